What follows belongs to an exercise in optimizing a design on an open flow for small area, a short achievable clock period and few clock cycles; a production flow would make more cautious choices. The RTL was checked by simulation tests, not by an equivalence proof against the original design. Runs are listed by start time; runs that overlapped did not see each other's results, and the first one shown may already differ from the original design. The series may have gaps, and a smaller design here may also do less where the tests do not look.

File: design/flow/config.mk
export PLATFORM = sky130hd
export DESIGN_NAME = md5
export DESIGN_NICKNAME = md5
export VERILOG_FILES = /design/flow/design.v
export SDC_FILE = /design/flow/constraint.sdc
export NUM_CORES = 4
export LEC_CHECK = 0
export CAP_MARGIN = 20
export CORE_MARGIN = 2
export CORE_UTILIZATION = 30
export SLEW_MARGIN = 20
File: design/flow/constraint.sdc
create_clock -name core_clock -period 11.0 [get_ports {PCLK_IN}]
set_input_delay 2.2000 -clock core_clock [delete_from_list [all_inputs] [get_ports {PCLK_IN}]]
set_output_delay 2.2000 -clock core_clock [all_outputs]
set_load 0.01 [all_outputs]
File: design/flow/design.v
module rodadas(
	input logic [31:0] a, b, c, d, x, s, t,
	input logic [1:0] e,
	output logic [31:0] output_A
  );
	logic [31:0] aa;
	always_comb
		case(e)
			2'b00: begin
				aa = ((a + (((b) & (c)) | ((~b) & (d))) + x + t) << s) | ((a + (((b) & (c)) | ((~b) & (d))) + x + t) >> (6'd32 - s));
			end
			2'b01: begin
				aa = ((a + (((b) & (d)) | ((c) & (~d))) + x + t) << s) | ((a + (((b) & (d)) | ((c) & (~d))) + x + t) >> (6'd32 - s));
			end
			2'b10: begin
				aa = ((a + ((b) ^ (c) ^ (d)) + x + t) << s) | ((a + ((b) ^ (c) ^ (d)) + x + t) >> (6'd32 - s));
			end
			default: begin
				aa = ((a + ((c) ^ ((b) | (~d))) + x + t) << s) | ((a + ((c) ^ ((b) | (~d))) + x + t) >> (6'd32 - s));
			end
		endcase
	assign output_A = aa + b;
endmodule
module md5(
	input  logic  PCLK_IN,            
	input  logic  PRESETn_IN,         
	input  logic  PSEL_IN,            
	input  logic  PENABLE_IN,         
	input  logic  PWRITE_IN,          
	input  logic  [04:0] PADDR_IN,    
	input  logic  [31:0] PWDATA_IN,   
	output logic  [31:0] PRDATA_OUT,  
	output logic  PREADY_OUT
);
	logic [2:0] APB;
	localparam logic [2:0] IDLE = 3'd0;
	localparam logic [2:0] SETUP = 3'd1;
	localparam logic [2:0] ACCESS = 3'd2;
	logic [31:0]PRDATA[19:0];   
	logic [31:0]S[15:0];		    
	logic [31:0]T[63:0];		    
	logic [31:0] XX, SS, TT, RR,
		     MA, MB, MC, MD;
	logic [01:0] EE;
	logic [0:03]j;      
	logic [0:03]k;      
	logic [0:01]c;      
	logic [0:31]CONS;   
	rodadas rod(
		 .a(MA), .b(MB), .c(MC), .d(MD),
		 .x(XX), .s(SS), .t(TT), .e(EE),
		 .output_A(RR)
	);
	function automatic [31:0] changeEndian;
		input [31:0] value;
		changeEndian = {value[7:0], value[15:8], value[23:16], value[31:24]};
	endfunction
	always @(negedge PRESETn_IN or posedge PCLK_IN) begin
		if (!PRESETn_IN) begin
	S[4'd00] <= 32'd07;
	S[4'd01] <= 32'd12;
	S[4'd02] <= 32'd17;
	S[4'd03] <= 32'd22;
	S[4'd04] <= 32'd05;
	S[4'd05] <= 32'd09;
	S[4'd06] <= 32'd14;
	S[4'd07] <= 32'd20;
	S[4'd08] <= 32'd04;
	S[4'd09] <= 32'd11;
	S[4'd10] <= 32'd16;
	S[4'd11] <= 32'd23;
	S[4'd12] <= 32'd06;
	S[4'd13] <= 32'd10;
	S[4'd14] <= 32'd15;
	S[4'd15] <= 32'd21;
	T[6'd00] <= 32'hd76aa478;
	T[6'd01] <= 32'he8c7b756;
	T[6'd02] <= 32'h242070db;
	T[6'd03] <= 32'hc1bdceee;
	T[6'd04] <= 32'hf57c0faf;
	T[6'd05] <= 32'h4787c62a;
	T[6'd06] <= 32'ha8304613;
	T[6'd07] <= 32'hfd469501;
	T[6'd08] <= 32'h698098d8;
	T[6'd09] <= 32'h8b44f7af;
	T[6'd10] <= 32'hffff5bb1;
	T[6'd11] <= 32'h895cd7be;
	T[6'd12] <= 32'h6b901122;
	T[6'd13] <= 32'hfd987193;
	T[6'd14] <= 32'ha679438e;
	T[6'd15] <= 32'h49b40821;
	T[6'd16] <= 32'hf61e2562;
	T[6'd17] <= 32'hc040b340;
	T[6'd18] <= 32'h265e5a51;
	T[6'd19] <= 32'he9b6c7aa;
	T[6'd20] <= 32'hd62f105d;
	T[6'd21] <= 32'h02441453;
	T[6'd22] <= 32'hd8a1e681;
	T[6'd23] <= 32'he7d3fbc8;
	T[6'd24] <= 32'h21e1cde6;
	T[6'd25] <= 32'hc33707d6;
	T[6'd26] <= 32'hf4d50d87;
	T[6'd27] <= 32'h455a14ed;
	T[6'd28] <= 32'ha9e3e905;
	T[6'd29] <= 32'hfcefa3f8;
	T[6'd30] <= 32'h676f02d9;
	T[6'd31] <= 32'h8d2a4c8a;
	T[6'd32] <= 32'hfffa3942;
	T[6'd33] <= 32'h8771f681;
	T[6'd34] <= 32'h6d9d6122;
	T[6'd35] <= 32'hfde5380c;
	T[6'd36] <= 32'ha4beea44;
	T[6'd37] <= 32'h4bdecfa9;
	T[6'd38] <= 32'hf6bb4b60;
	T[6'd39] <= 32'hbebfbc70;
	T[6'd40] <= 32'h289b7ec6;
	T[6'd41] <= 32'heaa127fa;
	T[6'd42] <= 32'hd4ef3085;
	T[6'd43] <= 32'h04881d05;
	T[6'd44] <= 32'hd9d4d039;
	T[6'd45] <= 32'he6db99e5;
	T[6'd46] <= 32'h1fa27cf8;
	T[6'd47] <= 32'hc4ac5665;
	T[6'd48] <= 32'hf4292244;
	T[6'd49] <= 32'h432aff97;
	T[6'd50] <= 32'hab9423a7;
	T[6'd51] <= 32'hfc93a039;
	T[6'd52] <= 32'h655b59c3;
	T[6'd53] <= 32'h8f0ccc92;
	T[6'd54] <= 32'hffeff47d;
	T[6'd55] <= 32'h85845dd1;
	T[6'd56] <= 32'h6fa87e4f;
	T[6'd57] <= 32'hfe2ce6e0;
	T[6'd58] <= 32'ha3014314;
	T[6'd59] <= 32'h4e0811a1;
	T[6'd60] <= 32'hf7537e82;
	T[6'd61] <= 32'hbd3af235;
	T[6'd62] <= 32'h2ad7d2bb;
	T[6'd63] <= 32'heb86d391;
			for(int i = 0; i <= 15; i++) PRDATA[i] <= 32'h0;
			PRDATA[5'h10] <= 32'h67452301;
			PRDATA[5'h11] <= 32'hefcdab89;
			PRDATA[5'h12] <= 32'h98badcfe;
			PRDATA[5'h13] <= 32'h10325476;
			j <= 4'b0;
			k <= 4'b0;
			c <= 2'b0;
			CONS <= 32'b0;
			PREADY_OUT <= 1'd0;
			APB <= IDLE;
		end
		else begin
			case (APB)
				IDLE : begin
					if (PSEL_IN && !PENABLE_IN)
						APB <= SETUP;
				end
				SETUP : begin
					if (PSEL_IN) begin
						if(PENABLE_IN) begin
							APB <= ACCESS;
							j <= 4'b0;
							k <= 4'b0;
							c <= 2'b0;
							CONS <= 32'b0;
							PREADY_OUT <= 1'd0;
						end
						else
							if (PWRITE_IN) begin
								if(PADDR_IN <= 5'h0f)
									PRDATA[PADDR_IN] <= PWDATA_IN;
							end
							else
								if(PADDR_IN <= 5'h0f)
									PRDATA_OUT <= PRDATA[PADDR_IN];
								else if(PADDR_IN <= 5'h13)
									PRDATA_OUT <= changeEndian(PRDATA[PADDR_IN]);
								else
									PRDATA_OUT <= 32'h0;
					end
				end
				ACCESS : begin
					if(CONS <= 64) begin
						if(CONS == 0) begin
							MA <= PRDATA[5'h10];
							MB <= PRDATA[5'h11];
							MC <= PRDATA[5'h12];
							MD <= PRDATA[5'h13];
						end
						else begin
							MA <= MD;
							MD <= MC;
							MC <= MB;
							MB <= RR;
						end
						XX <= changeEndian(PRDATA[k]);
						SS <= S[j];
						TT <= T[CONS[26:31]];
						EE <= c;
						if((CONS <= 11) && (j == 4'd3 )) j <= 4'd0;
						else if((CONS <= 27) && (j == 4'd07 )) j <= 4'd04;
						else if((CONS <= 43) && (j == 4'd11 )) j <= 4'd08;
						else if((CONS <= 59) && (j == 4'd15 )) j <= 4'd12;
						else j <= j + 1'b1;
						if(CONS < 15) k <= k + 1'b1;
						else if(CONS == 15) begin
							k <= 4'd1;
							c <= c + 1'b1;
						end
						else if(CONS <= 30) k <= k + 4'b0101;
						else if(CONS == 31) begin
							k <= 4'd5;
							c <= c + 1'b1;
						end
						else if(CONS <= 46) k <= k + 4'b0011;
						else if(CONS == 47) begin
							k <= 4'd0;
							c <= c + 1'b1;
						end
						else if(CONS <= 63) k <= k + 4'b0111;
						else k <= 0;
						CONS <= CONS + 32'b1;
						PRDATA_OUT <= 32'b1;
					end
					else begin
						PRDATA[5'h10] <= PRDATA[5'h10] + MA;
						PRDATA[5'h11] <= PRDATA[5'h11] + MB;
						PRDATA[5'h12] <= PRDATA[5'h12] + MC;
						PRDATA[5'h13] <= PRDATA[5'h13] + MD;
						CONS <= CONS + 32'b1;
						PREADY_OUT <= 1'd1;
						APB <= SETUP;
					end
				end
				default : APB <= IDLE;
			endcase
		end
	end
endmodule
File: design/flow/run.sh
#!/bin/bash
# synth_recipe.tcl (not shown) runs the flow's synth.tcl, then flattens the netlist and writes it again
# the make line also repeats each setting of config.mk as NAME=value (left out here)
make -C /OpenROAD-flow-scripts/flow DESIGN_CONFIG=/design/flow/config.mk WORK_HOME=/design/flow/orfs CLKGATE_MAP_FILE= SYNTH_SCRIPT=/design/flow/synth_recipe.tcl finish
==> metrics.yaml, run 1 <==
required_ns: 11.43
drc: 0
layout_setup_ws_ns: 0.349
tightest_slew_ns: 1.35
cp-start-kind: "register"
die_w_um: 514
yosysTopAreaCellShare_pct: 19.9
routed-via-count: 76142
cp_max_fo: 7
path_delay_family: "compound AO/OA/AOI/OAI gates"
slew_viol_final: 0
clkLatencyLatePin_ns: 0.75
portBuffers: 74
cts_num_sinks: 916
endpoint_kind: "register"
globalRouteOverflowTotal: 0
root_buffer: "clkbuf_16"
synth_enable_flop_cells: 231
avgSynthCellArea_um2: 9.00
yosysTopAreaCell: "dfrtp_1"
synth.area.top_cells: "dfrtp_1 (20%), mux2_2 (9.8%), edfxtp_1 (8.9%)"
drt_iter0_markers: 10461
routedWlPerCell_um: 32.8
cts_buffer_depth: 3
rsz0062_at_grt: "no"
fin_crit_sh_pct: 96.8
drt_pass1_iterations: 9
synth_seq_cells: 916
met1_length_um: 156000
holdCritPathClass: "reg2reg"
setup_violations: 0
relSlewSlack_pct: 9.26
first_global_vias: 73316
path_clk_slew_ns: 0.06
fmax_mhz: 93.9
gp_congestion: 1.03
clock_skew_ns: 0.0777
maxCapViolCount: 0
crit_top_cell: "a21oi_1"
worstSetupPathType: "reg2reg"
via_per_inst: 6.29
grtUsageTotal_pct: 28.9
fill_cells: 26518
cts-buffers-inserted: 90
wirelength_um: 397000
yosys.cell_count.top_type: "nand2_1"
place_ws_ns: 0.476
pin_count: 75
die_h_um: 514
seq_area_um2: 24200
start_util_pct: 30.1
nets: 9092
wl_met2_um: 172000
worst-path-buf-inv: 5
synthCells: 8666
core-area_um2: 259000
drive_gt1_share_pct: 16.7
hold_violations: 0
antenna_found_initial: 37
row_count: 187
synth_common_cells: "nand2_1 (730), mux2_2 (677), nor2_1 (663), a21oi_1 (648), dfrtp_1 (621)"
synth-async-reset-ratio_pct: 74.8
dpl.hpwl_um: 294000
crit_path_max_incr_delay_ns: 0.60
status: "complete, no violations"
period_needed_ns: 10.65
hold_buffers: 0
tritoncts: "yes"
grt_pass1_wl_um: 556000
ant_nets: 0
critPathArrivalTime_ns: 11.08
cts_max_level: 3
dr_wl_met3_um: 38400
ys_types: 87
finalSetupTns_ns: 0
grt_max_degree: 191
yosysSeqAreaShare_pct: 31.0
syn_nets: 9161
ys_warn_count: 5
area_growth_pct: 11.9
dieArea_um2: 264000
routed.top_layer: "met5"
cpMaxStageDelayCell: "xnor2_1"
multi_input_area_um2: 50600
syn_area_um2: 78000
synth_ff_type: "dfrtp_1"
[per-layer routing]
layer / up-vias / track usage (%)
li1: 32110 / -
met1: 37745 / 36.9
met2: 4908 / 44.4
met3: 1345 / 5.86
met4: 34 / 18.4
met5: - / 0
[worst paths after layout]
| kind | depth (start not counted) | slack [ns] | start | to |
|---|---|---|---|---|
| max in group asynchronous | 4 | 6.61 | PRESETn_IN | PRDATA[18][29] |
| hold reg to reg | 2 | 0.48 | PRDATA[19][20] | PRDATA[19][20] |
| setup / recovery | 35 | 0.35 | XX[12] | MB[31] |
| hold / removal | 2 | 0.48 | PRDATA[19][20] | PRDATA[19][20] |
| setup reg to reg | 35 | 0.35 | XX[12] | MB[31] |
| min in group asynchronous | 1 | 1.40 | PRESETn_IN | PRDATA[3][7] |
[per-stage QoR]
stage | hold slack [ns] | utilization [%] | std cells | cell area [um^2]
2_1_floorplan | 0.435 | - | 8666 | 78000
3_3_place_gp | 0.455 | 32.4 | 11903 | 84000
3_5_place_dp | 0.469 | 32.5 | 11907 | 84100
4_1_cts | 0.478 | 33.6 | 12074 | 87100
5_1_grt | 0.504 | 33.6 | 12077 | 87100
6_report | 0.479 | 33.7 | 12105 | 87200
[cell type report]
class | instances | area share, %
repair buffers | 449 | 4.19
diodes | 31 | 0.0890
well taps | 3402 | 4.88
multi-input cells | 6758 | 58.0
inverters | 382 | 1.66
clock inverters | 39 | 0.588
flip-flops and latches | 916 | 27.7
clock buffers | 128 | 2.91
[worst min-delay path, stage by stage (launching register included)]
cell	delay, ns
dfstp_2	0.39
nand2_1	0.05
nand2_1	0.04
[state kept, by name (all words and copies together) (netlist names)]
register / cells
PRDATA_OUT: 32
c: 2
CONS: 32
MA: 32
EE: 2
MC: 32
MD: 32
SS: 5
k: 4
PREADY_OUT: 1
XX: 32
TT: 32
APB: 2
j: 4
PRDATA: 640
MB: 32
[layout by cell type (no fill, tap or decap), types with 50 or more instances in the layout]
cell / n
a22oi_1: 266
mux2i_1: 259
nand4_1: 113
a221oi_1: 122
dfstp_2: 64
nand3_1: 148
and2_1: 56
o211ai_1: 71
xnor2_1: 229
a211oi_1: 134
inv_1: 375
o21a_1: 63
nand2_1: 717
and3_1: 72
o21ai_0: 544
a21oi_1: 645
nor2b_1: 50
buf_4: 365
nor2_1: 643
nand2b_1: 84
o22ai_1: 63
a21o_1: 139
xor2_1: 166
clkdlybuf4s50_1: 72
ha_1: 291
edfxtp_1: 231
a22o_1: 114
a31oi_1: 87
fa_1: 160
clkbuf_16: 91
dfrtp_1: 619
mux2_2: 677
nor3_1: 111
mux4_2: 61
[timing repair]
| action | CTS | global route |
|---|---|---|
| setup endpoints to repair | 0 | 5 |
| endpoints found under the hold margin | 0 | 0 |
| resized for setup | 0 | 1 |
| setup buffers | 0 | 0 |
[kinds of logic after synthesis]
kind of cell	after synthesis	synth area share, %
compound gates	2704	23.1
xor+xnor	405	4.55
fa+ha+maj	453	8.81
buf+inv	992	4.78
flops	916	31.0
mux	997	14.9
simple gates	2199	12.9
Testbench counts, summed over its fixed seeds: cycles 8,352.
Power of run 1 is not shown: default switching activity piles up to over one toggle a cycle in this logic, so the estimate is an artifact.
==> run 2: changes to the inputs <==
==> design/flow/design.v (replaced) <==
module rodadas(
	input  logic [31:0] b, c, d, p, addend,
	input  logic [1:0]  grp,
	input  logic [3:0]  sidx,
	input  logic        en,
	output logic [31:0] output_A
);
	logic [31:0] f, t, r;
	always_comb
		case (grp)
			2'd0: f = (b & c) | (~b & d);
			2'd1: f = (b & d) | (c & ~d);
			2'd2: f = b ^ c ^ d;
			default: f = c ^ (b | ~d);
		endcase
	assign t = f + p;
	always_comb begin
		case (sidx)
			4'd0:  r = {t[24:0], t[31:25]};   
			4'd1:  r = {t[19:0], t[31:20]};   
			4'd2:  r = {t[14:0], t[31:15]};   
			4'd3:  r = {t[9:0],  t[31:10]};   
			4'd4:  r = {t[26:0], t[31:27]};   
			4'd5:  r = {t[22:0], t[31:23]};   
			4'd6:  r = {t[17:0], t[31:18]};   
			4'd7:  r = {t[11:0], t[31:12]};   
			4'd8:  r = {t[27:0], t[31:28]};   
			4'd9:  r = {t[20:0], t[31:21]};   
			4'd10: r = {t[15:0], t[31:16]};   
			4'd11: r = {t[8:0],  t[31:9]};    
			4'd12: r = {t[25:0], t[31:26]};   
			4'd13: r = {t[21:0], t[31:22]};   
			4'd14: r = {t[16:0], t[31:17]};   
			default: r = {t[10:0], t[31:11]};  
		endcase
		if (!en) r = 32'd0;
	end
	assign output_A = addend + r;
endmodule
module md5(
	input  logic  PCLK_IN,
	input  logic  PRESETn_IN,
	input  logic  PSEL_IN,
	input  logic  PENABLE_IN,
	input  logic  PWRITE_IN,
	input  logic  [04:0] PADDR_IN,
	input  logic  [31:0] PWDATA_IN,
	output logic  [31:0] PRDATA_OUT,
	output logic  PREADY_OUT
);
	logic [31:0] M [15:0];
	logic [31:0] R0, R1, R2, R3;
	logic [31:0] A, B, C, D, P;
	logic [1:0]  ph;
	logic [5:0]  rnd;      
	logic        run;      
	logic        pend;     
	logic        fin;      
	logic        w0;       
	wire wr    = PSEL_IN & ~PENABLE_IN & PWRITE_IN;
	wire start = PSEL_IN & PENABLE_IN & ~run & ~fin;
	wire go0   = ~run & (ph == 2'd0) & (start | pend) & ~w0;    
	wire spec  = run | (ph == 2'd0);    
	wire load3 = ~run & (ph == 2'd3);   
	wire addf  = fin | (run & (rnd >= 6'd61));
	logic [5:0] kidx;
	assign kidx = load3 ? 6'd0 : rnd + 6'd1;
	logic [31:0] K;
	always_comb
		case (kidx)
			6'd00: K = 32'hd76aa478; 6'd01: K = 32'he8c7b756; 6'd02: K = 32'h242070db; 6'd03: K = 32'hc1bdceee;
			6'd04: K = 32'hf57c0faf; 6'd05: K = 32'h4787c62a; 6'd06: K = 32'ha8304613; 6'd07: K = 32'hfd469501;
			6'd08: K = 32'h698098d8; 6'd09: K = 32'h8b44f7af; 6'd10: K = 32'hffff5bb1; 6'd11: K = 32'h895cd7be;
			6'd12: K = 32'h6b901122; 6'd13: K = 32'hfd987193; 6'd14: K = 32'ha679438e; 6'd15: K = 32'h49b40821;
			6'd16: K = 32'hf61e2562; 6'd17: K = 32'hc040b340; 6'd18: K = 32'h265e5a51; 6'd19: K = 32'he9b6c7aa;
			6'd20: K = 32'hd62f105d; 6'd21: K = 32'h02441453; 6'd22: K = 32'hd8a1e681; 6'd23: K = 32'he7d3fbc8;
			6'd24: K = 32'h21e1cde6; 6'd25: K = 32'hc33707d6; 6'd26: K = 32'hf4d50d87; 6'd27: K = 32'h455a14ed;
			6'd28: K = 32'ha9e3e905; 6'd29: K = 32'hfcefa3f8; 6'd30: K = 32'h676f02d9; 6'd31: K = 32'h8d2a4c8a;
			6'd32: K = 32'hfffa3942; 6'd33: K = 32'h8771f681; 6'd34: K = 32'h6d9d6122; 6'd35: K = 32'hfde5380c;
			6'd36: K = 32'ha4beea44; 6'd37: K = 32'h4bdecfa9; 6'd38: K = 32'hf6bb4b60; 6'd39: K = 32'hbebfbc70;
			6'd40: K = 32'h289b7ec6; 6'd41: K = 32'heaa127fa; 6'd42: K = 32'hd4ef3085; 6'd43: K = 32'h04881d05;
			6'd44: K = 32'hd9d4d039; 6'd45: K = 32'he6db99e5; 6'd46: K = 32'h1fa27cf8; 6'd47: K = 32'hc4ac5665;
			6'd48: K = 32'hf4292244; 6'd49: K = 32'h432aff97; 6'd50: K = 32'hab9423a7; 6'd51: K = 32'hfc93a039;
			6'd52: K = 32'h655b59c3; 6'd53: K = 32'h8f0ccc92; 6'd54: K = 32'hffeff47d; 6'd55: K = 32'h85845dd1;
			6'd56: K = 32'h6fa87e4f; 6'd57: K = 32'hfe2ce6e0; 6'd58: K = 32'ha3014314; 6'd59: K = 32'h4e0811a1;
			6'd60: K = 32'hf7537e82; 6'd61: K = 32'hbd3af235; 6'd62: K = 32'h2ad7d2bb; default: K = 32'heb86d391;
		endcase
	logic [3:0] g;
	always_comb
		case (kidx[5:4])
			2'd0: g = kidx[3:0];
			2'd1: g = {kidx[1:0], 2'b0} + kidx[3:0] + 4'd1;           
			2'd2: g = {kidx[2:0], 1'b0} + kidx[3:0] + 4'd5;           
			default: g = {kidx[0], 3'b0} - kidx[3:0];                 
		endcase
	wire [31:0] X = {M[g][7:0], M[g][15:8], M[g][23:16], M[g][31:24]};
	wire [31:0] Ain = load3 ? R1 : D;
	wire [31:0] Bnext;
	rodadas rod(
		.b(B), .c(C), .d(D), .p(P),
		.addend(spec ? B : R2),
		.grp(rnd[5:4]), .sidx({rnd[5:4], rnd[1:0]}), .en(spec),
		.output_A(Bnext)
	);
	wire [31:0] Hsum = R3 + (B & {32{addf}});
	always @(posedge PCLK_IN) begin
		if (wr) M[PADDR_IN[3:0]] <= PWDATA_IN;
		A <= Ain;
		B <= Bnext;
		C <= B;
		D <= C;
		P <= Ain + K + X;
	end
	always @(posedge PCLK_IN or negedge PRESETn_IN) begin
		if (!PRESETn_IN) begin
			R3 <= 32'hefcdab89;
			R2 <= 32'h67452301;
			R1 <= 32'h10325476;
			R0 <= 32'h98badcfe;
			ph <= 2'd0;
			rnd <= 6'd0;
			run <= 1'b0;
			pend <= 1'b0;
			fin <= 1'b0;
			w0 <= 1'b0;
			PREADY_OUT <= 1'b0;
		end else begin
			R0 <= Hsum;
			R1 <= R0;
			R2 <= R1;
			R3 <= R2;
			ph <= ph + 2'd1;
			w0 <= wr & (PADDR_IN[3:0] == 4'd0);
			fin <= run & (rnd == 6'd63);
			if (go0) begin
				run <= 1'b1;
				pend <= 1'b0;
				rnd <= 6'd1;
			end else if (run) begin
				rnd <= rnd + 6'd1;
				if (rnd == 6'd63) run <= 1'b0;
			end else if (start)
				pend <= 1'b1;
			if (start)
				PREADY_OUT <= 1'b0;
			else if (run & (rnd == 6'd63))
				PREADY_OUT <= 1'b1;
		end
	end
	wire [1:0] j = (PADDR_IN[1:0] ^ 2'd1) - ph;
	logic [31:0] rsel;
	always_comb
		case (j)
			2'd0: rsel = Hsum;
			2'd1: rsel = R2;
			2'd2: rsel = R1;
			default: rsel = R0;
		endcase
	always @(posedge PCLK_IN)
		PRDATA_OUT <= {rsel[7:0], rsel[15:8], rsel[23:16], rsel[31:24]};
endmodule
==> metrics.yaml, run 2 <==
worstSetupPathType: "reg2reg"
ys_warn_count: 2  # -3
core-area_um2: 148000  # -43%
routed-via-count: 35872  # -53%
finalSetupTns_ns: 0  # unchanged
first_global_vias: 34045  # -54%
required_ns: 11.59  # +0.16 ns
die_w_um: 390  # -24%
drt_pass1_iterations: 8  # -1
syn_nets: 4594  # -50%
maxCapViolCount: 0  # unchanged
area_growth_pct: 14.5
cts-buffers-inserted: 89  # -1.1%
cpMaxStageDelayCell: "dfrtp_1"
routedWlPerCell_um: 25.1  # -24%
reg2reg_from: "rnd[0]"
drive_gt1_share_pct: 10.6  # -6.1 points
slew_viol_final: 0  # unchanged
cp-start-kind: "register"
crit_path_max_incr_delay_ns: 0.85  # +0.25 ns
critPathArrivalTime_ns: 9.65  # -1.43 ns
pin_count: 75  # unchanged
synth_enable_flop_cells: 512  # +120%
antenna_found_initial: 9  # -76%
grtUsageTotal_pct: 20.4  # -8.5 points
cp_max_fo: 34  # +27
hold_violations: 0  # unchanged
nets: 4590  # -50%
min_from: "R0[28]"
final_cell_mix: "nand2_1 (652), edfxtp_1 (512), a21oi_1 (331)"
path_clk_slew_ns: 0.07  # about the same
gp_congestion: 1.01  # -1.2%
avgSynthCellArea_um2: 10.3  # +14%
yosysTopAreaCellShare_pct: 34.4  # +14 points
clock_skew_ns: 0.0658  # -0.0119 ns
status: "complete, no violations"
r2r_slack_ns: 1.94  # +1.59 ns
synth-adder-area-share_pct: 6.43  # -2.4 points
synth_compound_area_share_pct: 21.2  # -1.9 points
synth_seq_cells: 813  # -11%
ys_types: 104  # +20%
syn_area_um2: 44700  # -43%
hold_buffers: 0  # unchanged
period_needed_ns: 9.06  # -1.59 ns
ant_nets: 0  # unchanged
setup_violations: 0  # unchanged
tightest_slew_ns: 1.20  # -0.157 ns
synthCells: 4346  # -50%
postCtsSetupBuffers: 0  # unchanged
relSlewSlack_pct: 19.7  # +10 points
root_buffer: "clkbuf_16"
synth.area.top_cells: "edfxtp_1 (34%), dfxtp_1 (7.2%), nand2_1 (5.5%)"
synth_top_family_by_area: "compound AO/OA/AOI/OAI gates"
dieArea_um2: 152000  # -42%
fin_crit_sh_pct: 82.4  # -14 points
grt_max_degree: 110  # -42%
endpoint_kind: "register"
synth_common_cells: "nand2_1 (653), edfxtp_1 (512), a21oi_1 (331), clkbuf_1 (227), o21ai_0 (220)"
yosys.cell_count.top_type: "nand2_1"
rsz0062_at_grt: "no"
rr_endpoint: "P[31]"
portBuffers: 73  # -1.4%
wirelength_um: 159000  # -60%
dpl.hpwl_um: 107000  # -64%
yosys.area_share.simple_pct: 13.3  # +0.38 points
worstRegToRegCells: 28  # -20%
ctsResizeCount: 0  # unchanged
synth-async-reset-ratio_pct: 17.3  # -57 points
cts_buffer_depth: 3  # unchanged
cts_num_sinks: 813  # -11%
row_count: 141  # -25%
cts_max_level: 3  # unchanged
via_per_inst: 5.65  # -10%
start_util_pct: 30.3  # +0.16 points
grt_pass1_wl_um: 233000  # -58%
holdCritPathClass: "reg2reg"
holdPathStages: 0  # -2
drt_iter0_markers: 4039  # -61%
die_h_um: 390  # -24%
drc: 0  # unchanged
synth_ff_type: "edfxtp_1"
yosysSeqAreaShare_pct: 49.6  # +19 points
synth_mux_area_share_pct: 2.03  # -13 points
largest_reg_flops: 512  # -20%
globalRouteOverflowTotal: 0  # unchanged
final_common_cell: "nand2_1"
fmax_mhz: 110  # +18%
synth_xor_area_share_pct: 4.27  # -0.28 points
clkLatencyLatePin_ns: 0.73  # -0.02 ns
yosysTopAreaCell: "edfxtp_1"
tritoncts: "yes"
holdPathEnd: "R1[28]"
run 2: routing by layer:
layer	up-vias	global-route usage [%]	routed length, um
met5	-	0	85
met4	14	7.44	6070
met3	340	4.75	13100
met2	1462	31.8	71200
met1	17750	27.7	68800
li1	16306	-	-
run 2: cell type report:
class / count / area, um^2
fillers: 14720 / 96600
flip-flops and latches: 813 / 22200
multi-input cells: 3174 / 21400
clock buffers: 119 / 2420
well taps: 1930 / 2410
repair buffers: 206 / 1820
clock inverters: 48 / 711
inverters: 58 / 218
diodes: 3 / 7.51
run 2: how the worst max path moves through the flow:
| stage | start | endpoint | slack, ns | cells past startpoint |
|---|---|---|---|---|
| finish | rnd[0] | P[31] | 1.94 | 28 |
| detailed placement | rnd[0] | P[31] | 2.14 | 28 |
| CTS | rnd[0] | P[31] | 2.09 | 28 |
| global placement | rnd[0] | P[31] | 2.11 | 28 |
| floorplan | rnd[5] | B[30] | 3.71 | 34 |
| global route | rnd[0] | P[31] | 1.46 | 30 |
run 2: kinds of logic (layout without fill, tap and decap cells):
kind of cell | Yosys count | in the layout
and+or+nand+nor | 1301 | 1301
adders and majority gates | 206 | 206
other | 0 | 3
buffers and inverters | 359 | 431
xor gates and xnor gates | 211 | 211
DFF | 813 | 813
AOI/OAI and AO/OA | 1409 | 1409
muxes | 47 | 47
run 2: critical path: cells and delay by family (launching register included):
kind,cells,cell delay (ns)
xor+xnor,3,0.55
fa+ha+maj,5,2.12
buf+inv,5,1.63
compound gates,10,2.24
flops,1,0.85
simple gates,5,1.54
run 2: per-stage QoR:
step / setup WS (ns) / hold WS, ns / instance area [um^2] / std cells / util (%)
after floorplan: 3.71 / 0.349 / 44700 / 4346 / -
after global placement: 2.11 / 0.352 / 48100 / 6181 / 32.5
after detailed placement: 2.14 / 0.356 / 48100 / 6181 / 32.5
after CTS: 2.09 / 0.350 / 51200 / 6348 / 34.6
after global routing: 1.46 / 0.356 / 51200 / 6348 / 34.6
final: 1.94 / 0.353 / 51200 / 6351 / 34.6
Testbench counts for the RTL of run 2, summed over its fixed seeds: cycles 8,116.
Power of run 2 is left out for the same reason.
==> run 3: changes to the inputs <==
==> design/flow/design.v (replaced) <==
module rodadas(
	input  logic [31:0] b, c, d, p, addend,
	input  logic [3:0]  fsel,
	input  logic [1:0]  ysel,
	input  logic [3:0]  xsel,
	output logic [31:0] output_A
);
	logic [31:0] f, t, y, r;
	assign f = ({32{fsel[0]}} & ((b & c) | (~b & d)))
	         | ({32{fsel[1]}} & ((b & d) | (c & ~d)))
	         | ({32{fsel[2]}} & (b ^ c ^ d))
	         | ({32{fsel[3]}} & (c ^ (b | ~d)));
	assign t = f + p;
	always_comb
		case (ysel)
			2'd0: y = {t[27:0], t[31:28]};   
			2'd1: y = {t[22:0], t[31:23]};   
			2'd2: y = {t[17:0], t[31:18]};   
			default: y = {t[11:0], t[31:12]};  
		endcase
	assign r = ({32{xsel[0]}} & y)
	         | ({32{xsel[1]}} & {y[30:0], y[31]})
	         | ({32{xsel[2]}} & {y[29:0], y[31:30]})
	         | ({32{xsel[3]}} & {y[28:0], y[31:29]});
	assign output_A = addend + r;
endmodule
module md5(
	input  logic  PCLK_IN,
	input  logic  PRESETn_IN,
	input  logic  PSEL_IN,
	input  logic  PENABLE_IN,
	input  logic  PWRITE_IN,
	input  logic  [04:0] PADDR_IN,
	input  logic  [31:0] PWDATA_IN,
	output logic  [31:0] PRDATA_OUT,
	output logic  PREADY_OUT
);
	logic [31:0] M [15:0];
	logic [31:0] R0, R1, R2, R3;
	logic [31:0] A, B, C, D, P, AK, XR;
	logic [1:0]  ph;
	logic [5:0]  rnd;      
	logic        run;      
	logic        pend;     
	logic        fin;      
	logic        w0;       
	logic        spec;     
	logic [3:0]  fsel;     
	logic [1:0]  ysel;     
	logic [3:0]  xsel;     
	wire wr    = PSEL_IN & ~PENABLE_IN & PWRITE_IN;
	wire start = PSEL_IN & PENABLE_IN & ~run & ~fin;
	wire go0   = ~run & (ph == 2'd0) & (start | pend) & ~w0;    
	wire idle2 = ~run & (ph == 2'd2);   
	wire idle3 = ~run & (ph == 2'd3);   
	wire idle0 = ~run & (ph == 2'd0);   
	wire addf  = fin | (run & (rnd >= 6'd61));
	logic [5:0] n2;
	always_comb
		if (run) n2 = rnd + 6'd2;
		else case (ph)
			2'd2: n2 = 6'd0;
			2'd3: n2 = 6'd1;
			default: n2 = 6'd2;
		endcase
	logic [31:0] K;
	always_comb
		case (n2)
			6'd00: K = 32'hd76aa478; 6'd01: K = 32'he8c7b756; 6'd02: K = 32'h242070db; 6'd03: K = 32'hc1bdceee;
			6'd04: K = 32'hf57c0faf; 6'd05: K = 32'h4787c62a; 6'd06: K = 32'ha8304613; 6'd07: K = 32'hfd469501;
			6'd08: K = 32'h698098d8; 6'd09: K = 32'h8b44f7af; 6'd10: K = 32'hffff5bb1; 6'd11: K = 32'h895cd7be;
			6'd12: K = 32'h6b901122; 6'd13: K = 32'hfd987193; 6'd14: K = 32'ha679438e; 6'd15: K = 32'h49b40821;
			6'd16: K = 32'hf61e2562; 6'd17: K = 32'hc040b340; 6'd18: K = 32'h265e5a51; 6'd19: K = 32'he9b6c7aa;
			6'd20: K = 32'hd62f105d; 6'd21: K = 32'h02441453; 6'd22: K = 32'hd8a1e681; 6'd23: K = 32'he7d3fbc8;
			6'd24: K = 32'h21e1cde6; 6'd25: K = 32'hc33707d6; 6'd26: K = 32'hf4d50d87; 6'd27: K = 32'h455a14ed;
			6'd28: K = 32'ha9e3e905; 6'd29: K = 32'hfcefa3f8; 6'd30: K = 32'h676f02d9; 6'd31: K = 32'h8d2a4c8a;
			6'd32: K = 32'hfffa3942; 6'd33: K = 32'h8771f681; 6'd34: K = 32'h6d9d6122; 6'd35: K = 32'hfde5380c;
			6'd36: K = 32'ha4beea44; 6'd37: K = 32'h4bdecfa9; 6'd38: K = 32'hf6bb4b60; 6'd39: K = 32'hbebfbc70;
			6'd40: K = 32'h289b7ec6; 6'd41: K = 32'heaa127fa; 6'd42: K = 32'hd4ef3085; 6'd43: K = 32'h04881d05;
			6'd44: K = 32'hd9d4d039; 6'd45: K = 32'he6db99e5; 6'd46: K = 32'h1fa27cf8; 6'd47: K = 32'hc4ac5665;
			6'd48: K = 32'hf4292244; 6'd49: K = 32'h432aff97; 6'd50: K = 32'hab9423a7; 6'd51: K = 32'hfc93a039;
			6'd52: K = 32'h655b59c3; 6'd53: K = 32'h8f0ccc92; 6'd54: K = 32'hffeff47d; 6'd55: K = 32'h85845dd1;
			6'd56: K = 32'h6fa87e4f; 6'd57: K = 32'hfe2ce6e0; 6'd58: K = 32'ha3014314; 6'd59: K = 32'h4e0811a1;
			6'd60: K = 32'hf7537e82; 6'd61: K = 32'hbd3af235; 6'd62: K = 32'h2ad7d2bb; default: K = 32'heb86d391;
		endcase
	logic [3:0] g;
	always_comb
		case (n2[5:4])
			2'd0: g = n2[3:0];
			2'd1: g = {n2[1:0], 2'b0} + n2[3:0] + 4'd1;           
			2'd2: g = {n2[2:0], 1'b0} + n2[3:0] + 4'd5;           
			default: g = {n2[0], 3'b0} - n2[3:0];                 
		endcase
	function automatic [31:0] bswap(input [31:0] v);
		bswap = {v[7:0], v[15:8], v[23:16], v[31:24]};
	endfunction
	wire [31:0] Xin = idle3 ? bswap(M[0]) : idle0 ? bswap(M[1]) : XR;
	wire [31:0] Bnext;
	logic [5:0] rnd_n;
	logic       run_n;
	always_comb begin
		rnd_n = rnd;
		run_n = run;
		if (go0) begin
			run_n = 1'b1;
			rnd_n = 6'd1;
		end else if (run) begin
			rnd_n = rnd + 6'd1;
			if (rnd == 6'd63) run_n = 1'b0;
		end
	end
	wire spec_n = run_n | (ph == 2'd3);
	logic [1:0] xs;
	always_comb
		case ({rnd_n[5:4], rnd_n[1:0]})
			4'd0, 4'd1, 4'd2: xs = 2'd3;
			4'd3: xs = 2'd2;
			4'd4: xs = 2'd1;
			4'd5, 4'd6, 4'd7: xs = 2'd0;
			4'd8: xs = 2'd0;
			4'd9, 4'd10: xs = 2'd2;
			4'd11: xs = 2'd3;
			4'd12: xs = 2'd2;
			default: xs = 2'd1;
		endcase
	always @(posedge PCLK_IN) begin
		spec <= spec_n;
		fsel <= 4'b0001 << rnd_n[5:4];
		ysel <= rnd_n[1:0];
		xsel <= {4{spec_n}} & (4'b0001 << xs);
	end
	rodadas rod(
		.b(B), .c(C), .d(D), .p(P),
		.addend(spec ? B : R2),
		.fsel(fsel), .ysel(ysel), .xsel(xsel),
		.output_A(Bnext)
	);
	wire [31:0] Hsum = R3 + (B & {32{addf}});
	always @(posedge PCLK_IN) begin
		if (wr) M[PADDR_IN[3:0]] <= PWDATA_IN;
		A <= idle3 ? R1 : D;
		B <= Bnext;
		C <= B;
		D <= C;
		AK <= (idle2 ? R0 : C) + K;
		XR <= bswap(M[g]);
		P <= AK + Xin;
	end
	always @(posedge PCLK_IN or negedge PRESETn_IN) begin
		if (!PRESETn_IN) begin
			R3 <= 32'hefcdab89;
			R2 <= 32'h67452301;
			R1 <= 32'h10325476;
			R0 <= 32'h98badcfe;
			ph <= 2'd0;
			rnd <= 6'd0;
			run <= 1'b0;
			pend <= 1'b0;
			fin <= 1'b0;
			w0 <= 1'b0;
			PREADY_OUT <= 1'b0;
		end else begin
			R0 <= Hsum;
			R1 <= R0;
			R2 <= R1;
			R3 <= R2;
			ph <= ph + 2'd1;
			w0 <= wr & (PADDR_IN[3:0] == 4'd0);
			fin <= run & (rnd == 6'd63);
			run <= run_n;
			rnd <= rnd_n;
			if (go0)
				pend <= 1'b0;
			else if (start)
				pend <= 1'b1;
			if (start)
				PREADY_OUT <= 1'b0;
			else if (run & (rnd == 6'd63))
				PREADY_OUT <= 1'b1;
		end
	end
	wire [1:0] j = (PADDR_IN[1:0] ^ 2'd1) - ph;
	logic [31:0] rsel;
	always_comb
		case (j)
			2'd0: rsel = Hsum;
			2'd1: rsel = R2;
			2'd2: rsel = R1;
			default: rsel = R0;
		endcase
	always @(posedge PCLK_IN)
		PRDATA_OUT <= bswap(rsel);
endmodule
--- a/design/flow/config.mk
+++ b/design/flow/config.mk
@@ -8,4 +8,5 @@
 export CAP_MARGIN = 20
 export CORE_MARGIN = 2
 export CORE_UTILIZATION = 30
+export SETUP_SLACK_MARGIN = 5
 export SLEW_MARGIN = 20
==> metrics.yaml, run 3 <==
cp-start-kind: "register"
yosys.area_share.simple_pct: 10.2  # -3.1 points
finalSetupTns_ns: 0  # unchanged
die_w_um: 393  # +0.64%
fmax_mhz: 157  # +42%
grt_pass1_wl_um: 195000  # -17%
yosysSeqAreaShare_pct: 52.3  # +2.7 points
drt_iter0_markers: 2573  # -36%
synth_xor_area_share_pct: 4.19  # -0.088 points
worstSetupPathType: "reg2reg"
crit_path_max_incr_delay_ns: 0.53  # -0.32 ns
cts_buffer_depth: 3  # unchanged
clock_skew_ns: 0.0600  # -0.00577 ns
clkLatencyLatePin_ns: 0.73  # about the same
die_h_um: 393  # +0.64%
nets: 4142  # -9.8%
synth-async-reset-ratio_pct: 15.9  # -1.5 points
final_cell_mix: "edfxtp_1 (512), nand2_1 (337), dfxtp_1 (229)"
crit_top_cell: "nand2_2"
setup_violations: 0  # unchanged
synth_ff_type: "edfxtp_1"
relSlewSlack_pct: 23.6  # +3.9 points
period_needed_ns: 6.38  # -2.68 ns
synth_enable_flop_cells: 512  # unchanged
synth_common_cells: "edfxtp_1 (512), nand2_1 (350), a21oi_1 (238), dfxtp_1 (235), ha_1 (197)"
cp_max_fo: 14  # -59%
rsz0062_at_grt: "yes"
syn_area_um2: 45300  # +1.3%
synthCells: 3756  # -14%
use_met3_pct: 2.78  # -2.0 points
cpMaxStageDelayCell: "mux4_2"
maxCapViolCount: 0  # unchanged
portBuffers: 73  # unchanged
largest_reg_flops: 512  # unchanged
grt_use_met2_pct: 26.8  # -5.0 points
tritoncts: "yes"
grt_max_degree: 129  # +17%
gp_congestion: 0.933  # -8.0%
pin_count: 75  # unchanged
cts-buffers-inserted: 90  # +1.1%
routedWlPerCell_um: 21.8  # -13%
root_buffer: "clkbuf_16"
syn_nets: 4006  # -13%
grt_util_met1_pct: 22.7  # -5.0 points
final_common_cell: "edfxtp_1"
dpl.hpwl_um: 82200  # -23%
drive_gt1_share_pct: 21.9  # +11 points
ys_types: 90  # -13%
synth-adder-area-share_pct: 5.93  # -0.51 points
endpoint_kind: "register"
yosysTopAreaCellShare_pct: 33.9  # -0.44 points
synth_top_family_by_area: "compound AO/OA/AOI/OAI gates"
antenna_found_initial: 9  # unchanged
synth_seq_cells: 888  # +9.2%
drc: 0  # unchanged
synth_mux_area_share_pct: 11.0  # +9.0 points
core-area_um2: 150000  # +1.4%
slew_viol_final: 0  # unchanged
yosys.cell_count.top_type: "edfxtp_1"
cts_max_level: 3  # unchanged
area_growth_pct: 19.4
wirelength_um: 131000  # -18%
dieArea_um2: 154000  # +1.3%
tightest_slew_ns: 1.14  # -0.0516 ns
grtUsageTotal_pct: 16.5  # -3.9 points
ys_warn_count: 2  # unchanged
holdCritPathClass: "reg2reg"
drt_pass1_iterations: 6  # -2
critPathArrivalTime_ns: 6.96  # -2.69 ns
grt.busiest_layer: "met2"
synth.area.top_cells: "edfxtp_1 (34%), dfxtp_1 (10%), mux4_2 (8.3%)"
hold_violations: 0  # unchanged
routed-via-count: 31771  # -11%
globalRouteOverflowTotal: 0  # unchanged
status: "complete, no violations"
path_clk_slew_ns: 0.06  # about the same
start_util_pct: 30.2  # -0.038 points
cts_num_sinks: 888  # +9.2%
avgSynthCellArea_um2: 12.1  # +17%
via_per_inst: 5.31  # -6.0%
synth_compound_area_share_pct: 13.9  # -7.3 points
fin_crit_sh_pct: 58.0  # -24 points
first_global_vias: 30983  # -9.0%
row_count: 142  # +0.71%
ant_nets: 0  # unchanged
required_ns: 11.58  # about the same
yosysTopAreaCell: "edfxtp_1"
## run 3: per-layer routing
layer	up-vias	wire length, um	share of wire [%]
met5	-	37	0.028
met4	6	3550	2.7
met3	209	7530	5.8
met2	955	61600	47
met1	16033	57900	44
li1	14568	-	-
## run 3: final cells by class
cell class                 instances  area (um^2)
antenna                            1         2.50
clock buffer                     118         2490
clock inverter                    52          599
fill                           14595        95800
inverter                          68          268
multi-input combinational       2603        22100
sequential                       888        23700
tap                             2016         2520
timing repair buffer             241         2390
## run 3: timing repair
item,4_1_cts,5_1_grt
hold buffers,0,0
resized for setup,182,148
gates cloned,2,4
buffers inserted,58,44
setup endpoints to repair,47,35
pin swaps,60,86
hold endpoints to repair,0,0
## run 3: cells by family (layout without fill, tap and decap cells)
group                      after synthesis  count (layout)
DFF                                    888             888
other                                    0               1
muxes                                  282             282
AOI/OAI and AO/OA                      959             959
xor gates and xnor gates               215             215
and+or+nand+nor                        939             939
buffers and inverters                  265             479
adders and majority gates              208             208
## run 3: critical path, delay by kind of cell, from the launching register on
family | cells | cell delay (ns)
compound gates | 11 | 2.59
simple gates | 8 | 0.92
fa+ha+maj | 2 | 0.70
buf+inv | 4 | 0.60
mux | 1 | 0.53
flops | 1 | 0.42
xor+xnor | 2 | 0.46
## run 3: worst paths after layout
path                       startpoint  cells after the start  slack (ns)  endpoint
setup / recovery              fsel[1]                     28        4.62     B[31]
hold / removal                 R1[28]                      0        0.37    R2[28]
setup reg to reg              fsel[1]                     28        4.62     B[31]
hold reg to reg                R1[28]                      0        0.37    R2[28]
max in group asynchronous  PRESETn_IN                      2        8.20    R1[29]
min in group asynchronous  PRESETn_IN                      1        1.49     R0[9]
## run 3: through the flow
stage | hold WS [ns] | cells | util (%) | worst slack [ns] | area, um^2
2_1_floorplan | 0.347 | 3756 | - | 5.04 | 45300
4_1_cts | 0.356 | 5937 | 35.3 | 4.73 | 52900
3_5_place_dp | 0.357 | 5707 | 32.2 | 2.86 | 48300
3_3_place_gp | 0.350 | 5707 | 32.2 | 2.85 | 48300
5_1_grt | 0.363 | 5986 | 36.1 | 4.33 | 54100
6_report | 0.368 | 5987 | 36.1 | 4.62 | 54100
Testbench counts for the RTL of run 3, summed over its fixed seeds: cycles 8,116.
Power of run 3 is left out for the same reason.
==> run 4: changes to the inputs <==
==> design/flow/design.v (replaced) <==
module rodadas(
	input  logic [31:0] b, fu, fv, p, addend,
	input  logic [15:0] ssel,
	output logic [31:0] output_A
);
	logic [31:0] f, t, r;
	assign f = (b & fu) | (~b & fv);
	assign t = f + p;
	function automatic [31:0] rotl(input [31:0] v, input integer s);
		rotl = (v << s) | (v >> (32 - s));
	endfunction
	assign r = ({32{ssel[0]}}  & rotl(t, 7))  | ({32{ssel[1]}}  & rotl(t, 12))
	         | ({32{ssel[2]}}  & rotl(t, 17)) | ({32{ssel[3]}}  & rotl(t, 22))
	         | ({32{ssel[4]}}  & rotl(t, 5))  | ({32{ssel[5]}}  & rotl(t, 9))
	         | ({32{ssel[6]}}  & rotl(t, 14)) | ({32{ssel[7]}}  & rotl(t, 20))
	         | ({32{ssel[8]}}  & rotl(t, 4))  | ({32{ssel[9]}}  & rotl(t, 11))
	         | ({32{ssel[10]}} & rotl(t, 16)) | ({32{ssel[11]}} & rotl(t, 23))
	         | ({32{ssel[12]}} & rotl(t, 6))  | ({32{ssel[13]}} & rotl(t, 10))
	         | ({32{ssel[14]}} & rotl(t, 15)) | ({32{ssel[15]}} & rotl(t, 21));
	assign output_A = addend + r;
endmodule
module md5(
	input  logic  PCLK_IN,
	input  logic  PRESETn_IN,
	input  logic  PSEL_IN,
	input  logic  PENABLE_IN,
	input  logic  PWRITE_IN,
	input  logic  [04:0] PADDR_IN,
	input  logic  [31:0] PWDATA_IN,
	output logic  [31:0] PRDATA_OUT,
	output logic  PREADY_OUT
);
	logic [31:0] M [15:0];
	logic [31:0] R0, R1, R2, R3;
	logic [31:0] A, B, C, D, P;
	logic [1:0]  ph;
	logic [5:0]  rnd;      
	logic        run;      
	logic        pend;     
	logic        fin;      
	logic        w0;       
	logic        spec;     
	logic [31:0] FU, FV;   
	logic [15:0] ssel;     
	logic [5:0]  ki;       
	logic [3:0]  gi;       
	wire wr    = PSEL_IN & ~PENABLE_IN & PWRITE_IN;
	wire start = PSEL_IN & PENABLE_IN & ~run & ~fin;
	wire go0   = ~run & (ph == 2'd0) & (start | pend) & ~w0;    
	wire idle3 = ~run & (ph == 2'd3);   
	wire addf  = fin | (run & (rnd >= 6'd61));
	logic [31:0] K;
	always_comb
		case (ki)
			6'd00: K = 32'hd76aa478; 6'd01: K = 32'he8c7b756; 6'd02: K = 32'h242070db; 6'd03: K = 32'hc1bdceee;
			6'd04: K = 32'hf57c0faf; 6'd05: K = 32'h4787c62a; 6'd06: K = 32'ha8304613; 6'd07: K = 32'hfd469501;
			6'd08: K = 32'h698098d8; 6'd09: K = 32'h8b44f7af; 6'd10: K = 32'hffff5bb1; 6'd11: K = 32'h895cd7be;
			6'd12: K = 32'h6b901122; 6'd13: K = 32'hfd987193; 6'd14: K = 32'ha679438e; 6'd15: K = 32'h49b40821;
			6'd16: K = 32'hf61e2562; 6'd17: K = 32'hc040b340; 6'd18: K = 32'h265e5a51; 6'd19: K = 32'he9b6c7aa;
			6'd20: K = 32'hd62f105d; 6'd21: K = 32'h02441453; 6'd22: K = 32'hd8a1e681; 6'd23: K = 32'he7d3fbc8;
			6'd24: K = 32'h21e1cde6; 6'd25: K = 32'hc33707d6; 6'd26: K = 32'hf4d50d87; 6'd27: K = 32'h455a14ed;
			6'd28: K = 32'ha9e3e905; 6'd29: K = 32'hfcefa3f8; 6'd30: K = 32'h676f02d9; 6'd31: K = 32'h8d2a4c8a;
			6'd32: K = 32'hfffa3942; 6'd33: K = 32'h8771f681; 6'd34: K = 32'h6d9d6122; 6'd35: K = 32'hfde5380c;
			6'd36: K = 32'ha4beea44; 6'd37: K = 32'h4bdecfa9; 6'd38: K = 32'hf6bb4b60; 6'd39: K = 32'hbebfbc70;
			6'd40: K = 32'h289b7ec6; 6'd41: K = 32'heaa127fa; 6'd42: K = 32'hd4ef3085; 6'd43: K = 32'h04881d05;
			6'd44: K = 32'hd9d4d039; 6'd45: K = 32'he6db99e5; 6'd46: K = 32'h1fa27cf8; 6'd47: K = 32'hc4ac5665;
			6'd48: K = 32'hf4292244; 6'd49: K = 32'h432aff97; 6'd50: K = 32'hab9423a7; 6'd51: K = 32'hfc93a039;
			6'd52: K = 32'h655b59c3; 6'd53: K = 32'h8f0ccc92; 6'd54: K = 32'hffeff47d; 6'd55: K = 32'h85845dd1;
			6'd56: K = 32'h6fa87e4f; 6'd57: K = 32'hfe2ce6e0; 6'd58: K = 32'ha3014314; 6'd59: K = 32'h4e0811a1;
			6'd60: K = 32'hf7537e82; 6'd61: K = 32'hbd3af235; 6'd62: K = 32'h2ad7d2bb; default: K = 32'heb86d391;
		endcase
	function automatic [31:0] bswap(input [31:0] v);
		bswap = {v[7:0], v[15:8], v[23:16], v[31:24]};
	endfunction
	wire [31:0] Bnext;
	logic [5:0] rnd_n;
	logic       run_n;
	always_comb begin
		rnd_n = rnd;
		run_n = run;
		if (go0) begin
			run_n = 1'b1;
			rnd_n = 6'd1;
		end else if (run) begin
			rnd_n = rnd + 6'd1;
			if (rnd == 6'd63) run_n = 1'b0;
		end
	end
	wire spec_n = run_n | (ph == 2'd3);
	wire [5:0] ki_n = (~run_n & (ph == 2'd2)) ? 6'd0 : rnd_n + 6'd1;
	logic [3:0] g_n;
	always_comb
		case (ki_n[5:4])
			2'd0: g_n = ki_n[3:0];
			2'd1: g_n = {ki_n[1:0], 2'b0} + ki_n[3:0] + 4'd1;           
			2'd2: g_n = {ki_n[2:0], 1'b0} + ki_n[3:0] + 4'd5;           
			default: g_n = {ki_n[0], 3'b0} - ki_n[3:0];                 
		endcase
	always @(posedge PCLK_IN) begin
		spec <= spec_n;
		ssel <= {16{spec_n}} & (16'd1 << {rnd_n[5:4], rnd_n[1:0]});
		ki <= ki_n;
		gi <= g_n;
	end
	rodadas rod(
		.b(B), .fu(FU), .fv(FV), .p(P),
		.addend(spec ? B : R2),
		.ssel(ssel),
		.output_A(Bnext)
	);
	wire [31:0] Hsum = R3 + (B & {32{addf}});
	always @(posedge PCLK_IN) begin
		if (wr) M[PADDR_IN[3:0]] <= PWDATA_IN;
		A <= idle3 ? R1 : D;
		B <= Bnext;
		C <= B;
		D <= C;
		case (rnd_n[5:4])
			2'd0: begin FU <= B;       FV <= C;        end
			2'd1: begin FU <= B | C;   FV <= B & ~C;   end
			2'd2: begin FU <= ~(B ^ C); FV <= B ^ C;   end
			default: begin FU <= ~B;   FV <= ~(B ^ C); end
		endcase
		P <= (idle3 ? R1 : D) + K + bswap(M[gi]);
	end
	always @(posedge PCLK_IN or negedge PRESETn_IN) begin
		if (!PRESETn_IN) begin
			R3 <= 32'hefcdab89;
			R2 <= 32'h67452301;
			R1 <= 32'h10325476;
			R0 <= 32'h98badcfe;
			ph <= 2'd0;
			rnd <= 6'd0;
			run <= 1'b0;
			pend <= 1'b0;
			fin <= 1'b0;
			w0 <= 1'b0;
			PREADY_OUT <= 1'b0;
		end else begin
			R0 <= Hsum;
			R1 <= R0;
			R2 <= R1;
			R3 <= R2;
			ph <= ph + 2'd1;
			w0 <= wr & (PADDR_IN[3:0] == 4'd0);
			fin <= run & (rnd == 6'd63);
			run <= run_n;
			rnd <= rnd_n;
			if (go0)
				pend <= 1'b0;
			else if (start)
				pend <= 1'b1;
			if (start)
				PREADY_OUT <= 1'b0;
			else if (run & (rnd == 6'd63))
				PREADY_OUT <= 1'b1;
		end
	end
	logic [1:0] ra;
	always @(posedge PCLK_IN)
		ra <= PADDR_IN[1:0];
	wire [1:0] j = (ra ^ 2'd1) - ph;
	logic [31:0] rsel;
	always_comb
		case (j)
			2'd0: rsel = R3;
			2'd1: rsel = R2;
			2'd2: rsel = R1;
			default: rsel = R0;
		endcase
	assign PRDATA_OUT = bswap(rsel);
endmodule
--- a/design/flow/config.mk
+++ b/design/flow/config.mk
@@ -7,6 +7,8 @@
 export LEC_CHECK = 0
 export CAP_MARGIN = 20
 export CORE_MARGIN = 2
-export CORE_UTILIZATION = 30
+export CORE_UTILIZATION = 50
+export CTS_CLUSTER_DIAMETER = 100
+export CTS_CLUSTER_SIZE = 30
 export SETUP_SLACK_MARGIN = 5
 export SLEW_MARGIN = 20
==> metrics.yaml, run 4 <==
status: "complete, no violations"
r2r_slack_ns: 4.55  # -0.07 ns
cts_max_level: 2  # -1
synthCells: 3836  # +2.1%
core-area_um2: 91700  # -39%
multi_input_area_um2: 21800  # -1.5%
fin_cells: 5058  # -16%
path_clk_slew_ns: 0.12  # +0.06 ns
nets: 4137  # -0.12%
area_growth_pct: 10.5
maxCapViolCount: 0  # unchanged
cts_buffer_depth: 3  # unchanged
rsz0062_at_grt: "yes"
synth.area.top_cells: "edfxtp_1 (33%), dfxtp_1 (11%), mux4_2 (9.3%)"
drt_pass1_iterations: 12  # +6
via_per_inst: 6.43  # +21%
root_buffer: "clkbuf_16"
synth_ff_type: "edfxtp_1"
synth_enable_flop_cells: 512  # unchanged
ys_warn_count: 2  # unchanged
synth_seq_cells: 900  # +1.4%
ant_nets: 0  # unchanged
critPathArrivalTime_ns: 7.02  # +0.06 ns
worstSetupPathType: "reg2reg"
finalSetupTns_ns: 0  # unchanged
grtUsageTotal_pct: 27.8  # +11 points
hold_violations: 0  # unchanged
tightest_slew_ns: 1.10  # -0.0460 ns
holdCritPathClass: "reg2reg"
routedWlPerCell_um: 26.4  # +21%
met1_length_um: 57500  # -0.77%
endpoint_kind: "register"
dp.cells: 4927  # -14%
syn_nets: 4132  # +3.1%
ys_types: 90  # unchanged
routed-via-count: 32498  # +2.3%
min_from: "R0[24]"
routed.top_layer: "met4"
cp_max_fo: 16  # +2
whs_ns: 0.365  # -0.00314 ns
rr_endpoint: "B[30]"
diodes: 0  # -1
grt_pass1_wl_um: 200000  # +2.9%
relSlewSlack_pct: 26.4  # +2.8 points
holdPathStages: 0  # unchanged
grt_max_degree: 84  # -35%
syn_area_um2: 46300  # +2.2%
tritoncts: "yes"
fin_crit_sh_pct: 58.7  # +0.67 points
clkLatencyLatePin_ns: 0.65  # -0.08 ns
die_h_um: 308  # -21%
cp-start-kind: "register"
dieArea_um2: 95100  # -38%
start_util_pct: 50.5  # +20 points
required_ns: 11.56  # -0.02 ns
yosysSeqAreaShare_pct: 51.7  # -0.61 points
gp_congestion: 0.974  # +4.3%
antenna_found_initial: 1  # -8
avgSynthCellArea_um2: 12.1  # about the same
synth_common_cells: "edfxtp_1 (512), a21oi_1 (301), nand2_1 (270), dfxtp_1 (247), nor2_1 (243)"
slew_viol_final: 0  # unchanged
drc: 0  # unchanged
drive_gt1_share_pct: 19.5  # -2.4 points
design_area_um2: 51200  # -5.4%
yosys.cell_count.top_type: "edfxtp_1"
wl_met2_um: 63600  # +3.1%
wirelength_um: 134000  # +2.3%
portBuffers: 73  # unchanged
yosysTopAreaCellShare_pct: 33.2  # -0.73 points
final_common_cell: "edfxtp_1"
worstRegToRegCells: 27  # -3.6%
period_needed_ns: 6.45  # +0.0736 ns
reg2reg_from: "B[1]"
clock_skew_ns: 0.0362  # -0.0238 ns
fill_cells: 7696  # -47%
placed_area_um2: 48500  # +0.43%
holdPathEnd: "R1[24]"
die_w_um: 308  # -21%
drt_iter0_markers: 4140  # +61%
setup_violations: 0  # unchanged
pin_count: 75  # unchanged
fmax_mhz: 155  # -1.1%
cts-buffers-inserted: 39  # -57%
synth-async-reset-ratio_pct: 15.7  # -0.21 points
largest_reg_flops: 512  # unchanged
first_global_vias: 31323  # +1.1%
dr_wl_met3_um: 8880  # +18%
final_cell_mix: "edfxtp_1 (512), a21oi_1 (286), nand2_1 (262)"
cts_num_sinks: 900  # +1.4%
yosysTopAreaCell: "edfxtp_1"
globalRouteOverflowTotal: 0  # unchanged
seq_area_um2: 24000  # +1.3%
dpl.hpwl_um: 84800  # +3.2%
row_count: 111  # -22%
run 4: worst max path at each step:
stage,start,to,slack (ns),cells past startpoint
floorplan,B[0],B[30],5.00,29
global placement,PENABLE_IN,register,3.13,18
detailed placement,PENABLE_IN,register,3.07,18
CTS,B[0],B[31],4.56,29
global route,B[0],B[30],4.34,30
finish,B[1],B[30],4.55,27
run 4: layer usage:
layer | global-route usage, % | vias to the layer above
met5 | 0 | -
met4 | 7.44 | 0
met3 | 3.02 | 222
met2 | 45.6 | 1352
met1 | 39.6 | 16245
li1 | - | 14679
run 4: layout make-up:
class                   count  share of cell area (%)
inverters                 140                    1.07
clock inverters            13                   0.372
repair buffers            229                    4.00
clock buffers              59                    2.14
well taps                1186                    2.90
multi-input cells        2531                    42.6
flip-flops and latches    900                    46.9
run 4: metrics by stage:
step	util (%)	setup slack (ns)
2_1_floorplan	-	5.00
3_3_place_gp	53.0	3.13
3_5_place_dp	53.0	3.07
4_1_cts	55.4	4.56
5_1_grt	55.8	4.34
6_report	55.8	4.55
run 4: repair_timing:
item | CTS | global route
setup endpoints to repair | 70 | 52
setup buffers | 40 | 18
pin swaps | 47 | 31
resized for setup | 127 | 74
hold buffers | 0 | 0
cloned | 0 | 1
run 4: kinds of logic after synthesis:
family          synth area share [%]
compound gates                  15.2
flops                           51.7
simple gates                    7.49
buf+inv                         3.35
mux                             11.7
fa+ha+maj                       7.45
xor+xnor                        3.08
run 4: worst max-delay path, cell delays in order, from the launching register on:
cell and delay [ns]:
dfxtp_4 0.43, mux2i_4 0.28, inv_1 0.07, ha_1 0.29, a211oi_2 0.27, o21a_1 0.24, a2bb2oi_4 0.25, o211ai_4 0.12
a41oi_4 0.31, xnor2_1 0.11, buf_4 0.21, a222oi_1 0.35, nand3_1 0.12, a221o_1 0.28, a221o_1 0.36, fa_2 0.39
a21o_1 0.17, a21oi_2 0.18, o21ai_2 0.12, a2111oi_4 0.37, a211oi_2 0.06, buf_4 0.18, a221oi_4 0.26, o21ai_2 0.13
o41ai_2 0.36, o21bai_1 0.12, a21oi_1 0.18, xnor2_1 0.14
Testbench counts for the RTL of run 4, summed over its fixed seeds: cycles 8,116.
Power of run 4 is not shown: the default activity estimate is doubtful for this run.
==> run 5: changes to the inputs <==
--- a/design/flow/design.v
+++ b/design/flow/design.v
@@ -1,10 +1,17 @@
 module rodadas(
-	input  logic [31:0] b, fu, fv, p, addend,
+	input  logic [31:0] b, c, d, p, addend,
+	input  logic [15:0] fsel,
 	input  logic [15:0] ssel,
 	output logic [31:0] output_A
 );
 	logic [31:0] f, t, r;
-	assign f = (b & fu) | (~b & fv);
+	integer i;
+	always_comb
+		for (i = 0; i < 32; i++)
+			f[i] = (fsel[4*(i/8)+0] & ((b[i] & c[i]) | (~b[i] & d[i])))
+			     | (fsel[4*(i/8)+1] & ((b[i] & d[i]) | (c[i] & ~d[i])))
+			     | (fsel[4*(i/8)+2] & (b[i] ^ c[i] ^ d[i]))
+			     | (fsel[4*(i/8)+3] & (c[i] ^ (b[i] | ~d[i])));
 	assign t = f + p;
 	function automatic [31:0] rotl(input [31:0] v, input integer s);
 		rotl = (v << s) | (v >> (32 - s));
@@ -40,7 +47,7 @@
 	logic        fin;      
 	logic        w0;       
 	logic        spec;     
-	logic [31:0] FU, FV;   
+	logic [15:0] fsel;     
 	logic [15:0] ssel;     
 	logic [5:0]  ki;       
 	logic [3:0]  gi;       
@@ -98,14 +105,15 @@
 		endcase
 	always @(posedge PCLK_IN) begin
 		spec <= spec_n;
+		fsel <= {4{4'b0001 << rnd_n[5:4]}};
 		ssel <= {16{spec_n}} & (16'd1 << {rnd_n[5:4], rnd_n[1:0]});
 		ki <= ki_n;
 		gi <= g_n;
 	end
 	rodadas rod(
-		.b(B), .fu(FU), .fv(FV), .p(P),
+		.b(B), .c(C), .d(D), .p(P),
 		.addend(spec ? B : R2),
-		.ssel(ssel),
+		.fsel(fsel), .ssel(ssel),
 		.output_A(Bnext)
 	);
 	wire [31:0] Hsum = R3 + (B & {32{addf}});
@@ -115,12 +123,6 @@
 		B <= Bnext;
 		C <= B;
 		D <= C;
-		case (rnd_n[5:4])
-			2'd0: begin FU <= B;       FV <= C;        end
-			2'd1: begin FU <= B | C;   FV <= B & ~C;   end
-			2'd2: begin FU <= ~(B ^ C); FV <= B ^ C;   end
-			default: begin FU <= ~B;   FV <= ~(B ^ C); end
-		endcase
 		P <= (idle3 ? R1 : D) + K + bswap(M[gi]);
 	end
 	always @(posedge PCLK_IN or negedge PRESETn_IN) begin
==> design/flow/flow/run.sh (new file) <==
#!/bin/bash
set -euo pipefail
bash standard.sh SETUP_SLACK_MARGIN=6 finish > standard.log 2>&1
==> design/flow/standard.sh (new file) <==
#!/bin/bash
# synth_recipe.tcl (not shown) runs the flow's synth.tcl, then flattens the netlist and writes it again
# the make line also repeats each setting of config.mk as NAME=value (left out here)
make -C /OpenROAD-flow-scripts/flow DESIGN_CONFIG=/design/flow/config.mk WORK_HOME=/design/flow/orfs CLKGATE_MAP_FILE= SYNTH_SCRIPT=/design/flow/synth_recipe.tcl "${@:-finish}"
--- a/design/flow/config.mk
+++ b/design/flow/config.mk
@@ -5,6 +5,7 @@
 export SDC_FILE = /design/flow/constraint.sdc
 export NUM_CORES = 4
 export LEC_CHECK = 0
+export ABC_AREA = 1
 export CAP_MARGIN = 20
 export CORE_MARGIN = 2
 export CORE_UTILIZATION = 50
removed: design/flow/run.sh
==> metrics.yaml, run 5 <==
slew_viol_final: 0  # unchanged
period_needed_ns: 5.08  # -1.38 ns
via_per_inst: 5.91  # -8.1%
grt_pass1_wl_um: 242000  # +21%
relSlewSlack_pct: 23.3  # -3.2 points
status: "complete, no violations"
drive_gt1_share_pct: 17.2  # -2.2 points
tritoncts: "yes"
worstRegToRegCells: 29  # +7.4%
fill_cells: 8082  # +5.0%
final_util_pct: 59.3  # +3.5 points
ys_warn_count: 2  # unchanged
rr_endpoint: "B[30]"
holdPathEnd: "D[12]"
globalRouteOverflowTotal: 0  # unchanged
synth_common_cells: "nand2_1 (1,206), inv_1 (629), edfxtp_1 (512), nor2_1 (387), a21oi_1 (386)"
portBuffers: 73  # unchanged
drt_iter0_markers: 4665  # +13%
path_delay_family: "simple AND/OR/NAND/NOR gates"
drc: 0  # unchanged
design_area_um2: 54500  # +6.4%
min_from: "C[12]"
grt_max_degree: 78  # -7.1%
cts-buffers-inserted: 39  # unchanged
cp_max_fo: 8  # -8
core-area_um2: 91800  # +0.15%
yosysTopAreaCellShare_pct: 33.1  # -0.064 points
synth-async-reset-ratio_pct: 16.8  # +1.1 points
syn_area_um2: 46400  # +0.19%
grt.busiest_layer: "met2"
worst-path-buf-inv: 3  # unchanged
antenna_found_initial: 7  # +6
gp_congestion: 1.03  # +5.5%
wirelength_um: 168000  # +26%
first_global_vias: 37495  # +20%
avgSynthCellArea_um2: 8.67  # -28%
area_growth_pct: 17.4
cts_num_sinks: 840  # -6.7%
routed-via-count: 40089  # +23%
yosysTopAreaCell: "edfxtp_1"
final_common_cell: "nand2_1"
synth_ff_type: "edfxtp_1"
reg2reg_from: "fsel[11]"
finalSetupTns_ns: 0  # unchanged
routedWlPerCell_um: 24.8  # -6.2%
cpMaxStageDelayCell: "ha_4"
grtUsageTotal_pct: 34.3  # +6.5 points
holdCritPathClass: "reg2reg"
multi_input_area_um2: 23000  # +5.2%
pin_count: 75  # unchanged
cts_max_level: 2  # unchanged
cp-start-kind: "register"
fmax_mhz: 197  # +27%
syn_nets: 5591  # +35%
die_w_um: 309  # about the same
endpoint_kind: "register"
synthCells: 5353  # +40%
rsz0062_at_grt: "yes"
final_cell_mix: "nand2_1 (1,082), inv_1 (597), edfxtp_1 (512)"
ys_types: 60  # -33%
yosysSeqAreaShare_pct: 49.0  # -2.7 points
hold_violations: 0  # unchanged
clkLatencyLatePin_ns: 0.66  # about the same
cts_buffer_depth: 3  # unchanged
drt_pass1_iterations: 7  # -5
holdPathStages: 0  # unchanged
largest_reg_flops: 512  # unchanged
nets: 5757  # +39%
worstSetupPathType: "reg2reg"
critPathArrivalTime_ns: 5.62  # -1.40 ns
synth_seq_cells: 840  # -6.7%
crit_path_max_incr_delay_ns: 0.45  # +0.02 ns
ant_nets: 0  # unchanged
crit_start: "fsel[11]"
dpl.hpwl_um: 108000  # +27%
yosys.cell_count.top_type: "nand2_1"
clock_skew_ns: 0.0384  # +0.00220 ns
grt_use_met2_pct: 57.5  # +12 points
crit_top_cell: "nand2_1"
seq_area_um2: 22800  # -5.0%
start_util_pct: 50.5  # about the same
required_ns: 11.54  # -0.02 ns
die_h_um: 309  # about the same
r2r_slack_ns: 5.92  # +1.38 ns
synth.area.top_cells: "edfxtp_1 (33%), nand2_1 (9.8%), dfxtp_1 (8.1%)"
use_met3_pct: 4.87  # +1.9 points
tightest_slew_ns: 1.14  # +0.0407 ns
row_count: 111  # unchanged
placed_area_um2: 48300  # -0.45%
path_clk_slew_ns: 0.12  # about the same
fin_crit_sh_pct: 46.1  # -13 points
maxCapViolCount: 0  # unchanged
grt_util_met1_pct: 43.4  # +3.8 points
setup_violations: 0  # unchanged
synth_enable_flop_cells: 512  # unchanged
root_buffer: "clkbuf_16"
dieArea_um2: 95300  # +0.19%
## run 5: changes by cell type after synthesis, sizes merged, moves of 60 or more
cell / change
mux2i: +118
xnor2: -94
nand2: +949
nand3: +169
dfxtp: -60
mux4: -192
mux2: -89
o211ai: +158
nor2: +156
inv: +499
a21oi: +82
o2111ai: +63
o21ai: +224
a222oi: -63
## run 5: area by class of cell
type | count | area share (%)
diodes | 2 | 0.00919
inverters | 648 | 4.71
clock buffers | 46 | 1.92
multi-input cells | 3646 | 42.1
well taps | 1243 | 2.86
flip-flops and latches | 840 | 41.9
repair buffers | 344 | 6.04
clock inverters | 18 | 0.453
## run 5: cell families after synthesis
family / synth area share, %
AND/OR/NAND/NOR: 18.3
multiplexers: 2.76
XOR/XNOR: 1.92
buffers and inverters: 7.30
AO/OA/AOI/OAI: 14.9
adder cells (fa/ha/maj): 5.87
flip-flops: 49.0
## run 5: routing by layer
layer,part of all wire (%),vias up
li1,-,18621
met1,39,19097
met2,47,1869
met3,7.3,494
met4,6.2,8
met5,0.032,-
## run 5: repair_timing
item / CTS / global route
cloned: 7 / 5
buffers inserted: 122 / 82
hold buffers: 0 / 0
pin swaps: 74 / 179
gates resized for setup: 454 / 368
setup endpoints to repair: 119 / 102
## run 5: worst max path at each step
| stage | to | cells past startpoint |
|---|---|---|
| after floorplan | register | 18 |
| after global placement | B[29] | 29 |
| after detailed placement | B[29] | 29 |
| after CTS | PRDATA_OUT[27] | 11 |
| after global routing | B[30] | 34 |
| final | B[30] | 29 |
## run 5: through the flow
step / setup slack [ns] / cells / hold WS (ns)
finish: 5.92 / 6787 / 0.366
global route: 5.73 / 6786 / 0.371
CTS: 5.82 / 6698 / 0.357
detailed placement: 4.57 / 6505 / 0.357
global placement: 4.52 / 6505 / 0.354
floorplan: 6.09 / 5353 / 0.354
## run 5: worst register-to-register path: cells and delay by family (launching register included)
| kind | cells | cell delay, ns |
|---|---|---|
| compound gates | 5 | 0.73 |
| buf+inv | 3 | 0.45 |
| fa+ha+maj | 2 | 0.85 |
| simple gates | 19 | 2.59 |
| flops | 1 | 0.37 |
Testbench counts for the RTL of run 5, summed over its fixed seeds: cycles 8,116.
Power of run 5 is not shown: default switching activity piles up to over one toggle a cycle in this logic, so the estimate is an artifact.
==> run 6: changes to the inputs <==
--- a/design/flow/design.v
+++ b/design/flow/design.v
@@ -1,29 +1,27 @@
 module rodadas(
 	input  logic [31:0] b, c, d, p, addend,
-	input  logic [15:0] fsel,
-	input  logic [15:0] ssel,
+	input  logic [3:0]  fsel,
+	input  logic [1:0]  ysel,
+	input  logic [3:0]  xsel,
 	output logic [31:0] output_A
 );
-	logic [31:0] f, t, r;
-	integer i;
+	logic [31:0] f, t, y, r;
+	assign f = ({32{fsel[0]}} & ((b & c) | (~b & d)))
+	         | ({32{fsel[1]}} & ((b & d) | (c & ~d)))
+	         | ({32{fsel[2]}} & (b ^ c ^ d))
+	         | ({32{fsel[3]}} & (c ^ (b | ~d)));
+	assign t = f + p;
 	always_comb
-		for (i = 0; i < 32; i++)
-			f[i] = (fsel[4*(i/8)+0] & ((b[i] & c[i]) | (~b[i] & d[i])))
-			     | (fsel[4*(i/8)+1] & ((b[i] & d[i]) | (c[i] & ~d[i])))
-			     | (fsel[4*(i/8)+2] & (b[i] ^ c[i] ^ d[i]))
-			     | (fsel[4*(i/8)+3] & (c[i] ^ (b[i] | ~d[i])));
-	assign t = f + p;
-	function automatic [31:0] rotl(input [31:0] v, input integer s);
-		rotl = (v << s) | (v >> (32 - s));
-	endfunction
-	assign r = ({32{ssel[0]}}  & rotl(t, 7))  | ({32{ssel[1]}}  & rotl(t, 12))
-	         | ({32{ssel[2]}}  & rotl(t, 17)) | ({32{ssel[3]}}  & rotl(t, 22))
-	         | ({32{ssel[4]}}  & rotl(t, 5))  | ({32{ssel[5]}}  & rotl(t, 9))
-	         | ({32{ssel[6]}}  & rotl(t, 14)) | ({32{ssel[7]}}  & rotl(t, 20))
-	         | ({32{ssel[8]}}  & rotl(t, 4))  | ({32{ssel[9]}}  & rotl(t, 11))
-	         | ({32{ssel[10]}} & rotl(t, 16)) | ({32{ssel[11]}} & rotl(t, 23))
-	         | ({32{ssel[12]}} & rotl(t, 6))  | ({32{ssel[13]}} & rotl(t, 10))
-	         | ({32{ssel[14]}} & rotl(t, 15)) | ({32{ssel[15]}} & rotl(t, 21));
+		case (ysel)
+			2'd0: y = {t[27:0], t[31:28]};   
+			2'd1: y = {t[22:0], t[31:23]};   
+			2'd2: y = {t[17:0], t[31:18]};   
+			default: y = {t[11:0], t[31:12]};  
+		endcase
+	assign r = ({32{xsel[0]}} & y)
+	         | ({32{xsel[1]}} & {y[30:0], y[31]})
+	         | ({32{xsel[2]}} & {y[29:0], y[31:30]})
+	         | ({32{xsel[3]}} & {y[28:0], y[31:29]});
 	assign output_A = addend + r;
 endmodule
 module md5(
@@ -47,10 +45,11 @@
 	logic        fin;      
 	logic        w0;       
 	logic        spec;     
-	logic [15:0] fsel;     
-	logic [15:0] ssel;     
+	logic [3:0]  fsel;     
+	logic [1:0]  ysel;     
 	logic [5:0]  ki;       
 	logic [3:0]  gi;       
+	logic [3:0]  xsel;     
 	wire wr    = PSEL_IN & ~PENABLE_IN & PWRITE_IN;
 	wire start = PSEL_IN & PENABLE_IN & ~run & ~fin;
 	wire go0   = ~run & (ph == 2'd0) & (start | pend) & ~w0;    
@@ -103,17 +102,31 @@
 			2'd2: g_n = {ki_n[2:0], 1'b0} + ki_n[3:0] + 4'd5;           
 			default: g_n = {ki_n[0], 3'b0} - ki_n[3:0];                 
 		endcase
+	logic [1:0] xs;
+	always_comb
+		case ({rnd_n[5:4], rnd_n[1:0]})
+			4'd0, 4'd1, 4'd2: xs = 2'd3;
+			4'd3: xs = 2'd2;
+			4'd4: xs = 2'd1;
+			4'd5, 4'd6, 4'd7: xs = 2'd0;
+			4'd8: xs = 2'd0;
+			4'd9, 4'd10: xs = 2'd2;
+			4'd11: xs = 2'd3;
+			4'd12: xs = 2'd2;
+			default: xs = 2'd1;
+		endcase
 	always @(posedge PCLK_IN) begin
 		spec <= spec_n;
-		fsel <= {4{4'b0001 << rnd_n[5:4]}};
-		ssel <= {16{spec_n}} & (16'd1 << {rnd_n[5:4], rnd_n[1:0]});
+		fsel <= 4'b0001 << rnd_n[5:4];
+		ysel <= rnd_n[1:0];
 		ki <= ki_n;
 		gi <= g_n;
+		xsel <= {4{spec_n}} & (4'b0001 << xs);
 	end
 	rodadas rod(
 		.b(B), .c(C), .d(D), .p(P),
 		.addend(spec ? B : R2),
-		.fsel(fsel), .ssel(ssel),
+		.fsel(fsel), .ysel(ysel), .xsel(xsel),
 		.output_A(Bnext)
 	);
 	wire [31:0] Hsum = R3 + (B & {32{addf}});
--- a/design/flow/config.mk
+++ b/design/flow/config.mk
@@ -9,7 +9,7 @@
 export CAP_MARGIN = 20
 export CORE_MARGIN = 2
 export CORE_UTILIZATION = 50
-export CTS_CLUSTER_DIAMETER = 100
-export CTS_CLUSTER_SIZE = 30
+export CTS_CLUSTER_DIAMETER = 70
+export CTS_CLUSTER_SIZE = 25
 export SETUP_SLACK_MARGIN = 5
 export SLEW_MARGIN = 20
==> metrics.yaml, run 6 <==
start_util_pct: 50.4  # -0.18 points
synth.area.top_cells: "edfxtp_1 (35%), nand2_1 (8.5%), dfxtp_1 (8.0%)"
row_count: 109  # -1.8%
relSlewSlack_pct: 32.8  # +9.5 points
die_h_um: 302  # -2.2%
path_clk_slew_ns: 0.09  # -0.03 ns
status: "complete, no violations"
maxCapViolCount: 0  # unchanged
dieArea_um2: 91100  # -4.3%
ys_warn_count: 2  # unchanged
slew_viol_final: 0  # unchanged
tightest_slew_ns: 1.00  # -0.134 ns
placed_area_um2: 46300  # -4.2%
final_cell_mix: "nand2_1 (904), inv_1 (551), edfxtp_1 (512)"
syn_nets: 5125  # -8.3%
final_util_pct: 58.9  # -0.44 points
wirelength_um: 149000  # -12%
ant_nets: 0  # unchanged
min_from: "R0[6]"
fmax_mhz: 199  # +0.87%
synth_seq_cells: 830  # -1.2%
core-area_um2: 88100  # -4.0%
yosys.cell_count.top_type: "nand2_1"
globalRouteOverflowTotal: 0  # unchanged
tritoncts: "yes"
via_per_inst: 5.82  # -1.4%
cts-buffers-inserted: 52  # +33%
clkLatencyLatePin_ns: 0.69  # +0.03 ns
largest_reg_flops: 512  # unchanged
crit_start: "ra[0]"
ys_types: 53  # -12%
gp_congestion: 0.983  # -4.3%
synth_common_cells: "nand2_1 (1,001), inv_1 (569), edfxtp_1 (512), o21ai_0 (424), a21oi_1 (305)"
reg2reg_from: "fsel[1]"
synth-async-reset-ratio_pct: 17.0  # +0.20 points
synthCells: 4892  # -8.6%
whs_ns: 0.365  # -0.000974 ns
portBuffers: 73  # unchanged
required_ns: 8.80  # -2.74 ns
grtUsageTotal_pct: 31.8  # -2.5 points
fill_cells: 7768  # -3.9%
cts_max_level: 2  # unchanged
drt_iter0_markers: 3710  # -20%
yosysTopAreaCellShare_pct: 34.7  # +1.5 points
final_common_cell: "nand2_1"
routedWlPerCell_um: 24.0  # -3.2%
avgSynthCellArea_um2: 9.07  # +4.6%
routed-via-count: 36085  # -10%
holdCritPathClass: "reg2reg"
endpoint_kind: "output port"
fin_crit_sh_pct: 45.7  # -0.40 points
pin_count: 75  # unchanged
cts_num_sinks: 830  # -1.2%
cp-start-kind: "register"
drc: 0  # unchanged
first_global_vias: 33799  # -9.9%
period_needed_ns: 5.03  # -0.0436 ns
synth_ff_type: "edfxtp_1"
root_buffer: "clkbuf_16"
grt_max_degree: 142  # +82%
clock_skew_ns: 0.0663  # +0.0279 ns
die_w_um: 302  # -2.2%
antenna_found_initial: 5  # -2
dpl.hpwl_um: 98400  # -9.0%
yosysSeqAreaShare_pct: 50.8  # +1.8 points
synth_enable_flop_cells: 512  # unchanged
drt_pass1_iterations: 6  # -1
setup_violations: 0  # unchanged
cp_max_fo: 7  # -1
finalSetupTns_ns: 0  # unchanged
hold_violations: 0  # unchanged
cts_buffer_depth: 3  # unchanged
worstSetupPathType: "reg2out"
nets: 5224  # -9.3%
critPathArrivalTime_ns: 2.83  # -2.79 ns
design_area_um2: 51900  # -4.7%
grt_pass1_wl_um: 215000  # -11%
area_growth_pct: 16.9
yosysTopAreaCell: "edfxtp_1"
rsz0062_at_grt: "yes"
syn_area_um2: 44400  # -4.4%
drive_gt1_share_pct: 17.0  # -0.20 points
[run 6: cell count changes after synthesis, moves of 32 or more]
cell,change
clkbuf_1,-32
inv_1,-60
o22ai_1,-75
o21ai_0,+39
a21oi_1,-81
a21o_1,+34
nand2_1,-205
nor2_1,-98
[run 6: logic make-up (layout without fill, tap and decap cells)]
kind of cell	after synthesis	count (layout)	share of synthesized area (%)
adder cells (fa/ha/maj)	191	191	6.00
XOR/XNOR	110	110	2.19
buffers and inverters	768	906	6.73
other	0	1	0
AO/OA/AOI/OAI	1084	1084	14.3
multiplexers	128	128	2.89
flip-flops	830	830	50.8
AND/OR/NAND/NOR	1781	1782	17.1
[run 6: final timing paths]
kind                                       end  slack [ns]  cells past startpoint
worst max register to register           B[31]        6.04                     27
min in group asynchronous                   w0        1.53                      1
worst min register to register           R1[6]        0.36                      0
worst max-delay path            PRDATA_OUT[20]        5.97                     10
max in group asynchronous                R1[8]        7.99                      2
worst min-delay path                     R1[6]        0.36                      0
[run 6: repair_timing]
action                                  CTS  global route
resized for setup                       315           489
pin swaps                                35           158
hold endpoints to repair                  0             0
gates cloned                              4             2
endpoints found under the setup margin  105            91
setup buffers                            43            59
hold buffers                              0             0
[run 6: metrics by stage]
step           setup WS [ns]  std cells
2_1_floorplan           6.32       4892
3_3_place_gp            4.45       5994
3_5_place_dp            4.40       5994
4_1_cts                 5.90       6135
5_1_grt                 5.82       6197
6_report                5.97       6197
[run 6: layout make-up]
cell class	count	area [um^2]	share of cell area [%]
multi-input combinational	3295	21500	41.5
timing repair buffer	228	2200	4.23
tap	1165	1460	2.81
sequential	830	22600	43.6
clock buffer	59	1370	2.64
antenna	1	2.50	0.00482
inverter	584	2230	4.30
clock inverter	35	482	0.929
[run 6: worst max-delay path, stage by stage, from the launching register on]
cell,delay [ns]
dfxtp_4,0.39
ha_4,0.18
xnor2_4,0.12
or2_4,0.28
nand2_8,0.13
clkinvlp_4,0.16
nor2_4,0.17
buf_4,0.21
nand2_1,0.08
o2111ai_2,0.13
clkdlybuf4s15_2,0.28
[run 6: layer usage]
metal | GRT usage [%] | wire length, um
met1 | 43.3 | 63300
met2 | 50.7 | 68400
met3 | 4.40 | 9160
met4 | 14.5 | 7790
met5 | 0 | 34
Testbench counts for the RTL of run 6, summed over its fixed seeds: cycles 8,116.
Power of run 6 is not shown: the default activity estimate is doubtful for this run.
==> run 7: changes to the inputs <==
--- a/design/flow/design.v
+++ b/design/flow/design.v
@@ -1,15 +1,11 @@
 module rodadas(
-	input  logic [31:0] b, c, d, p, addend,
-	input  logic [3:0]  fsel,
+	input  logic [31:0] b, fu, fv, p, addend,
 	input  logic [1:0]  ysel,
 	input  logic [3:0]  xsel,
 	output logic [31:0] output_A
 );
 	logic [31:0] f, t, y, r;
-	assign f = ({32{fsel[0]}} & ((b & c) | (~b & d)))
-	         | ({32{fsel[1]}} & ((b & d) | (c & ~d)))
-	         | ({32{fsel[2]}} & (b ^ c ^ d))
-	         | ({32{fsel[3]}} & (c ^ (b | ~d)));
+	assign f = (b & fu) | (~b & fv);
 	assign t = f + p;
 	always_comb
 		case (ysel)
@@ -45,7 +41,7 @@
 	logic        fin;      
 	logic        w0;       
 	logic        spec;     
-	logic [3:0]  fsel;     
+	logic [31:0] FU, FV;   
 	logic [1:0]  ysel;     
 	logic [5:0]  ki;       
 	logic [3:0]  gi;       
@@ -93,7 +89,8 @@
 		end
 	end
 	wire spec_n = run_n | (ph == 2'd3);
-	wire [5:0] ki_n = (~run_n & (ph == 2'd2)) ? 6'd0 : rnd_n + 6'd1;
+	wire [5:0] rnd_x = run ? rnd + 6'd1 : {5'd0, ph == 2'd0};
+	wire [5:0] ki_n = (~run & (ph == 2'd2)) ? 6'd0 : rnd_x + 6'd1;
 	logic [3:0] g_n;
 	always_comb
 		case (ki_n[5:4])
@@ -104,7 +101,7 @@
 		endcase
 	logic [1:0] xs;
 	always_comb
-		case ({rnd_n[5:4], rnd_n[1:0]})
+		case ({rnd_x[5:4], rnd_x[1:0]})
 			4'd0, 4'd1, 4'd2: xs = 2'd3;
 			4'd3: xs = 2'd2;
 			4'd4: xs = 2'd1;
@@ -117,16 +114,15 @@
 		endcase
 	always @(posedge PCLK_IN) begin
 		spec <= spec_n;
-		fsel <= 4'b0001 << rnd_n[5:4];
-		ysel <= rnd_n[1:0];
+		ysel <= rnd_x[1:0];
 		ki <= ki_n;
 		gi <= g_n;
 		xsel <= {4{spec_n}} & (4'b0001 << xs);
 	end
 	rodadas rod(
-		.b(B), .c(C), .d(D), .p(P),
+		.b(B), .fu(FU), .fv(FV), .p(P),
 		.addend(spec ? B : R2),
-		.fsel(fsel), .ysel(ysel), .xsel(xsel),
+		.ysel(ysel), .xsel(xsel),
 		.output_A(Bnext)
 	);
 	wire [31:0] Hsum = R3 + (B & {32{addf}});
@@ -136,6 +132,12 @@
 		B <= Bnext;
 		C <= B;
 		D <= C;
+		case (rnd_x[5:4])
+			2'd0: begin FU <= B;       FV <= C;        end
+			2'd1: begin FU <= B | C;   FV <= B & ~C;   end
+			2'd2: begin FU <= ~(B ^ C); FV <= B ^ C;   end
+			default: begin FU <= ~B;   FV <= ~(B ^ C); end
+		endcase
 		P <= (idle3 ? R1 : D) + K + bswap(M[gi]);
 	end
 	always @(posedge PCLK_IN or negedge PRESETn_IN) begin
@@ -171,17 +173,11 @@
 				PREADY_OUT <= 1'b1;
 		end
 	end
-	logic [1:0] ra;
+	logic [3:0] jsel;
+	wire [1:0] j_n = (PADDR_IN[1:0] ^ 2'd1) - (ph + 2'd1);
 	always @(posedge PCLK_IN)
-		ra <= PADDR_IN[1:0];
-	wire [1:0] j = (ra ^ 2'd1) - ph;
-	logic [31:0] rsel;
-	always_comb
-		case (j)
-			2'd0: rsel = R3;
-			2'd1: rsel = R2;
-			2'd2: rsel = R1;
-			default: rsel = R0;
-		endcase
+		jsel <= 4'b0001 << j_n;
+	wire [31:0] rsel = ({32{jsel[0]}} & R3) | ({32{jsel[1]}} & R2)
+	                 | ({32{jsel[2]}} & R1) | ({32{jsel[3]}} & R0);
 	assign PRDATA_OUT = bswap(rsel);
 endmodule
==> design/flow/flow/run.sh (replaced) <==
#!/bin/bash
set -euo pipefail
bash standard.sh SETUP_SLACK_MARGIN=6.5 finish > standard.log 2>&1
==> metrics.yaml, run 7 <==
via_per_inst: 5.86  # +0.65%
root_buffer: "clkbuf_16"
fmax_mhz: 224  # +13%
holdCritPathClass: "reg2reg"
finalSetupTns_ns: 0  # unchanged
routed-via-count: 36196  # +0.31%
crit_path_max_incr_delay_ns: 0.36  # -0.03 ns
wirelength_um: 152000  # +2.4%
grt_pass1_wl_um: 221000  # +2.9%
final_cell_mix: "nand2_1 (857), inv_1 (540), edfxtp_1 (512)"
routedWlPerCell_um: 24.6  # +2.8%
synthCells: 4850  # -0.86%
portBuffers: 73  # unchanged
tightest_slew_ns: 0.997  # -0.00837 ns
die_h_um: 306  # +1.4%
period_needed_ns: 4.46  # -0.569 ns
grtUsageTotal_pct: 31.8  # +0.045 points
clock_skew_ns: 0.0399  # -0.0263 ns
synth_common_cells: "nand2_1 (962), inv_1 (567), edfxtp_1 (512), o21ai_0 (443), a21oi_1 (312)"
avgSynthCellArea_um2: 9.41  # +3.8%
yosysSeqAreaShare_pct: 52.1  # +1.3 points
synth-async-reset-ratio_pct: 15.8  # -1.2 points
hold_violations: 0  # unchanged
endpoint_kind: "output port"
dpl.hpwl_um: 99800  # +1.5%
row_count: 110  # +0.92%
first_global_vias: 34066  # +0.79%
slew_viol_final: 0  # unchanged
worst-path-buf-inv: 4  # +1
synth_seq_cells: 892  # +7.5%
gp_congestion: 0.977  # -0.67%
drc: 0  # unchanged
cp_cell_sequence: "buf_12 > clkinvlp_4 > buf_4 > o21ai_0 > a21oi_1 > o21ai_2 > clkdlybuf4s15_2"
relSlewSlack_pct: 33.6  # +0.81 points
cp_max_fo: 3  # -4
syn_nets: 5145  # +0.39%
required_ns: 8.80  # about the same
worstSetupPathType: "reg2out"
drt_iter0_markers: 3627  # -2.2%
path_delay_family: "buffers and inverters"
drt_pass1_iterations: 6  # unchanged
nets: 5249  # +0.48%
cts-buffers-inserted: 52  # unchanged
whs_ns: 0.357  # -0.00798 ns
dieArea_um2: 93700  # +2.8%
start_util_pct: 50.6  # +0.19 points
synth_enable_flop_cells: 512  # unchanged
status: "complete, no violations"
maxCapViolCount: 0  # unchanged
ys_warn_count: 2  # unchanged
cp-start-kind: "register"
drive_gt1_share_pct: 15.5  # -1.5 points
largest_reg_flops: 512  # unchanged
core-area_um2: 90300  # +2.5%
cts_num_sinks: 892  # +7.5%
syn_area_um2: 45600  # +2.9%
yosys.cell_count.top_type: "nand2_1"
path_clk_slew_ns: 0.09  # about the same
pin_count: 75  # unchanged
cpMaxStageDelayCell: "dfxtp_1"
tritoncts: "yes"
yosysTopAreaCell: "edfxtp_1"
synth_ff_type: "edfxtp_1"
cts_max_level: 2  # unchanged
die_w_um: 306  # +1.4%
synth.area.top_cells: "edfxtp_1 (34%), dfxtp_1 (10%), nand2_1 (7.9%)"
antenna_found_initial: 5  # unchanged
yosysTopAreaCellShare_pct: 33.7  # -0.97 points
cts_buffer_depth: 3  # unchanged
globalRouteOverflowTotal: 0  # unchanged
ys_types: 61  # +15%
clkLatencyLatePin_ns: 0.67  # -0.02 ns
rsz0062_at_grt: "yes"
area_growth_pct: 15.6
r2r_slack_ns: 6.54  # +0.50 ns
final_common_cell: "nand2_1"
setup_violations: 0  # unchanged
ant_nets: 0  # unchanged
fin_crit_sh_pct: 40.6  # -5.2 points
grt_max_degree: 102  # -28%
critPathArrivalTime_ns: 2.26  # -0.57 ns
run 7: cell types whose count changed in the layout (fill, tap and decap cells not counted), moves of 28 or more:
cell / change
dfxtp_1: +83
nand4_1: -28
o22ai_1: +35
dfxtp_2: -36
nand2_1: -47
a21o_1: -28
nor2_1: -42
nand3_1: -60
ha_1: +72
o21ai_0: +47
o21ai_1: -41
run 7: per-stage QoR:
step	util, %	std cells	instance area (um^2)	worst slack [ns]
after floorplan	-	4850	45600	6.53
after detailed placement	52.8	5963	47600	4.92
after CTS	56.6	6107	51100	6.32
after global placement	52.8	5963	47600	5.03
after global routing	58.4	6175	52700	6.34
final	58.4	6176	52700	6.54
run 7: routing by layer:
layer / share of wire, % / track usage, %
met5: 0 / 0
met4: 4.6 / 13.3
met3: 6.5 / 3.30
met2: 46 / 51.2
met1: 43 / 44.1
run 7: worst register-to-register path, delay by kind of cell (launching register included):
kind                     cells  cell delay [ns]
adder cells (fa/ha/maj)      3             0.77
XOR/XNOR                     1             0.13
buffers and inverters        8             0.95
AND/OR/NAND/NOR             16             1.53
flip-flops                   1             0.38
AO/OA/AOI/OAI                4             0.60
run 7: area by class of cell:
cell class              count  area, um^2
clock buffers              70        1420
well taps                1176        1470
fillers                  7816       37500
flip-flops and latches    892       23900
inverters                 577        2220
diodes                      3        7.51
multi-input cells        3186       21000
repair buffers            245        2350
clock inverters            27         365
run 7: cells by family (layout without fill, tap and decap cells):
group / count (synthesis) / in the layout / share of synthesized area, %
other cells: 0 / 3 / 0
fa+ha+maj: 253 / 253 / 7.53
compound gates: 1106 / 1106 / 14.1
xor+xnor: 115 / 115 / 2.25
mux: 144 / 144 / 3.20
buf+inv: 772 / 919 / 6.54
simple gates: 1568 / 1568 / 14.3
flops: 892 / 892 / 52.1
run 7: path summary, 6_finish.rpt:
path | endpoint | startpoint | depth (start not counted)
max | PRDATA_OUT[25] | jsel[2] | 7
min | D[0] | C[0] | 0
max reg2reg | B[26] | B[0] | 32
min reg2reg | D[0] | C[0] | 0
max in group asynchronous | R3[6] | PRESETn_IN | 2
min in group asynchronous | R1[27] | PRESETn_IN | 1
run 7: timing repair:
item,4_1_cts,5_1_grt
resized for setup,332,288
setup buffers,44,64
hold buffers,0,0
setup endpoints to repair,93,48
gates cloned,3,2
pin swaps,49,114
Testbench counts for the RTL of run 7, summed over its fixed seeds: cycles 8,116.
Power of run 7 is left out: the tool's default activity adds up to more than one toggle a clock period on the data nets, which glitch-free logic cannot reach.
==> run 8: changes to the inputs <==
==> design/flow/flow/run.sh (replaced) <==
#!/bin/bash
set -euo pipefail
bash standard.sh SETUP_SLACK_MARGIN=7 finish > standard.log 2>&1
==> metrics.yaml, run 8 <==
synthCells: 4850  # unchanged
nets: 5344  # +1.8%
antenna_found_initial: 4  # -1
tightest_slew_ns: 1.10  # +0.107 ns
period_needed_ns: 4.34  # -0.120 ns
yosysTopAreaCellShare_pct: 33.7  # unchanged
fill_cells: 7600  # -2.8%
synth_enable_flop_cells: 512  # unchanged
die_h_um: 306  # unchanged
cp_max_fo: 4  # +1
tritoncts: "yes"
globalRouteOverflowTotal: 0  # unchanged
ant_nets: 0  # unchanged
dieArea_um2: 93700  # unchanged
setup_violations: 0  # unchanged
avgSynthCellArea_um2: 9.41  # unchanged
root_buffer: "clkbuf_16"
synth_common_cells: "nand2_1 (962), inv_1 (567), edfxtp_1 (512), o21ai_0 (443), a21oi_1 (312)"
cts_buffer_depth: 3  # unchanged
maxCapViolCount: 0  # unchanged
grtUsageTotal_pct: 31.9  # +0.073 points
path_clk_slew_ns: 0.10  # about the same
cts_num_sinks: 892  # unchanged
synth.area.top_cells: "edfxtp_1 (34%), dfxtp_1 (10%), nand2_1 (7.9%)"
worstSetupPathType: "reg2reg"
core-area_um2: 90300  # unchanged
drive_gt1_share_pct: 20.7  # +5.2 points
endpoint_kind: "register"
placed_area_um2: 47600  # about the same
critPathArrivalTime_ns: 4.90  # +2.64 ns
grt_max_degree: 96  # -5.9%
synth_seq_cells: 892  # unchanged
pin_count: 75  # unchanged
yosysSeqAreaShare_pct: 52.1  # unchanged
syn_area_um2: 45600  # unchanged
portBuffers: 73  # unchanged
yosysTopAreaCell: "edfxtp_1"
drc: 0  # unchanged
crit_path_max_incr_delay_ns: 0.39  # +0.03 ns
slew_viol_final: 0  # unchanged
first_global_vias: 34446  # +1.1%
design_area_um2: 54800  # +3.9%
largest_reg_flops: 512  # unchanged
cpMaxStageDelayCell: "dfxtp_4"
drt_pass1_iterations: 6  # unchanged
finalSetupTns_ns: 0  # unchanged
wirelength_um: 155000  # +1.9%
die_w_um: 306  # unchanged
ys_types: 61  # unchanged
final_common_cell: "nand2_1"
yosys.cell_count.top_type: "nand2_1"
relSlewSlack_pct: 26.3  # -7.2 points
holdCritPathClass: "reg2reg"
cts_max_level: 2  # unchanged
clkLatencyLatePin_ns: 0.66  # about the same
seq_area_um2: 23900  # about the same
routedWlPerCell_um: 24.8  # +0.51%
final_cell_mix: "nand2_1 (824), inv_1 (525), edfxtp_1 (512)"
hold_buffers: 0  # unchanged
ys_warn_count: 2  # unchanged
required_ns: 11.55  # +2.75 ns
row_count: 110  # unchanged
rsz0062_at_grt: "yes"
fin_crit_sh_pct: 39.5  # -1.1 points
grt_pass1_wl_um: 223000  # +0.79%
via_per_inst: 5.90  # +0.71%
cts-buffers-inserted: 52  # unchanged
start_util_pct: 50.6  # unchanged
gp_congestion: 0.997  # +2.0%
hold_violations: 0  # unchanged
synth_ff_type: "edfxtp_1"
synth-async-reset-ratio_pct: 15.8  # unchanged
crit_top_cell: "nand2_1"
clock_skew_ns: 0.0585  # +0.0185 ns
dpl.hpwl_um: 96200  # -3.7%
fmax_mhz: 230  # +2.8%
area_growth_pct: 20.0
syn_nets: 5145  # unchanged
cp-start-kind: "register"
multi_input_area_um2: 21800  # +3.5%
drt_iter0_markers: 3496  # -3.6%
routed-via-count: 36942  # +2.1%
status: "complete, no violations"
-- run 8: final timing paths --
path | start | to | slack [ns] | cells past startpoint
setup / recovery | B[10] | B[23] | 6.66 | 31
hold / removal | C[0] | D[0] | 0.36 | 0
setup reg to reg | B[10] | B[23] | 6.66 | 31
hold reg to reg | C[0] | D[0] | 0.36 | 0
max in group asynchronous | PRESETn_IN | rnd[0] | 7.97 | 2
min in group asynchronous | PRESETn_IN | R1[29] | 1.53 | 1
-- run 8: cell families (layout without fill, tap and decap cells) --
logic type               Yosys count  in the layout  share of synthesized area [%]
AND/OR/NAND/NOR                 1568           1568                           14.3
AO/OA/AOI/OAI                   1106           1106                           14.1
flip-flops                       892            892                           52.1
buffers and inverters            772           1003                           6.54
adder cells (fa/ha/maj)          253            253                           7.53
multiplexers                     144            144                           3.20
XOR/XNOR                         115            115                           2.25
other                              0              2                              0
-- run 8: what timing repair did --
action,CTS,global route
cloned,14,8
endpoints found under the setup margin,621,246
buffers inserted,128,65
gates resized for setup,665,316
pin swaps,117,152
endpoints found under the hold margin,0,0
-- run 8: area by class of cell --
type,count,share of cell area (%)
timing repair buffer,340,6.79
clock buffer,56,2.50
inverter,577,4.06
tap,1176,2.69
multi-input combinational,3186,39.7
sequential,892,43.6
antenna,2,0.00913
clock inverter,30,0.612
-- run 8: per-layer routing --
layer  vias up  global-route usage (%)  routed length, um
li1      17103                       -                  -
met1     18057                    42.1              63000
met2      1442                    53.5              74400
met3       336                    4.23              10500
met4         4                    12.5               7060
met5         -                       0                 27
-- run 8: through the flow --
step | instances | hold slack (ns) | setup WS [ns] | util (%)
final | 6259 | 0.359 | 6.66 | 60.7
after global routing | 6259 | 0.363 | 6.43 | 60.7
after CTS | 6184 | 0.357 | 6.70 | 58.5
after detailed placement | 5956 | 0.341 | 5.26 | 52.7
after global placement | 5956 | 0.336 | 5.33 | 52.7
after floorplan | 4850 | 0.331 | 6.64 | -
-- run 8: critical path, delay by kind of cell (launching register included) --
family | cells | cell delay [ns]
compound gates | 7 | 0.99
simple gates | 14 | 1.34
buf+inv | 7 | 0.76
flops | 1 | 0.39
xor+xnor | 1 | 0.17
fa+ha+maj | 2 | 0.56
Power of run 8 is left out for the same reason.
==> run 9: changes to the inputs <==
--- a/design/flow/design.v
+++ b/design/flow/design.v
@@ -31,7 +31,7 @@
 	output logic  [31:0] PRDATA_OUT,
 	output logic  PREADY_OUT
 );
-	logic [31:0] M [15:0];
+	logic [511:0] M;
 	logic [31:0] R0, R1, R2, R3;
 	logic [31:0] A, B, C, D, P;
 	logic [1:0]  ph;
@@ -125,9 +125,16 @@
 		.ysel(ysel), .xsel(xsel),
 		.output_A(Bnext)
 	);
+	logic [31:0] Mg;
+	always_comb begin
+		Mg = 32'd0;
+		for (int i = 0; i < 16; i++)
+			if (gi == i) Mg = M[32*i +: 32];
+	end
 	wire [31:0] Hsum = R3 + (B & {32{addf}});
 	always @(posedge PCLK_IN) begin
-		if (wr) M[PADDR_IN[3:0]] <= PWDATA_IN;
+		for (int i = 0; i < 16; i++)
+			if (wr & (PADDR_IN[3:0] == i)) M[32*i +: 32] <= PWDATA_IN;
 		A <= idle3 ? R1 : D;
 		B <= Bnext;
 		C <= B;
@@ -138,7 +145,7 @@
 			2'd2: begin FU <= ~(B ^ C); FV <= B ^ C;   end
 			default: begin FU <= ~B;   FV <= ~(B ^ C); end
 		endcase
-		P <= (idle3 ? R1 : D) + K + bswap(M[gi]);
+		P <= (idle3 ? R1 : D) + K + bswap(Mg);
 	end
 	always @(posedge PCLK_IN or negedge PRESETn_IN) begin
 		if (!PRESETn_IN) begin
==> design/flow/flow/run.sh (replaced) <==
#!/bin/bash
set -euo pipefail
bash standard.sh ADDER_MAP_FILE= SETUP_SLACK_MARGIN=7 finish > standard.log 2>&1
==> metrics.yaml, run 9 <==
cts_num_sinks: 892  # unchanged
rsz0062_at_grt: "yes"
cp-start-kind: "register"
seq_area_um2: 23900  # about the same
endpoint_kind: "output port"
synth-async-reset-ratio_pct: 15.8  # unchanged
setup_violations: 0  # unchanged
synth_seq_cells: 892  # unchanged
die_h_um: 313  # +2.3%
cp_cell_sequence: "buf_12 > clkinvlp_4 > buf_4 > buf_12 > o22ai_1 > a221o_2 > buf_6"
avgSynthCellArea_um2: 7.81  # -17%
relSlewSlack_pct: 24.2  # -2.1 points
dpl.hpwl_um: 125000  # +30%
start_util_pct: 50.4  # -0.19 points
area_growth_pct: 14.8
first_global_vias: 39463  # +15%
cts_max_level: 2  # unchanged
yosysSeqAreaShare_pct: 49.7  # -2.3 points
core-area_um2: 94900  # +5.1%
pin_count: 75  # unchanged
syn_nets: 6163  # +20%
synth.area.top_cells: "edfxtp_1 (32%), nand2_1 (15%), dfxtp_1 (10%)"
crit_path_max_incr_delay_ns: 0.41  # +0.02 ns
drt_pass1_iterations: 8  # +2
required_ns: 8.80  # -2.75 ns
holdPathEnd: "R3[10]"
drc: 0  # unchanged
gp_congestion: 1.02  # +2.1%
worstRegToRegCells: 29  # -6.5%
min_from: "R2[10]"
yosysTopAreaCell: "edfxtp_1"
tritoncts: "yes"
rr_endpoint: "B[31]"
slew_viol_final: 0  # unchanged
synthCells: 6121  # +26%
worstSetupPathType: "reg2out"
cts_buffer_depth: 3  # unchanged
row_count: 113  # +2.7%
maxCapViolCount: 0  # unchanged
critPathArrivalTime_ns: 2.23  # -2.67 ns
fin_crit_sh_pct: 40.3  # +0.83 points
ys_warn_count: 2  # unchanged
path_clk_slew_ns: 0.10  # about the same
crit_top_cell: "buf_12"
cpMaxStageDelayCell: "a221o_2"
final_common_cell: "nand2_1"
grtUsageTotal_pct: 34.4  # +2.5 points
reg2reg_from: "B[11]"
cp_max_fo: 6  # +2
grt_max_degree: 90  # -6.3%
hold_violations: 0  # unchanged
antenna_found_initial: 9  # +5
nets: 6301  # +18%
yosysTopAreaCellShare_pct: 32.2  # -1.5 points
root_buffer: "clkbuf_16"
final_cell_mix: "nand2_1 (1,832), inv_1 (725), edfxtp_1 (512)"
largest_reg_flops: 512  # unchanged
ys_types: 70  # +15%
tightest_slew_ns: 1.12  # +0.0208 ns
design_area_um2: 54900  # +0.12%
routed-via-count: 42965  # +16%
yosys.cell_count.top_type: "nand2_1"
syn_area_um2: 47800  # +4.7%
r2r_slack_ns: 7.07  # +0.41 ns
via_per_inst: 5.68  # -3.8%
holdPathStages: 0  # unchanged
final_util_pct: 57.8  # -2.9 points
clkLatencyLatePin_ns: 0.69  # +0.03 ns
grt_pass1_wl_um: 252000  # +13%
status: "complete, no violations"
fmax_mhz: 226  # -2.0%
routedWlPerCell_um: 22.7  # -8.4%
dieArea_um2: 98000  # +4.6%
period_needed_ns: 4.43  # +0.0909 ns
synth_enable_flop_cells: 512  # unchanged
placed_area_um2: 50000  # +5.0%
clock_skew_ns: 0.0331  # -0.0254 ns
finalSetupTns_ns: 0  # unchanged
synth_ff_type: "edfxtp_1"
holdCritPathClass: "reg2reg"
synth_common_cells: "nand2_1 (1,938), inv_1 (736), edfxtp_1 (512), nand3_1 (484), nor2_1 (450)"
diodes: 0  # -2
wirelength_um: 172000  # +11%
portBuffers: 73  # unchanged
cts-buffers-inserted: 53  # +1.9%
multi_input_area_um2: 22000  # +1.4%
globalRouteOverflowTotal: 0  # unchanged
ant_nets: 0  # unchanged
die_w_um: 313  # +2.3%
drt_iter0_markers: 4592  # +31%
fill_cells: 8627  # +14%
drive_gt1_share_pct: 16.4  # -4.3 points
==> run 9: cell types whose count changed after synthesis, moves of 76 or more <==
cell and change:
inv_1 +169, ha_1 -217, nand4_1 +77, o21ai_0 -76, nand3_1 +246, o211ai_1 -130
nand2_2 +82, a21oi_1 -111, nor2_1 +230, nand2_1 +976, mux2i_1 -126
==> run 9: how the worst max path moves through the flow <==
stage	cells past startpoint	from	slack, ns	endpoint
after floorplan	4	PWRITE_IN	6.64	M[100]
after global placement	5	PSEL_IN	5.58	M[76]
after detailed placement	5	PSEL_IN	5.54	M[204]
after CTS	7	jsel[0]	6.58	PRDATA_OUT[31]
after global routing	8	jsel[0]	6.55	PRDATA_OUT[30]
final	7	jsel[0]	6.57	PRDATA_OUT[18]
==> run 9: stage by stage <==
stage | instances | setup slack, ns | hold slack, ns
6_report | 7566 | 6.57 | 0.357
3_5_place_dp | 7351 | 5.54 | 0.357
4_1_cts | 7515 | 6.58 | 0.359
3_3_place_gp | 7351 | 5.58 | 0.355
5_1_grt | 7566 | 6.55 | 0.357
2_1_floorplan | 6121 | 6.64 | 0.326
==> run 9: what timing repair did <==
item / in CTS / in global routing
resized for setup: 346 / 314
setup buffers: 48 / 49
setup endpoints to repair: 629 / 127
hold buffers: 0 / 0
pin swaps: 39 / 62
hold endpoints to repair: 0 / 0
gates cloned: 19 / 2
==> run 9: per-layer routing <==
layer | vias to the layer above | GRT usage (%) | wire [um]
li1 | 20371 | - | -
met1 | 20594 | 50.9 | 76700
met2 | 1708 | 51.3 | 73500
met3 | 288 | 4.90 | 14500
met4 | 4 | 12.9 | 6980
met5 | - | 0 | 27
==> run 9: layout make-up <==
type	count	share of cell area (%)
Timing Repair Buffer	239	4.47
Clock inverter	30	0.766
Multi-Input combinational cell	4278	40.2
Sequential cell	892	43.5
Clock buffer	67	2.57
Timing Repair inverter	1	0.0137
Tap cell	1265	2.89
Inverter	794	5.55
==> run 9: logic make-up after synthesis <==
kind of cell	synth area share (%)
AOI/OAI and AO/OA	10.2
xor gates and xnor gates	1.57
buffers and inverters	7.80
DFF	49.7
muxes	0.0838
and+or+nand+nor	30.6
==> run 9: critical path: cells and delay by family, from the launching register on <==
| family | cells | cell delay (ns) |
|---|---|---|
| AOI/OAI and AO/OA | 2 | 0.50 |
| buffers and inverters | 5 | 0.68 |
| DFF | 1 | 0.34 |
Testbench counts for the RTL of run 9, summed over its fixed seeds: cycles 8,116.
Power of run 9 is left out for the same reason.

==> static timing again, ports no longer ideal <==
The results above use ideal ports. As a check the final layouts listed here were re-extracted and re-timed, cells and wires unchanged.
Step 1 (the two cells are an assumption about what drives the block):
set clk [get_ports {PCLK_IN}]
set_driving_cell -lib_cell sky130_fd_sc_hd__clkbuf_16 $clk
set_driving_cell -lib_cell sky130_fd_sc_hd__buf_2 [delete_from_list [all_inputs] $clk]
Step 2 adds t to the input delays and takes it off the output delays; t is the mean of the earliest and latest rising clock arrival at the registers after step 1. Input paths then give back, and output paths get back, about the clock's delay inside the block.
Three values: no drivers, after step 1, after step 2; two values: the first two.
run | shift t [ns] | slack for setup (ns) | clock arrival spread, ns | worst register clock-pin slew, ns | pins driven straight from the clock port
run 1 | 0.787 | 0.349 / 0.349 / 0.349 | 0.080 / 0.079 | 0.08 / 0.08 | 1
run 2 | 0.772 | 1.940 / 1.940 / 1.940 | 0.068 / 0.068 | 0.07 / 0.07 | 1
run 3 | 0.774 | 4.621 / 4.621 / 4.621 | 0.061 / 0.060 | 0.08 / 0.08 | 1
run 4 | 0.701 | 4.547 / 4.547 / 4.505 | 0.037 / 0.037 | 0.12 / 0.12 | 1
run 5 | 0.715 | 5.924 / 5.888 / 5.412 | 0.041 / 0.042 | 0.12 / 0.12 | 1
run 6 | 0.719 | 5.968 / 5.901 / 5.454 | 0.067 / 0.066 | 0.10 / 0.10 | 1
run 7 | 0.728 | 6.537 / 6.464 / 6.143 | 0.047 / 0.048 | 0.10 / 0.10 | 1
run 8 | 0.707 | 6.657 / 6.657 / 6.503 | 0.063 / 0.063 | 0.10 / 0.10 | 1
run 9 | 0.751 | 6.567 / 6.490 / 6.455 | 0.040 / 0.040 | 0.10 / 0.10 | 1
After both steps setup and hold are still met in every run listed. The setup slack of run 6, which loses most, moves by -0.067 ns with the drivers and by -0.514 ns with both steps.
